Background: an optimization exercise with open tools, aiming at small area and a short achievable clock period. Do not read the settings as production practice. Function was checked by simulation only, so behaviour that the tests miss may differ from the original. Order is by start time. A run may have started before the one above it ended, and the first run may already hold edits. The series may have gaps, and a smaller design here may also do less where the tests do not look. No activity file was given, so power comes from the tool's default toggle rates.

$ cat design.v
module ALU ( SrcA, SrcB, ALUControl, Zero, ALUResult, sign_flag);
    input [31:0] SrcA, SrcB;
    input [2:0]ALUControl;
    output reg Zero, sign_flag;
    output reg [31:0]ALUResult;
    always @(*) begin
        case (ALUControl)
            3'b000: ALUResult=SrcA+SrcB;
            3'b001: ALUResult=SrcA<<SrcB;
            3'b010: ALUResult=SrcA-SrcB;
            3'b100: ALUResult=SrcA^SrcB;
            3'b101: ALUResult=SrcA>>SrcB;
            3'b110: ALUResult=SrcA|SrcB;
            3'b111: ALUResult=SrcA&SrcB;
            default: ALUResult=0;
        endcase
        Zero =~|ALUResult;
        sign_flag=ALUResult[31];
    end
endmodule
module ALU_Decoder (
    input [1:0] ALUOP, 
    input [2:0]Funct3, 
    input Op5,
    input Funct7,
    output reg [2:0] ALUcontrol
);
 wire [6:0]sel={ALUOP,Funct3,Op5,Funct7};
 localparam [2:0]   ADD = 3'b000,
                    SUB = 3'b010,
                    SHL = 3'b001,
                    XOR = 3'b100,
                    SHR = 3'b101,
                    OR = 3'b110,
                    AND = 3'b111,
                    Default = 3'b000;
 always @(*) begin
casex (sel)
    7'b00_???_??, 7'b10_000_00, 7'b10_000_01, 7'b10_000_10: ALUcontrol =ADD;
    7'b01_000_??, 7'b01_001_??, 7'b01_100_??, 7'b10_000_11: ALUcontrol =SUB;
    7'b10_001_??: ALUcontrol =SHL;
    7'b10_101_??: ALUcontrol =SHR;
    7'b10_100_??: ALUcontrol =XOR;
    7'b10_110_??: ALUcontrol =OR;
    7'b10_111_??: ALUcontrol =AND;
    default: ALUcontrol =Default;
endcase
 end
endmodule
module Main_Decoder ( 
    input [6:0] Opcode,
    output reg RegWrite,ALUSrc,MemWrite,ResultSrc,Branch, load,
    output reg [1:0] ImmSrc,ALUOp
);
localparam Load =7'b000_0011 ,
           Store =7'b010_0011 ,
           R_Type =7'b011_0011 ,
           I_Type =7'b001_0011 ,
           Branch_if =7'b110_0011,
           halt = 7'b000_0000;
always @(*) begin
    RegWrite=0; 
    ImmSrc=2'b00; 
    ALUSrc=0;
    MemWrite=0;
    ResultSrc=0;
    Branch=0;
    ALUOp=2'b00;
    load = 1;
    case (Opcode)
        Load: 
        begin
            RegWrite=1; 
            ImmSrc=2'b00; 
            ALUSrc=1;
            MemWrite=0;
            ResultSrc=1;
            Branch=0;
            ALUOp=2'b00;
        end
        Store:
        begin
             RegWrite=0;
             ImmSrc=2'b01;
             ALUSrc=1;
             MemWrite=1;
             Branch=0;
             ALUOp=2'b00;
        end
        R_Type: 
        begin
            RegWrite=1;
            ALUSrc=0;
            MemWrite=0;
            ResultSrc=0;
            Branch=0;
            ALUOp=2'b10;
        end
        I_Type: 
        begin
            RegWrite=1;
            ImmSrc=2'b00;
            ALUSrc=1;
            MemWrite=0;
            ResultSrc=0;
            Branch=0;  
        ALUOp=2'b10;
        end
        Branch_if: 
        begin
            RegWrite=0;
            ImmSrc=2'b10;
            ALUSrc=0;
            MemWrite=0;
            Branch=1;
            ALUOp=2'b01;
        end
        halt:
        load=0;
        default:
        begin
            RegWrite=0;
            ImmSrc=2'b00;
            ALUSrc=0;
            MemWrite=0;
            ResultSrc=0;
            Branch=0;
            ALUOp=2'b00; 
        end
    endcase
end
endmodule
module Control_unit (
    input Zero, funct7,Sign_Flag,
    input [6:0] OP,
    input [2:0]  funct3,
    output ResultSrc,MemWrite,ALUSrc,RegWrite, load,
    output [1:0] ImmSrc,
    output [2:0] ALUControl,
    output reg PCSrc
);
wire Branch;
wire [1:0] ALUOp;
ALU_Decoder U1 (
.Op5(OP[5]),.Funct3(funct3),.Funct7(funct7),
.ALUOP(ALUOp),.ALUcontrol(ALUControl)
);
Main_Decoder U2(
    .Opcode(OP),.RegWrite(RegWrite),.ALUSrc(ALUSrc),
    .MemWrite(MemWrite),.ResultSrc(ResultSrc),
    .Branch(Branch),.ImmSrc(ImmSrc),.ALUOp(ALUOp),.load(load)
);
reg beq,bnq,blt;
always @(*) begin
    beq=Zero&Branch;
    bnq=~Zero&Branch;
    blt=Sign_Flag&Branch;
    case (funct3)
       3'b000 : PCSrc=beq;
       3'b001 : PCSrc=bnq;
       3'b100 : PCSrc=blt;
        default: PCSrc=0;
    endcase
end
endmodule
module Register_file #(
    parameter Adress_width =5,
                Data_width = 32
) (
    input [4:0] A1,A2,A3,
    input [31:0] WD3,
    input CLK , WE3,reset,
    output reg [31:0] RD1,RD2
);
    reg [31:0] REG_FILE[0:31];   
    integer i;
    always @(posedge CLK or negedge reset) begin
        if (reset==0) begin
            for (i=0  ; i<=31; i=i+1) begin
                REG_FILE[i]<=0;
            end
        end
        else if (WE3==1) begin
            REG_FILE[A3]<=WD3;
        end
    end
    always @(*) begin
        RD1=REG_FILE[A1];        
        RD2=REG_FILE[A2];        
    end
endmodule 
module Data_Path (
    input [4:0] A1_DP,A2_DP,A3_DP,
    input [31:0]WD3_DP,ImmExt_DP,
    input [2:0]ALUControl_DP,
    input CLK_DP,WE3_DP,reset_DP,ALUSrc,
    output Zero_DP, sign_flag_DP,
    output [31:0] ALUResult_DP,RD2_DP
);
wire [31:0]RD1_DP;
reg [31:0]SrcB_DP;
ALU U1(
.SrcA(RD1_DP),.SrcB(SrcB_DP),.ALUControl(ALUControl_DP),
.Zero(Zero_DP),.sign_flag(sign_flag_DP),
.ALUResult(ALUResult_DP)
);
Register_file U2 (
.A1(A1_DP),.A2(A2_DP),.A3(A3_DP),
.WD3(WD3_DP),.CLK(CLK_DP),.WE3(WE3_DP),.reset(reset_DP),
.RD1(RD1_DP),.RD2(RD2_DP)
);
always @(*) begin
if (ALUSrc) begin
    SrcB_DP=ImmExt_DP;
end else begin
   SrcB_DP=RD2_DP; 
end
end
endmodule
module Extender (
    input [1:0]ImmSrc,
    input [31:7]INPUT,
    output reg [31:0] ImmExt
);
localparam I_Type =2'b00,
           S_Type =2'b01,
           B_Type =2'b10;
 always @(*) begin
    case (ImmSrc)
        I_Type:ImmExt={{ 20{INPUT[31] }},INPUT[31:20]};
        S_Type:ImmExt={{ 20{INPUT[31] }},INPUT[31:25],INPUT[11:7]};
        B_Type:ImmExt={{ 20{INPUT[31] }},INPUT[7],INPUT[30:25],INPUT[11:8],1'b0};
         default: ImmExt=0;
    endcase
 end   
endmodule
module PC_Next (
    PCSrc,immExt,PC_next,PC
);
 input PCSrc;
 input [31:0]  immExt,PC;
 output reg [31:0] PC_next;
 always @(*) begin
    if (PCSrc==0) begin
        PC_next=PC+4;
    end else begin
        PC_next=PC+immExt;
    end
 end
endmodule
module PC_Register (
    PC_next,areset,clk,load,PC
);
    input [31:0]PC_next;
    input areset,clk,load;
    output reg [31:0]PC;
    always @(posedge clk or negedge areset ) begin
        if (areset==0) begin
            PC<=0;
        end else begin
            if (load==1) begin
               PC<=PC_next;
            end
        end
    end
endmodule
module IFU (
    input PCSrc_IF,
    input [1:0] ImmSrc_IF,
    input [31:7] Instr,
    input areset_IF,clk_IF,load_IF,
    output [31:0]ImmExt_IF,PC_IF
);
  wire [31:0] PC_Next_IF; 
PC_Next U1(
.PCSrc(PCSrc_IF),
.immExt(ImmExt_IF),
.PC(PC_IF),
.PC_next(PC_Next_IF)
);
PC_Register U2(
.areset(areset_IF),
.clk(clk_IF),
.load(load_IF),
.PC_next(PC_Next_IF),
.PC(PC_IF)
);
Extender U3(
.ImmSrc(ImmSrc_IF),
.INPUT(Instr),
.ImmExt(ImmExt_IF)
);
endmodule
module MIPS (
    input[31:0] instr, ReadData,
    input CLK_MIPS,reset_MIPS,
    output [31:0] ALUResult_MIPS,PC_MIPS,
    output [31:0] WriteData_MIPS,
    output MemWrite_MIPS
);
wire ResultSrc_MIPS,ALUSrc_MIPS,RegWrite_MIPS,load_MIPS,PCSrc_MIPS;
wire [31:0] ImmExt_MIPS;
wire [1:0] ImmSrc_MIPS;
wire [2:0] ALUControl_MIPS;
reg [31:0]Result;
wire Zero_MIPS,sign_flag_MIPS;
Control_unit U1(
.Zero(Zero_MIPS),
.Sign_Flag(sign_flag_MIPS),
.funct7(instr[30]),
.OP(instr[6:0]),
.funct3(instr[14:12]),
.ResultSrc(ResultSrc_MIPS),
.MemWrite(MemWrite_MIPS),
.ALUSrc(ALUSrc_MIPS),
.RegWrite(RegWrite_MIPS),
.load(load_MIPS),
.ImmSrc(ImmSrc_MIPS),
.ALUControl(ALUControl_MIPS),
.PCSrc(PCSrc_MIPS)
);
IFU U2(
.areset_IF(reset_MIPS),
.clk_IF(CLK_MIPS),
.load_IF(load_MIPS),
.PCSrc_IF(PCSrc_MIPS),
.ImmSrc_IF(ImmSrc_MIPS),
.Instr(instr[31:7]),
.ImmExt_IF(ImmExt_MIPS),
.PC_IF(PC_MIPS)
);
Data_Path U3(
.A1_DP(instr[19:15]),
.A2_DP(instr[24:20]),
.A3_DP(instr [11:7]),
.WD3_DP(Result),
.ImmExt_DP(ImmExt_MIPS),
.ALUControl_DP(ALUControl_MIPS),
.CLK_DP(CLK_MIPS),
.WE3_DP(RegWrite_MIPS),
.reset_DP(reset_MIPS),
.ALUSrc(ALUSrc_MIPS),
.Zero_DP(Zero_MIPS),
.sign_flag_DP(sign_flag_MIPS),
.ALUResult_DP(ALUResult_MIPS),
.RD2_DP(WriteData_MIPS)
);
always @(*) begin
  if (ResultSrc_MIPS)
Result =ReadData;
else
Result =ALUResult_MIPS;  
end
endmodule
$ cat run.sh
#!/bin/bash
# synth_recipe.tcl (not shown) runs the flow's synth.tcl, then flattens the netlist and writes it again
# the make line also repeats each setting of config.mk as NAME=value (left out here)
make -C /OpenROAD-flow-scripts/flow DESIGN_CONFIG=/design/flow/config.mk WORK_HOME=/design/flow/orfs CLKGATE_MAP_FILE= SYNTH_SCRIPT=/design/flow/synth_recipe.tcl finish
$ cat config.mk
export PLATFORM = sky130hd
export DESIGN_NAME = MIPS
export DESIGN_NICKNAME = MIPS
export VERILOG_FILES = /design/flow/design.v
export SDC_FILE = /design/flow/constraint.sdc
export NUM_CORES = 4
export LEC_CHECK = 0
export CAP_MARGIN = 20
export CORE_MARGIN = 2
export CORE_UTILIZATION = 30
export PLACE_DENSITY = 0.5
export SLEW_MARGIN = 20
$ cat constraint.sdc
create_clock -name core_clock -period 17.0 [get_ports {CLK_MIPS}]
set_input_delay 3.4000 -clock core_clock [delete_from_list [all_inputs] [get_ports {CLK_MIPS}]]
set_output_delay 3.4000 -clock core_clock [all_outputs]
set_load 0.01 [all_outputs]
==> results of run 1 <==
==> routing by layer <==
metal	part of all wire	vias to the layer above	GRT usage
met1	0.37	35067	0.469
met5	0.0011	-	0.00791
met4	0.090	34	0.270
li1	-	28532	-
met2	0.40	6324	0.538
met3	0.14	1943	0.155
==> power by group <==
part | leakage [nW] | total (mW) | switching [mW] | internal (mW)
registers | 14.6 | 2.74 | 0.138 | 2.61
clock network | 2.20 | 3.01 | 1.27 | 1.74
logic | 15.9 | 1.70 | 1.21 | 0.484
total | 32.7 | 7.45 | 2.62 | 4.83
==> final timing paths <==
kind	cells past startpoint	from	slack (ps)	to
worst max-delay path	32	instr[24]	720	ALUResult_MIPS[31]
min in group asynchronous	1	reset_MIPS	2630	U3.U2.REG_FILE[22][25]$_DFFE_PN0P_
worst min register to register	2	U3.U2.REG_FILE[19][31]$_DFFE_PN0P_	480	U3.U2.REG_FILE[19][31]$_DFFE_PN0P_
max in group asynchronous	4	reset_MIPS	11190	U3.U2.REG_FILE[0][26]$_DFFE_PN0P_
worst min-delay path	2	U3.U2.REG_FILE[19][31]$_DFFE_PN0P_	480	U3.U2.REG_FILE[19][31]$_DFFE_PN0P_
worst max register to register	31	U3.U2.REG_FILE[24][2]$_DFFE_PN0P_	6890	U2.U2.PC[1]$_DFFE_PN0P_
==> logic make-up (layout without fill, tap and decap cells) <==
family | Yosys count | after routing | synth area share
flip-flops | 1056 | 1056 | 0.412
other | 0 | 47 | 0
AO/OA/AOI/OAI | 2284 | 2284 | 0.225
AND/OR/NAND/NOR | 3296 | 3296 | 0.252
adder cells (fa/ha/maj) | 130 | 130 | 0.0256
XOR/XNOR | 76 | 76 | 0.0104
multiplexers | 127 | 127 | 0.0212
buffers and inverters | 829 | 833 | 0.0539
==> cells in the mapped netlist, types with 15 or more instances <==
library cell,instances
and2_1,28
o21ai_0,1157
a221oi_1,40
and4_1,27
a211oi_1,25
o21ai_1,16
inv_1,93
nor2b_1,26
a22oi_1,326
buf_1,33
a21o_1,23
nor3_1,96
a32oi_1,45
a21oi_1,151
a22o_1,42
o21a_1,21
o31a_1,16
mux2i_1,66
buf_4,15
a2111oi_0,117
dfrtp_1,1056
nand2_1,1281
or3_1,36
nor3b_1,22
and3_1,415
mux2_2,54
nor2_1,248
nand3b_1,35
o31ai_1,15
or2_2,17
nand3_1,698
nand4_1,213
nand2b_1,20
nor4_1,61
a31oi_1,49
xnor2_1,63
clkbuf_1,574
o22ai_1,26
buf_6,24
ha_1,128
buf_2,86
o211ai_1,24
==> layout make-up <==
| cell class | count | area share |
|---|---|---|
| clock buffers | 188 | 0.0512 |
| multi-input cells | 5913 | 0.473 |
| flip-flops and latches | 1056 | 0.355 |
| inverters | 96 | 0.00484 |
| repair buffers | 503 | 0.0572 |
| well taps | 2821 | 0.0474 |
| diodes | 47 | 0.00158 |
| clock inverters | 46 | 0.00946 |
==> flip-flops by register name, indices dropped and copies added (netlist names) <==
| signal | count |
|---|---|
| U3.U2.REG_FILE | 1024 |
| U2.U2.PC | 32 |
==> worst max-delay path: cells and delay by family <==
family                   cells  cell delay, ps
AND/OR/NAND/NOR             13            4100
buffers and inverters        6            2220
adder cells (fa/ha/maj)      1             360
XOR/XNOR                     2             200
AO/OA/AOI/OAI               10            2480
==> metrics.yaml, run 1 <==
drt:
  viasPerCell: 6.74
  drtAntennaViolNets: 0
  wire_per_inst_um: 40.1
  firstDrtPassIters: 7
  dr.first_iter.drc_count: 12640
  num_vias: 71900
  drc: 0
  wl_um: 428000
timing:
  min_period_ps: 16280
  skew_ps: 84.2
  period_share: 0.958
  rsz0062_at_grt: "false"
  fin_ws_ps: 720
  setup_tns_ps: 0
  setup_viol: 0
  slew_headroom: 0.0757
  maxSlewViolCount: 0
  whs_ps: 485
  worstMarginPinSlew_ps: 1380
  hold_viol: 0
  clock.fmax_mhz: 61.4
cells_and_area:
  utilization: 0.351
  layout_commonest_cell: "nand2_1"
  stdcell_area_um2: 74500
  final_cell_mix: "nand2_1 (1247), o21ai_0 (1154), dfrtp_1 (1056), nand3_1 (698), and3_1 (413)"
  n_fill_cell: 22113
  seqCellArea_um2: 26400
  multi_input_area_um2: 35200
  area_delta_synth_final_pct: 16.1
  layout-drive-gt1-share: 0.109
  layout.cells.non_filler: 10670
  nNetsFinal: 7896
global_route:
  antenna_found_initial: 63
  grt_pass1_wl_um: 578000
  grt_max_degree: 153
  grt_pass1_vias: 65914
  grt_overflow_total: 0
  track_usage: 0.382
worst_setup_path:
  cp_data_arrival_time_ps: 12880
  cp_common_cell: "buf_4"
  critPathRequiredTime_ps: 13600
  end_kind: "output port"
  worst-setup-path-type: "in -> out"
  startpoint_type: "primary input"
  cp_slowest_stage_delay_ps: 980
  path_max_fanout: 38
  crit_slowest_cell: "nor4_2"
cts:
  ctsResizeCount: 0
  path_clk_slew_ps: 60
  htree_levels: 4
  clk-insertion-delay-late_ps: 860
  cts_sinks: 1056
  cts_setup_buffers: 0
  hold_buffers: 0
  cts_tree: "done"
  clock_path_buffers: 3
  cts_root_buffer: "clkbuf_16"
  cts_buffers: 130
pwr:
  p_total_mw: 7.45
  power_density_nw_per_um2: 100
  ir_drop_uv: 100
  p_leak_nw: 32.7
floorplan:
  die_h_um: 466
  initial_core_util: 0.302
  num_io_pins: 163
  die_area_um2: 218000
  core-area_um2: 212000
  num_rows: 169
  die_w_um: 466
synthesis:
  ys_ff_latch: 1056
  ys_warn_count: 11
  syn_area_um2: 64100
  synth_ff_type: "dfrtp_1"
  synth-async-reset-ratio: 1.00
  synth_top_cell_area_share: 0.412
  synth.distinct_cells: 107
  syn_inst: 7798
  ys_seq_area_frac: 0.412
  synth_nets: 7994
  synth.top_cells.by_area: "dfrtp_1 (41%), o21ai_0 (9.0%), nand2_1 (7.5%), nand3_1 (5.4%), and3_1 (4.0%)"
  yosys.area.top_type: "dfrtp_1"
  synth_edf_count: 0
  avgSynthCellArea_um2: 8.23
placed_design:
  numPortBuffers: 162
  placed_cell_area_um2: 69700
  pre_cts_ws_ps: 1220
  hpwl_um: 292000
  gp_congestion: 1.09
  dpl.cell_count: 10385
run:
  drv_cap: 0
worst_hold_path:
  worst_hold_path_type: "reg -> reg"
outcome:
  outcome: "timing/DRC/antenna clean"
==> inputs of run 2 (changes only) <==
==> design.v (replaced) <==
module ALU (
    input  [31:0] SrcA, SrcB,
    input         Sub, IsAlu,
    input  [2:0]  Funct3,
    output [31:0] ALUResult, Sum
);
    wire [31:0] B = SrcB ^ {32{Sub}};
    wire [32:0] S = {SrcA, Sub} + {B, Sub};
    assign Sum = S[32:1];
    wire        Big = |SrcB[31:5];
    wire        Left = ~Funct3[2];
    wire [31:0] ARev;
    genvar i;
    generate
        for (i = 0; i < 32; i = i + 1) begin : rev
            assign ARev[i] = SrcA[31-i];
        end
    endgenerate
    wire [31:0] ShIn = Left ? ARev : SrcA;
    wire [31:0] ShOut = ShIn >> SrcB[4:0];
    wire [31:0] ShRev;
    generate
        for (i = 0; i < 32; i = i + 1) begin : rev2
            assign ShRev[i] = ShOut[31-i];
        end
    endgenerate
    wire selAdd = ~IsAlu | (Funct3 == 3'b000) | (Funct3[2:1] == 2'b01);
    wire selShl = IsAlu & (Funct3 == 3'b001) & ~Big;
    wire selShr = IsAlu & (Funct3 == 3'b101) & ~Big;
    wire selXor = IsAlu & (Funct3 == 3'b100);
    wire selOr  = IsAlu & (Funct3 == 3'b110);
    wire selAnd = IsAlu & (Funct3 == 3'b111);
    assign ALUResult = ({32{selAdd}} & Sum)
                     | ({32{selShl}} & ShRev)
                     | ({32{selShr}} & ShOut)
                     | ({32{selXor}} & (SrcA ^ SrcB))
                     | ({32{selOr}}  & (SrcA | SrcB))
                     | ({32{selAnd}} & (SrcA & SrcB));
endmodule
module Control_unit (
    input  [6:0] OP,
    input  [2:0] funct3,
    input        funct7,
    output       RegWrite, MemWrite, ALUSrc, ResultSrc, Sub, IsAlu, Halt, Branch
);
    assign RegWrite = (OP == 7'b0000011) | (OP == 7'b0110011) | (OP == 7'b0010011);
    assign MemWrite = (OP == 7'b0100011);
    assign Branch   = (OP == 7'b1100011);
    assign Halt     = (OP == 7'b0000000);
    assign ResultSrc = ~OP[4];                     
    assign ALUSrc    = ~OP[5] | (~OP[4] & ~OP[6]);  
    assign IsAlu     = OP[4];                      
    assign Sub       = OP[6] | (OP[5] & OP[4] & (funct3 == 3'b000) & funct7);
endmodule
module Register_file (
    input  [4:0]  A1, A2, A3,
    input  [31:0] WD3,
    input         CLK, WE3, reset,
    output reg [31:0] RD1, RD2
);
    reg [1023:0] regs;
    reg [31:0]   valid;
    wire [31:0]  we = WE3 ? (32'd1 << A3) : 32'd0;
    genvar g;
    generate
        for (g = 0; g < 32; g = g + 1) begin : r
            always @(posedge CLK)
                if (we[g]) regs[32*g +: 32] <= WD3;
            always @(posedge CLK or negedge reset)
                if (!reset)     valid[g] <= 1'b0;
                else if (we[g]) valid[g] <= 1'b1;
        end
    endgenerate
    wire [31:0] s1 = valid & (32'd1 << A1);
    wire [31:0] s2 = valid & (32'd1 << A2);
    integer i;
    always @(*) begin
        RD1 = 32'd0;
        RD2 = 32'd0;
        for (i = 0; i < 32; i = i + 1) begin
            RD1 = RD1 | ({32{s1[i]}} & regs[32*i +: 32]);
            RD2 = RD2 | ({32{s2[i]}} & regs[32*i +: 32]);
        end
    end
endmodule
module PC_Register (
    input         clk, areset, load, PCSrc,
    input  [31:0] ImmB,
    output reg [31:0] PC
);
    wire [31:0] PC_next = PCSrc ? PC + ImmB : PC + 32'd4;
    always @(posedge clk or negedge areset)
        if (!areset)   PC <= 32'd0;
        else if (load) PC <= PC_next;
endmodule
module MIPS (
    input  [31:0] instr, ReadData,
    input         CLK_MIPS, reset_MIPS,
    output [31:0] ALUResult_MIPS, PC_MIPS,
    output [31:0] WriteData_MIPS,
    output        MemWrite_MIPS
);
    wire [6:0] op = instr[6:0];
    wire [2:0] f3 = instr[14:12];
    wire RegWrite, MemWrite, ALUSrc, ResultSrc, Sub, IsAlu, Halt, Branch;
    Control_unit U1 (
        .OP(op), .funct3(f3), .funct7(instr[30]),
        .RegWrite(RegWrite), .MemWrite(MemWrite), .ALUSrc(ALUSrc),
        .ResultSrc(ResultSrc), .Sub(Sub), .IsAlu(IsAlu),
        .Halt(Halt), .Branch(Branch)
    );
    wire [31:0] RD1, RD2, ALUResult, Sum;
    wire [31:0] Result = ResultSrc ? ReadData : ALUResult;
    Register_file U2 (
        .A1(instr[19:15]), .A2(instr[24:20]), .A3(instr[11:7]),
        .WD3(Result), .CLK(CLK_MIPS), .WE3(RegWrite), .reset(reset_MIPS),
        .RD1(RD1), .RD2(RD2)
    );
    wire [31:0] ImmIS = {{20{instr[31]}}, instr[31:25],
                         op[5] ? instr[11:7] : instr[24:20]};
    wire [31:0] SrcB = ALUSrc ? ImmIS : RD2;
    ALU U3 (
        .SrcA(RD1), .SrcB(SrcB), .Sub(Sub), .IsAlu(IsAlu), .Funct3(f3),
        .ALUResult(ALUResult), .Sum(Sum)
    );
    wire Zero = ~|Sum;
    reg PCSrc;
    always @(*) begin
        case (f3)
            3'b000:  PCSrc = Branch & Zero;
            3'b001:  PCSrc = Branch & ~Zero;
            3'b100:  PCSrc = Branch & Sum[31];
            default: PCSrc = 1'b0;
        endcase
    end
    wire [31:0] ImmB = {{20{instr[31]}}, instr[7], instr[30:25], instr[11:8], 1'b0};
    PC_Register U4 (
        .clk(CLK_MIPS), .areset(reset_MIPS), .load(~Halt),
        .PCSrc(PCSrc), .ImmB(ImmB), .PC(PC_MIPS)
    );
    assign ALUResult_MIPS = ALUResult;
    assign WriteData_MIPS = RD2;
    assign MemWrite_MIPS  = MemWrite;
endmodule
==> run 2 against run 1 <==
Worst hold slack got worse by 1.7 ps. Still clean on timing, DRC and antenna. Die area shrank 14%. Routed wire length is 30% lower. Critical path depth down 8. First-iteration DRC count fell by 14%. Synthesized cell count shrank 43%. Highest routed layer unchanged. Cell count shrank 34%. Setup slack better by 810 ps. Sequential share of layout area rose by 15 points.
==> metrics.yaml, run 2 <==
outcome:
  outcome: "timing/DRC/antenna clean"
drt:
  num_vias: 48597  # -32%
  wl_um: 300000  # -30%
  firstDrtPassIters: 12  # +5
  wire_per_inst_um: 42.7  # +6.6%
  viasPerCell: 6.93  # +2.9%
  drc: 0  # unchanged
  dr.first_iter.drc_count: 10887  # -14%
  drtAntennaViolNets: 0  # unchanged
synthesis:
  syn_inst: 4413  # -43%
  synth_most_common_cell: "edfxtp_1"
  synth.top_cells.by_area: "edfxtp_1 (56%), a22oi_1 (12%), dfrtp_1 (2.9%), ha_1 (2.9%), mux2i_1 (1.8%)"
  synth_top_cell_area_share: 0.561  # +0.149
  avgSynthCellArea_um2: 12.4  # +51%
  synth_common_cells: "edfxtp_1 (1024), a22oi_1 (867), nand2_1 (206), nor2_1 (191), clkbuf_1 (180)"
  synth-async-reset-ratio: 0.0580  # -0.942
  synth_nets: 4606  # -42%
  synth_ff_type: "edfxtp_1"
  ys_warn_count: 3  # -8
  synth_edf_count: 1024  # +1024
  synth.distinct_cells: 94  # -12%
  ys_seq_area_frac: 0.590  # +0.178
  yosys.area.top_type: "edfxtp_1"
  syn_area_um2: 54800  # -15%
  ys_ff_latch: 1087  # +2.9%
cts:
  clk-insertion-delay-late_ps: 810  # -50 ps
  cts_tree: "done"
  hold_buffers: 0  # unchanged
  clock_path_buffers: 3  # unchanged
  htree_levels: 3  # -1
  cts_root_buffer: "clkbuf_16"
  cts_setup_buffers: 0  # unchanged
  ctsResizeCount: 0  # unchanged
  path_clk_slew_ps: 60  # about the same
  cts_sinks: 1087  # +2.9%
  cts_buffers: 114  # -12%
cells_and_area:
  reg_top3: "U2.regs x1024, U2.valid x32, U4.PC x31"
  layout.cells.non_filler: 7011  # -34%
  stdcell_area_um2: 63600  # -15%
  n_fill_cell: 17534  # -21%
  layout-drive-gt1-share: 0.122  # +0.0138
  largest_reg_flops: 1024  # unchanged
  final_cell_mix: "edfxtp_1 (1024), a22oi_1 (867), nand2_1 (206), nand3_1 (171), clkdlybuf4s50_1 (158)"
  area_delta_synth_final_pct: 16.1  # about the same
  regMostFlops: "U2.regs"
  utilization: 0.351  # +0.000373
  nNetsFinal: 4725  # -40%
  layout_commonest_cell: "edfxtp_1"
timing:
  maxSlewViolCount: 0  # unchanged
  rsz0062_at_grt: "false"
  hold_viol: 0  # unchanged
  period_share: 0.910  # -0.0479
  setup_viol: 0  # unchanged
  skew_ps: 78.1  # -6.15 ps
  whs_ps: 483  # -1.71 ps
  clock.fmax_mhz: 64.7  # +5.3%
  setup_tns_ps: 0  # unchanged
  slew_headroom: 0.108  # +0.0320
  worstMarginPinSlew_ps: 1340  # -46.5 ps
  min_period_ps: 15470  # -813 ps
worst_setup_path:
  critPathRequiredTime_ps: 13600  # about the same
  reg2reg_slack_ps: 8140  # +1250 ps
  cp_slowest_stage_delay_ps: 1260  # +280 ps
  path_cells: "clkdlybuf4s50_1 -> nor2b_1 -> and4_2 -> buf_4 -> a22oi_1 -> nand2_1 -> nor3_1 -> nand4_1 -> mux2_2 -> mux2_2 -> xnor2_1 -> ha_1 -> nand4_1 -> a211oi_1 -> a21boi_1 -> o21ai_0 -> o22ai_1 -> o2111ai_1 -> and3_1 -> or2_2 -> o21ai_0 -> xnor2_1 -> o21ai_0 -> clkdlybuf4s50_1"
  cp_common_cell: "o21ai_0"
  r2r_cells: 29  # -6.5%
  path_max_fanout: 21  # -45%
  crit_slowest_cell: "and4_2"
  worst-setup-path-type: "in -> out"
  reg2reg_from: "U2.valid[15]$_DFFE_PN0P_"
  timing.rr.end: "U4.PC[23]$_DFFE_PN0P_"
  cp_data_arrival_time_ps: 12070  # -810 ps
  startpoint_type: "primary input"
  end_kind: "output port"
global_route:
  grt_overflow_total: 0  # unchanged
  grt_max_degree: 64  # -58%
  antenna_found_initial: 19  # -70%
  grt_pass1_wl_um: 397000  # -31%
  track_usage: 0.311  # -0.0702
  grt_pass1_vias: 45293  # -31%
floorplan:
  die_w_um: 431  # -7.5%
  initial_core_util: 0.302  # about the same
  die_area_um2: 186000  # -14%
  die_h_um: 431  # -7.5%
  num_io_pins: 163  # unchanged
  core-area_um2: 181000  # -15%
  num_rows: 156  # -7.7%
pwr:
  p_sw_frac: 0.261  # -0.0908
  power_frac_clock: 0.411  # +0.007
  p_leak_nw: 21.2  # -35%
  pwr-share-comb: 0.117  # -0.111
  ir_drop_uv: 91.3  # -8.7%
  internal_power_mw: 4.78  # -1.0%
  p_sw_mw: 1.69  # -36%
  p_seq_frac: 0.472  # +0.104
  power_density_nw_per_um2: 102  # +1.7%
placed_design:
  hpwl_um: 180000  # -38%
  gp_congestion: 0.986  # -9.4%
  dpl.cell_count: 6784  # -35%
  numPortBuffers: 161  # -0.62%
  placed_cell_area_um2: 59600  # -15%
worst_hold_path:
  holdPathEnd: "U4.PC[31]$_DFFE_PN0P_"
  hp-start: "U4.PC[31]$_DFFE_PN0P_"
  worst_hold_path_type: "reg -> reg"
  holdPathStages: 1  # -1
run:
  drv_cap: 0  # unchanged
[run 2: cell types whose count changed in the layout (fill, tap and decap cells not counted), sizes merged, moves of 43 or more]
cell     change
nand3      -527
o21ai     -1097
buf        -188
edfxtp    +1024
nand4       -65
dfrtp      -993
clkbuf      -57
and3       -339
a21oi       -55
nand2     -1076
a2111oi    -121
a22oi      +541
nor2        -58
a32oi       -43
[run 2: cell families (layout without fill, tap and decap cells)]
| family | Yosys count | in the layout | share of synthesized area |
|---|---|---|---|
| compound gates | 1413 | 1413 | 0.193 |
| xor+xnor | 83 | 83 | 0.0133 |
| fa+ha+maj | 127 | 127 | 0.0291 |
| buf+inv | 413 | 630 | 0.0308 |
| flops | 1087 | 1087 | 0.590 |
| mux | 162 | 162 | 0.0346 |
| other cells | 1 | 12 | 0.0000685 |
| simple gates | 1127 | 1127 | 0.109 |
[run 2: power by group through the flow]
stage	sequential (mW)	clock (mW)	combinational, mW
2_1_floorplan	3.10	0	0.428
3_3_place_gp	3.11	0	0.734
3_5_place_dp	3.11	0	0.740
4_1_cts	3.05	2.66	0.742
5_1_grt	3.06	2.76	0.813
6_report	3.05	2.66	0.755
[run 2: through the flow]
| step | worst slack (ps) | power (mW) |
|---|---|---|
| 3_3_place_gp | 2120 | 3.84 |
| 2_1_floorplan | 4880 | 3.53 |
| 4_1_cts | 2010 | 6.45 |
| 5_1_grt | 1510 | 6.63 |
| 3_5_place_dp | 2060 | 3.85 |
| 6_report | 1530 | 6.47 |
[run 2: worst max path at each step]
stage,from,end,slack (ps)
6_report,instr[23],ALUResult_MIPS[28],1530
5_1_grt,instr[24],ALUResult_MIPS[28],1510
4_1_cts,instr[24],ALUResult_MIPS[28],2010
3_5_place_dp,instr[24],ALUResult_MIPS[28],2060
3_3_place_gp,instr[24],ALUResult_MIPS[3],2120
2_1_floorplan,instr[20],ALUResult_MIPS[28],4880
[run 2: layout make-up]
cell class	count	area (µm²)	area share
sequential	1087	32300	0.508
multi-input combinational	2913	21200	0.333
tap	2370	2970	0.0466
clock buffer	132	2940	0.0462
timing repair buffer	321	2840	0.0446
clock inverter	82	982	0.0154
inverter	95	357	0.00561
antenna	11	27.5	0.000433
[run 2: worst max-delay path, delay by kind of cell]
family | cells | cell delay, ps
XOR/XNOR | 2 | 270
AO/OA/AOI/OAI | 8 | 2130
AND/OR/NAND/NOR | 8 | 3170
adder cells (fa/ha/maj) | 1 | 410
multiplexers | 2 | 640
buffers and inverters | 3 | 1990
[run 2: layer usage]
layer | track usage | up-vias | part of all wire
li1 | - | 18281 | -
met1 | 0.387 | 23794 | 0.35
met2 | 0.443 | 4926 | 0.40
met3 | 0.133 | 1561 | 0.16
met4 | 0.191 | 35 | 0.084
met5 | 0.0174 | - | 0.0023
==> inputs of run 3 (changes only) <==
--- a/config.mk
+++ b/config.mk
@@ -5,8 +5,10 @@
 export SDC_FILE = /design/flow/constraint.sdc
 export NUM_CORES = 4
 export LEC_CHECK = 0
+export ABC_CLOCK_PERIOD_IN_PS = 2500
 export CAP_MARGIN = 20
 export CORE_MARGIN = 2
 export CORE_UTILIZATION = 30
 export PLACE_DENSITY = 0.5
+export SETUP_SLACK_MARGIN = 5
 export SLEW_MARGIN = 20
==> run 3 against run 2 <==
Total power increased by 2.3%. Clock skew increased by 34 ps. Clock power about the same. Critical path depth decreased by 1. Sequential share of layout area decreased by 4.4 points. Global-route usage increased by 1.8 points. Sequential power about the same. Maximum frequency increased by 27%. Routed wire length increased by 6.6%. Combinational power increased by 18%. First-iteration DRC count decreased by 0.82%. Register-to-register slack got worse by 560 ps. Critical endpoint is now ALUResult_MIPS[27].
==> metrics.yaml, run 3 <==
worst_setup_path:
  path_max_fanout: 16  # -24%
  cp_common_cell: "nand2_1"
  crit_slowest_cell: "and3_2"
  cp_slowest_stage_delay_ps: 620  # -640 ps
  timing.rr.end: "U4.PC[5]$_DFFE_PN0P_"
  reg2reg_slack_ps: 7580  # -560 ps
  startpoint_type: "primary input"
  end_kind: "output port"
  critPathRequiredTime_ps: 13600  # about the same
  worst-setup-path-type: "in -> out"
  r2r_cells: 51  # +76%
  reg2reg_from: "U2.valid[4]$_DFFE_PN0P_"
  cp_data_arrival_time_ps: 8740  # -3330 ps
  path_buf_inv: 3  # unchanged
  path_cells: "buf_6 -> nor3b_4 -> buf_4 -> and3_2 -> a22oi_1 -> nand3_1 -> nor3_1 -> nand3_1 -> mux2i_4 -> xnor2_1 -> ha_1 -> a21o_1 -> nand2_1 -> nand2b_1 -> a21o_1 -> nand2_1 -> nand2_1 -> o211a_1 -> o21ai_2 -> a21oi_1 -> or3_1 -> a221o_1 -> buf_2"
  critPathTopFamily: "simple AND/OR/NAND/NOR gates"
global_route:
  antenna_found_initial: 25  # +6
  track_usage: 0.329  # +0.0177
  grt_pass1_wl_um: 419000  # +5.5%
  grt_overflow_total: 0  # unchanged
  grt_max_degree: 64  # unchanged
  grt_pass1_vias: 47705  # +5.3%
floorplan:
  num_io_pins: 163  # unchanged
  die_area_um2: 186000  # unchanged
  die_w_um: 431  # unchanged
  num_rows: 156  # unchanged
  initial_core_util: 0.302  # unchanged
  die_h_um: 431  # unchanged
  core-area_um2: 181000  # unchanged
placed_design:
  numPortBuffers: 161  # unchanged
  hpwl_um: 181000  # +0.27%
  gp_congestion: 0.985  # about the same
synthesis:
  synth_xor_area_frac: 0.0133  # unchanged
  syn_inst: 4413  # unchanged
  synth_top_cell_area_share: 0.561  # unchanged
  yosys.area.top_type: "edfxtp_1"
  synth_nets: 4606  # unchanged
  synth-async-reset-ratio: 0.0580  # unchanged
  synth_edf_count: 1024  # unchanged
  syn_area_um2: 54800  # unchanged
  synth.top_cells.by_area: "edfxtp_1 (56%), a22oi_1 (12%), dfrtp_1 (2.9%), ha_1 (2.9%), mux2i_1 (1.8%)"
  synthSimpleGateAreaFrac: 0.109  # unchanged
  yosys-mux-area-fraction: 0.0346  # unchanged
  synth.distinct_cells: 94  # unchanged
  synth_top_family_by_area: "compound AO/OA/AOI/OAI gates"
  synth_compound_area_frac: 0.193  # unchanged
  synth_ff_type: "edfxtp_1"
  synthAdderAreaFrac: 0.0291  # unchanged
  synth_common_cells: "edfxtp_1 (1024), a22oi_1 (867), nand2_1 (206), nor2_1 (191), clkbuf_1 (180)"
  ys_seq_area_frac: 0.590  # unchanged
  synth_most_common_cell: "edfxtp_1"
  avgSynthCellArea_um2: 12.4  # unchanged
  ys_ff_latch: 1087  # unchanged
  ys_warn_count: 3  # unchanged
timing:
  period_share: 0.714  # -0.195
  worstMarginPinSlew_ps: 1220  # -123 ps
  setup_viol: 0  # unchanged
  rsz0062_at_grt: "true"
  maxSlewViolCount: 0  # unchanged
  hold_viol: 0  # unchanged
  slew_headroom: 0.190  # +0.0818
  min_period_ps: 12140  # -3320 ps
  whs_ps: 466  # -16.6 ps
  clock.fmax_mhz: 82.3  # +27%
  skew_ps: 112  # +34.4 ps
  setup_tns_ps: 0  # unchanged
cells_and_area:
  n_fill_cell: 17293  # -1.4%
  area_delta_synth_final_pct: 27.0
  final_cell_mix: "edfxtp_1 (1024), a22oi_1 (853), buf_4 (414), nand2_1 (192), nand3_1 (159)"
  nNetsFinal: 5102  # +8.0%
  seqCellArea_um2: 32300  # unchanged
  layout_commonest_cell: "edfxtp_1"
  layout-drive-gt1-share: 0.247  # +0.125
  regMostFlops: "U2.regs"
  largest_reg_flops: 1024  # unchanged
  multi_input_area_um2: 23100  # +9.2%
  reg_top3: "U2.regs x1024, U2.valid x32, U4.PC x31"
drt:
  drc: 0  # unchanged
  num_vias: 51423  # +5.8%
  wl_um: 320000  # +6.6%
  drtAntennaViolNets: 0  # unchanged
  dr.first_iter.drc_count: 10798  # -0.82%
  firstDrtPassIters: 13  # +1
  viasPerCell: 6.95  # +0.33%
  wire_per_inst_um: 43.2  # +1.1%
worst_hold_path:
  holdPathEnd: "U4.PC[31]$_DFFE_PN0P_"
  worst_hold_path_type: "reg -> reg"
  holdPathStages: 1  # unchanged
  hp-start: "U4.PC[31]$_DFFE_PN0P_"
cts:
  path_clk_slew_ps: 60  # about the same
  clk-insertion-delay-late_ps: 820  # about the same
  cts_tree: "done"
  hold_buffers: 0  # unchanged
  cts_root_buffer: "clkbuf_16"
  cts_sinks: 1087  # unchanged
  htree_levels: 3  # unchanged
  cts_buffers: 116  # +1.8%
  clock_path_buffers: 3  # unchanged
pwr:
  p_leak_nw: 24.0  # +13%
  p_total_mw: 6.62  # +2.3%
  power_density_nw_per_um2: 95.2  # -6.5%
  ir_drop_uv: 93.8  # +2.8%
outcome:
  outcome: "timing/DRC/antenna clean"
run:
  drv_cap: 0  # unchanged
run 3: cell counts after synthesis:
Identical to the previous run, type by type.
run 3: cell families after synthesis:
group	count (synthesis)
muxes	162
other	1
xor gates and xnor gates	83
buffers and inverters	413
and+or+nand+nor	1127
AOI/OAI and AO/OA	1413
DFF	1087
adders and majority gates	127
run 3: timing repair:
action	in CTS	in global routing
endpoints found under the setup margin	54	63
hold endpoints to repair	0	0
setup buffers	269	73
gates cloned	20	6
gates resized for setup	528	156
pin swaps	150	122
run 3: layout make-up:
cell class,count,area share
timing repair inverter,1,0.0000720
tap,2370,0.0426
antenna,13,0.000468
multi-input combinational,2920,0.332
inverter,95,0.00523
clock buffer,131,0.0425
clock inverter,89,0.0144
timing repair buffer,688,0.0977
sequential,1087,0.465
run 3: worst reg2reg max path: cells and delay by family (launching register included):
family / cells / cell delay [ps]
AO/OA/AOI/OAI: 11 / 2740
XOR/XNOR: 2 / 230
multiplexers: 2 / 540
AND/OR/NAND/NOR: 10 / 1730
flip-flops: 1 / 630
adder cells (fa/ha/maj): 1 / 240
buffers and inverters: 25 / 3190
run 3: worst max-delay path by stage:
stage / to / slack, ps / startpoint / depth (start not counted)
6_report: ALUResult_MIPS[27] / 4860 / instr[21] / 23
5_1_grt: ALUResult_MIPS[27] / 4750 / instr[20] / 24
4_1_cts: ALUResult_MIPS[30] / 5000 / instr[24] / 26
3_5_place_dp: ALUResult_MIPS[24] / 2310 / instr[21] / 24
3_3_place_gp: ALUResult_MIPS[31] / 2410 / instr[24] / 25
2_1_floorplan: ALUResult_MIPS[28] / 5010 / instr[20] / 27
run 3: per-stage QoR:
| stage | utilization | setup slack, ps | instances | area [µm²] |
|---|---|---|---|---|
| global route | 0.384 | 4750 | 7384 | 69500 |
| finish | 0.384 | 4860 | 7394 | 69600 |
| floorplan | - | 5010 | 4413 | 54800 |
| CTS | 0.376 | 5000 | 7302 | 68100 |
| global placement | 0.330 | 2410 | 6793 | 59700 |
| detailed placement | 0.330 | 2310 | 6793 | 59700 |
run 3: power by group:
group	total, mW	internal, mW	switching, mW
Combinational	0.893	0.349	0.545
Sequential	3.06	3.01	0.0451
Clock	2.67	1.49	1.18
run 3: layer usage:
metal | track usage | wire, µm
met1 | 0.393 | 107000
met2 | 0.464 | 126000
met3 | 0.155 | 53100
met4 | 0.233 | 32200
met5 | 0.00911 | 625
==> inputs of run 4 (changes only) <==
--- a/design.v
+++ b/design.v
@@ -88,7 +88,15 @@
     input  [31:0] ImmB,
     output reg [31:0] PC
 );
-    wire [31:0] PC_next = PCSrc ? PC + ImmB : PC + 32'd4;
+    wire [18:0] Hi   = PC[31:13];
+    wire [18:0] HiP1 = Hi + 19'd1;
+    wire [18:0] HiM1 = Hi - 19'd1;
+    wire [13:0] Lo4  = {1'b0, PC[12:0]} + 14'd4;
+    wire [13:0] LoB  = {1'b0, PC[12:0]} + {1'b0, ImmB[12:0]};
+    wire        Sign = ImmB[12];
+    wire [18:0] HiB  = Sign ? (LoB[13] ? Hi : HiM1) : (LoB[13] ? HiP1 : Hi);
+    wire [18:0] Hi4  = Lo4[13] ? HiP1 : Hi;
+    wire [31:0] PC_next = PCSrc ? {HiB, LoB[12:0]} : {Hi4, Lo4[12:0]};
     always @(posedge clk or negedge areset)
         if (!areset)   PC <= 32'd0;
         else if (load) PC <= PC_next;
==> flow/run.sh (new file) <==
#!/bin/bash
# Own flow: the standard layout (standard.sh), with these make settings
# given after the standard flow's own so that they take precedence:
#  - synthesis: no full/half-adder cells (ADDER_MAP_FILE empty), so that abc
#    sees the adders' timing, and abc's mapping script replaced by
#    flow/abc_speed.script (delay-targeted map with area recovery). The flow
#    scripts are copied unchanged apart from that one abc script.
#  - port buffers are buf_2 (the default pick is a delay cell), and the
#    resizer may change a cell's footprint, so it can size them up
#  - CTS without dummy loads, with clkbuf_16 clusters of up to 32 sinks
#    within 70 um
set -euo pipefail
cd "$(dirname "$0")/.."
W=$(pwd)
rm -rf "$W/scripts_mod"
cp -r "$FLOW_HOME/scripts" "$W/scripts_mod"
cp "$W/flow/abc_speed.script" "$W/scripts_mod/abc_speed.script"
bash standard.sh \
  "SCRIPTS_DIR=$W/scripts_mod" \
  "ADDER_MAP_FILE=" \
  "BUFFER_PORTS_ARGS=-buffer_cell sky130_fd_sc_hd__buf_2" \
  "MATCH_CELL_FOOTPRINT=0" \
  "CTS_ARGS=-sink_clustering_enable -repair_clock_nets -dont_use_dummy_load -buf_list sky130_fd_sc_hd__clkbuf_16 -sink_clustering_size 32 -sink_clustering_max_diameter 70" \
  finish > flow_standard.log 2>&1
==> flow/abc_speed.script (new file) <==
strash
dch -f
map -D 3500
topo
stime -c
buffer -c
upsize -c -D 3500
dnsize -c -D 3500
==> standard.sh (new file) <==
#!/bin/bash
# synth_recipe.tcl (not shown) runs the flow's synth.tcl, then flattens the netlist and writes it again
# the make line also repeats each setting of config.mk as NAME=value (left out here)
make -C /OpenROAD-flow-scripts/flow DESIGN_CONFIG=/design/flow/config.mk WORK_HOME=/design/flow/orfs CLKGATE_MAP_FILE= SYNTH_SCRIPT=/design/flow/synth_recipe.tcl "${@:-finish}"
==> config.mk (replaced) <==
export PLATFORM = sky130hd
export DESIGN_NAME = MIPS
export DESIGN_NICKNAME = MIPS
export VERILOG_FILES = /design/flow/design.v
export SDC_FILE = /design/flow/constraint.sdc
export NUM_CORES = 4
export LEC_CHECK = 0
export CAP_MARGIN = 20
export CORE_MARGIN = 2
export CORE_UTILIZATION = 35
export PLACE_DENSITY = 0.55
export SETUP_SLACK_MARGIN = 5
export SLEW_MARGIN = 20
removed: run.sh
==> run 4 against run 3 <==
Routed wire length is 7.3% lower. Clock skew is 2.0 ps lower. Core utilization is 2.5 points higher. Area after synthesis is 1.7% lower. First-iteration DRC count is 16% lower. Non-clock buffer count is 212 lower. Sequential power is 1% higher. Die area is 16% lower. Cell area is 10% lower. Sequential share of layout area is 5.4 points higher. Cell count is 1.1% lower. Still clean on timing, DRC and antenna. Register-to-register slack better by 1200 ps.
==> metrics.yaml, run 4 <==
worst_setup_path:
  cp_common_cell: "o21ai_0"
  reg2reg_slack_ps: 8780  # +1200 ps
  path_buf_inv: 7  # +4
  cp_data_arrival_time_ps: 8710  # -30 ps
  crit_slowest_cell: "nor3_2"
  cp_slowest_stage_delay_ps: 510  # -110 ps
  end_kind: "output port"
  path_max_fanout: 17  # +1
  worst-setup-path-type: "in -> out"
  critPathTopFamily: "compound AO/OA/AOI/OAI gates"
  critPathRequiredTime_ps: 13600  # about the same
  startpoint_type: "primary input"
  path_cells: "buf_2 -> inv_2 -> nor2_1 -> inv_1 -> nor3_2 -> buf_6 -> buf_6 -> a22oi_1 -> nand4_1 -> nor2_1 -> nand3_1 -> clkinvlp_4 -> o21ai_0 -> o21ai_0 -> nand2_1 -> o21ai_0 -> nand2_1 -> nand2_1 -> nand2_1 -> o21ai_0 -> o21ai_0 -> a221oi_2 -> o21ai_0 -> buf_2"
synthesis:
  synth.distinct_cells: 82  # -13%
  ys_ff_latch: 1087  # unchanged
  synth.top_cells.by_area: "edfxtp_1 (57%), a22oi_1 (9.8%), nand2_1 (5.7%), dfrtp_1 (2.9%), nor2_1 (2.8%)"
  avgSynthCellArea_um2: 10.8  # -13%
  yosys.area.top_type: "edfxtp_1"
  syn_area_um2: 53900  # -1.7%
  synth_most_common_cell: "edfxtp_1"
  ys_seq_area_frac: 0.600  # +0.00994
  synth_common_cells: "edfxtp_1 (1024), nand2_1 (821), a22oi_1 (700), nor2_1 (407), inv_1 (311)"
  synth_top_cell_area_share: 0.571  # +0.00945
  synth_edf_count: 1024  # unchanged
  synth_nets: 5055  # +9.7%
  syn_inst: 4989  # +13%
  ys_warn_count: 3  # unchanged
  synth_ff_type: "edfxtp_1"
  synth-async-reset-ratio: 0.0580  # unchanged
cells_and_area:
  reg_top3: "U2.regs x1024, U2.valid x32, U4.PC x31"
  area_delta_synth_final_pct: 15.7
  final_cell_mix: "edfxtp_1 (1024), nand2_1 (809), a22oi_1 (696), nor2_1 (351), inv_1 (297)"
  utilization: 0.409  # +0.0250
  regMostFlops: "U2.regs"
  seqCellArea_um2: 32300  # unchanged
  layout-drive-gt1-share: 0.168  # -0.0789
  n_fill_cell: 14626  # -15%
  nNetsFinal: 5331  # +4.5%
  largest_reg_flops: 1024  # unchanged
  layout_commonest_cell: "edfxtp_1"
  multi_input_area_um2: 20200  # -13%
timing:
  setup_viol: 0  # unchanged
  worstMarginPinSlew_ps: 1200  # -15.0 ps
  maxSlewViolCount: 0  # unchanged
  setup_tns_ps: 0  # unchanged
  skew_ps: 110  # -2.04 ps
  rsz0062_at_grt: "true"
  whs_ps: 502  # +35.4 ps
  min_period_ps: 12110  # -34.0 ps
  period_share: 0.712  # -0.00200
  fin_ws_ps: 4890  # +34.0 ps
  clock.fmax_mhz: 82.6  # +0.28%
  slew_headroom: 0.200  # +0.00997
  hold_viol: 0  # unchanged
cts:
  cts_tree: "done"
  htree_levels: 3  # unchanged
  cts_root_buffer: "clkbuf_16"
  clock_path_buffers: 3  # unchanged
  clk-insertion-delay-late_ps: 740  # -80 ps
  hold_buffers: 0  # unchanged
  path_clk_slew_ps: 60  # about the same
  cts_buffers: 73  # -37%
  cts_sinks: 1087  # unchanged
run:
  drv_cap: 0  # unchanged
floorplan:
  core-area_um2: 152000  # -16%
  num_rows: 143  # -8.3%
  die_w_um: 396  # -8.1%
  die_area_um2: 157000  # -16%
  num_io_pins: 163  # unchanged
  initial_core_util: 0.353  # +0.0510
  die_h_um: 396  # -8.1%
global_route:
  antenna_found_initial: 26  # +4.0%
  grt_pass1_wl_um: 391000  # -6.7%
  track_usage: 0.364  # +0.0344
  grt_overflow_total: 0  # unchanged
  grt_max_degree: 64  # unchanged
  grt_pass1_vias: 46317  # -2.9%
placed_design:
  gp_congestion: 1.02  # +3.3%
  numPortBuffers: 161  # unchanged
  pre_cts_ws_ps: 3120  # +813 ps
  hpwl_um: 178000  # -1.7%
drt:
  drc: 0  # unchanged
  firstDrtPassIters: 7  # -6
  num_vias: 50068  # -2.6%
  wire_per_inst_um: 40.5  # -6.3%
  dr.first_iter.drc_count: 9103  # -16%
  wl_um: 296000  # -7.3%
  drtAntennaViolNets: 0  # unchanged
  viasPerCell: 6.85  # -1.6%
worst_hold_path:
  worst_hold_path_type: "reg -> reg"
pwr:
  ir_drop_uv: 70.9  # -24%
  p_total_mw: 6.24  # -5.7%
  power_density_nw_per_um2: 100  # +5.2%
  p_leak_nw: 21.8  # -9.2%
outcome:
  outcome: "timing/DRC/antenna clean"
[run 4: cell count changes after synthesis, moves of 126 or more]
cell / delta
ha_1: -126
nand2_1: +615
a22oi_1: -167
o21ai_0: +193
nor2_1: +216
inv_1: +221
[run 4: timing repair]
item / in CTS / in global routing
resized for setup: 209 / 191
buffers inserted: 72 / 51
gates cloned: 2 / 4
endpoints found under the setup margin: 50 / 30
pin swaps: 36 / 30
[run 4: where the power goes]
group / switching (mW) / total, mW / internal (mW)
logic: 1.09 / 1.47 / 0.381
registers: 0.0133 / 3.10 / 3.08
clock network: 0.910 / 1.67 / 0.762
[run 4: cell type report]
type / instances / share of cell area
diodes: 20 / 0.000803
multi-input cells: 3277 / 0.324
repair buffers: 476 / 0.0621
well taps: 2030 / 0.0407
inverters: 349 / 0.0246
flip-flops and latches: 1087 / 0.519
repair inverters: 1 / 0.000140
clock buffers: 73 / 0.0293
[run 4: logic make-up (layout without fill, tap and decap cells)]
logic type	after synthesis	count (layout)	synth area share
other	1	21	0.0000696
AOI/OAI and AO/OA	1490	1490	0.193
DFF	1087	1087	0.600
and+or+nand+nor	1692	1693	0.142
muxes	1	1	0.000186
xor gates and xnor gates	91	91	0.0159
buffers and inverters	626	899	0.0489
adders and majority gates	1	1	0.000186
[run 4: layer usage]
metal	share of wire	global-route usage	routed length, µm	up-vias
li1	-	-	-	19383
met3	0.15	0.134	45100	1528
met1	0.32	0.417	95400	24250
met2	0.42	0.546	125000	4885
met5	0.00047	0	138	-
met4	0.10	0.291	31100	22
[run 4: path summary, 6_finish.rpt]
| check | from | end | cells past startpoint |
|---|---|---|---|
| hold reg to reg | U4.PC[1]$_DFFE_PN0P_ | U4.PC[1]$_DFFE_PN0P_ | 1 |
| setup / recovery | instr[18] | ALUResult_MIPS[21] | 24 |
| min in group asynchronous | reset_MIPS | U4.PC[24]$_DFFE_PN0P_ | 2 |
| setup reg to reg | U2.valid[13]$_DFFE_PN0P_ | U4.PC[29]$_DFFE_PN0P_ | 27 |
| max in group asynchronous | reset_MIPS | U2.valid[0]$_DFFE_PN0P_ | 2 |
| hold / removal | U4.PC[1]$_DFFE_PN0P_ | U4.PC[1]$_DFFE_PN0P_ | 1 |
[run 4: stage by stage]
stage,cell area [µm²],std cells
floorplan,53900,4989
global placement,57800,7084
detailed placement,57800,7087
CTS,61000,7234
global route,62300,7296
finish,62300,7313
==> inputs of run 5 (changes only) <==
--- a/design.v
+++ b/design.v
@@ -71,15 +71,23 @@
                 else if (we[g]) valid[g] <= 1'b1;
         end
     endgenerate
-    wire [31:0] s1 = valid & (32'd1 << A1);
-    wire [31:0] s2 = valid & (32'd1 << A2);
-    integer i;
+    wire [7:0] lo1 = 8'd1 << A1[2:0], lo2 = 8'd1 << A2[2:0];
+    wire [3:0] hi1 = 4'd1 << A1[4:3], hi2 = 4'd1 << A2[4:3];
+    reg  [31:0] g1 [0:3];
+    reg  [31:0] g2 [0:3];
+    integer h, l;
     always @(*) begin
         RD1 = 32'd0;
         RD2 = 32'd0;
-        for (i = 0; i < 32; i = i + 1) begin
-            RD1 = RD1 | ({32{s1[i]}} & regs[32*i +: 32]);
-            RD2 = RD2 | ({32{s2[i]}} & regs[32*i +: 32]);
+        for (h = 0; h < 4; h = h + 1) begin
+            g1[h] = 32'd0;
+            g2[h] = 32'd0;
+            for (l = 0; l < 8; l = l + 1) begin
+                g1[h] = g1[h] | ({32{lo1[l] & valid[8*h+l]}} & regs[32*(8*h+l) +: 32]);
+                g2[h] = g2[h] | ({32{lo2[l] & valid[8*h+l]}} & regs[32*(8*h+l) +: 32]);
+            end
+            RD1 = RD1 | ({32{hi1[h]}} & g1[h]);
+            RD2 = RD2 | ({32{hi2[h]}} & g2[h]);
         end
     end
 endmodule
--- a/flow/run.sh
+++ b/flow/run.sh
@@ -8,7 +8,8 @@
 #  - port buffers are buf_2 (the default pick is a delay cell), and the
 #    resizer may change a cell's footprint, so it can size them up
 #  - CTS without dummy loads, with clkbuf_16 clusters of up to 32 sinks
-#    within 70 um
+#    within 60 um
+#  - setup margin 5.5 ns for the resizer's timing repair
 set -euo pipefail
 cd "$(dirname "$0")/.."
 W=$(pwd)
@@ -20,5 +21,6 @@
   "ADDER_MAP_FILE=" \
   "BUFFER_PORTS_ARGS=-buffer_cell sky130_fd_sc_hd__buf_2" \
   "MATCH_CELL_FOOTPRINT=0" \
-  "CTS_ARGS=-sink_clustering_enable -repair_clock_nets -dont_use_dummy_load -buf_list sky130_fd_sc_hd__clkbuf_16 -sink_clustering_size 32 -sink_clustering_max_diameter 70" \
+  "SETUP_SLACK_MARGIN=5.5" \
+  "CTS_ARGS=-sink_clustering_enable -repair_clock_nets -dont_use_dummy_load -buf_list sky130_fd_sc_hd__clkbuf_16 -sink_clustering_size 32 -sink_clustering_max_diameter 60" \
   finish > flow_standard.log 2>&1
==> run 5 against run 4 <==
Largest cell class unchanged. Clock power up 8%. Worst hold slack gained 24 ps. Core utilization decreased by 0.067 points. Area after synthesis is 0.71% lower. Synthesized cell count shrank 4.6%. Still clean on timing, DRC and antenna. Sequential power about the same. Routed wire length decreased by 20%.
==> metrics.yaml, run 5 <==
timing:
  rsz0062_at_grt: "true"
  period_share: 0.680  # -0.0325
  slew_headroom: 0.270  # +0.0708
  setup_tns_ps: 0  # unchanged
  setup_viol: 0  # unchanged
  worstMarginPinSlew_ps: 1090  # -109 ps
  hold_viol: 0  # unchanged
  min_period_ps: 11560  # -553 ps
  clock.fmax_mhz: 86.5  # +4.8%
  skew_ps: 88.0  # -22.4 ps
  maxSlewViolCount: 0  # unchanged
floorplan:
  num_io_pins: 163  # unchanged
  core-area_um2: 152000  # -0.35%
  die_h_um: 395  # -0.35%
  die_w_um: 395  # -0.35%
  num_rows: 143  # unchanged
  die_area_um2: 156000  # -0.70%
  initial_core_util: 0.352  # -0.00127
cells_and_area:
  final_cell_mix: "a22oi_1 (1061), edfxtp_1 (1024), nand2_1 (580), nor2_1 (257), nand4_1 (243)"
  layout-drive-gt1-share: 0.176  # +0.00800
  layout_commonest_cell: "a22oi_1"
  layout.cells.non_filler: 6988  # -4.4%
  n_fill_cell: 14296  # -2.3%
  seqCellArea_um2: 32300  # unchanged
  reg_top3: "U2.regs x1024, U2.valid x32, U4.PC x31"
  nNetsFinal: 5024  # -5.8%
  regMostFlops: "U2.regs"
  area_delta_synth_final_pct: 16.0
  largest_reg_flops: 1024  # unchanged
  multi_input_area_um2: 20600  # +1.8%
worst_setup_path:
  critPathTopFamily: "compound AO/OA/AOI/OAI gates"
  startpoint_type: "primary input"
  cp_data_arrival_time_ps: 8160  # -550 ps
  path_cells: "clkbuf_4 -> clkinvlp_4 -> nand2_4 -> nor2_4 -> buf_4 -> a22oi_1 -> nand4_1 -> nand2_1 -> nand3_2 -> nand2_1 -> o21ai_0 -> o21ai_1 -> buf_4 -> nand2_1 -> nand2_1 -> nor2_1 -> a31oi_1 -> nand2_1 -> o21ai_0 -> nand2_1 -> o21ai_1 -> o211ai_1 -> buf_2"
  worst-setup-path-type: "in -> out"
  path_max_fanout: 32  # +15
  cp_common_cell: "nand2_1"
  critPathRequiredTime_ps: 13600  # about the same
  path_buf_inv: 5  # -2
  cp_slowest_stage_delay_ps: 360  # -150 ps
  end_kind: "output port"
  crit_slowest_cell: "o21ai_1"
drt:
  num_vias: 45949  # -8.2%
  firstDrtPassIters: 9  # +2
  wl_met3_um: 31600  # -30%
  viasPerCell: 6.58  # -4.0%
  drtAntennaViolNets: 0  # unchanged
  wl_met1_um: 91600  # -4.0%
  drc: 0  # unchanged
  routed.top_layer: "met4"
  dr.first_iter.drc_count: 7467  # -18%
  wire_per_inst_um: 33.9  # -16%
  wl_met2_um: 101000  # -19%
  wl_um: 237000  # -20%
cts:
  clk-insertion-delay-late_ps: 730  # about the same
  cts_root_buffer: "clkbuf_16"
  cts_sinks: 1087  # unchanged
  cts_buffers: 87  # +19%
  htree_levels: 3  # unchanged
  path_clk_slew_ps: 40  # -20 ps
  clock_path_buffers: 3  # unchanged
  cts_tree: "done"
synthesis:
  ys_ff_latch: 1087  # unchanged
  syn_area_um2: 53500  # -0.71%
  synth.top_cells.by_area: "edfxtp_1 (57%), a22oi_1 (15%), nand2_1 (4.3%), dfrtp_1 (2.9%), nand4_1 (2.8%)"
  synth_ff_type: "edfxtp_1"
  synth_common_cells: "a22oi_1 (1099), edfxtp_1 (1024), nand2_1 (615), nor2_1 (352), nand4_1 (243)"
  synth-async-reset-ratio: 0.0580  # unchanged
  synth_top_cell_area_share: 0.575  # +0.00409
  ys_seq_area_frac: 0.604  # +0.00429
  ys_warn_count: 5  # +2
  synth_nets: 4825  # -4.5%
  synth_edf_count: 1024  # unchanged
  synth_most_common_cell: "a22oi_1"
  synth.distinct_cells: 67  # -18%
  syn_inst: 4759  # -4.6%
  avgSynthCellArea_um2: 11.2  # +4.1%
  yosys.area.top_type: "edfxtp_1"
global_route:
  grt_overflow_total: 0  # unchanged
  grt_pass1_vias: 43444  # -6.2%
  track_usage: 0.292  # -0.0715
  grt_pass1_wl_um: 328000  # -16%
  antenna_found_initial: 4  # -85%
  grt_max_degree: 48  # -25%
pwr:
  p_leak_nw: 20.6  # -5.3%
  ir_drop_uv: 77.5  # +9.4%
  power_density_nw_per_um2: 103  # +3.1%
  p_total_mw: 6.40  # +2.6%
run:
  drv_cap: 0  # unchanged
placed_design:
  dpl.cell_count: 6793  # -4.1%
  gp_congestion: 0.999  # -1.9%
  numPortBuffers: 161  # unchanged
  hpwl_um: 149000  # -16%
outcome:
  outcome: "timing/DRC/antenna clean"
worst_hold_path:
  worst_hold_path_type: "reg -> reg"
run 5: routing by layer:
| layer | GRT usage | vias up |
|---|---|---|
| met2 | 0.430 | 3819 |
| met1 | 0.402 | 22594 |
| met5 | 0 | - |
| met4 | 0.131 | 0 |
| li1 | - | 18865 |
| met3 | 0.0793 | 671 |
run 5: report_power, final:
part	internal [mW]	switching, mW	total (mW)
Clock	0.898	0.898	1.80
Sequential	3.07	0.0196	3.09
Combinational	0.417	1.10	1.51
run 5: final cells by class:
| cell class | instances | area share |
|---|---|---|
| diodes | 2 | 0.0000807 |
| clock buffers | 87 | 0.0351 |
| inverters | 250 | 0.0160 |
| multi-input cells | 3117 | 0.331 |
| flip-flops and latches | 1087 | 0.521 |
| well taps | 2030 | 0.0410 |
| repair buffers | 412 | 0.0549 |
| repair inverters | 3 | 0.000323 |
run 5: tightest hold or removal path, stage by stage (launching register included):
cell,delay (ps)
dfrtp_1,370
nand2_1,70
o31ai_1,60
run 5: logic make-up after synthesis:
logic type	after synthesis	synth area share
other cells	1	0.0000701
mux	8	0.00150
compound gates	1603	0.215
buf+inv	555	0.0448
flops	1087	0.604
simple gates	1412	0.119
xor+xnor	93	0.0154
run 5: path summary, 6_finish.rpt:
| check | start | endpoint | slack, ps | cells after the start |
|---|---|---|---|---|
| worst min-delay path | U4.PC[20]$_DFFE_PN0P_ | U4.PC[20]$_DFFE_PN0P_ | 530 | 2 |
| worst max register to register | U2.valid[13]$_DFFE_PN0P_ | U4.PC[21]$_DFFE_PN0P_ | 9730 | 32 |
| min in group asynchronous | reset_MIPS | U2.valid[29]$_DFFE_PN0P_ | 2600 | 1 |
| max in group asynchronous | reset_MIPS | U4.PC[5]$_DFFE_PN0P_ | 13450 | 2 |
| worst max-delay path | instr[17] | ALUResult_MIPS[26] | 5440 | 23 |
| worst min register to register | U4.PC[20]$_DFFE_PN0P_ | U4.PC[20]$_DFFE_PN0P_ | 530 | 2 |
run 5: repair_timing:
| item | CTS | global route |
|---|---|---|
| setup endpoints to repair | 32 | 31 |
| hold buffers | 0 | 0 |
| gates resized for setup | 224 | 214 |
| setup buffers | 48 | 50 |
| pin swaps | 34 | 56 |
| gates cloned | 3 | 4 |
run 5: metrics by stage:
stage | cell area [µm²] | util | hold slack, ps | worst slack [ps]
floorplan | 53500 | - | 449 | 6820
global placement | 57100 | 0.376 | 505 | 4060
detailed placement | 57100 | 0.376 | 508 | 4150
CTS | 60600 | 0.399 | 518 | 5500
global route | 62000 | 0.408 | 530 | 5380
finish | 62000 | 0.408 | 526 | 5440
==> inputs of run 6 (changes only) <==
--- a/design.v
+++ b/design.v
@@ -30,12 +30,12 @@
     wire selXor = IsAlu & (Funct3 == 3'b100);
     wire selOr  = IsAlu & (Funct3 == 3'b110);
     wire selAnd = IsAlu & (Funct3 == 3'b111);
-    assign ALUResult = ({32{selAdd}} & Sum)
-                     | ({32{selShl}} & ShRev)
-                     | ({32{selShr}} & ShOut)
-                     | ({32{selXor}} & (SrcA ^ SrcB))
-                     | ({32{selOr}}  & (SrcA | SrcB))
-                     | ({32{selAnd}} & (SrcA & SrcB));
+    wire [31:0] Other = ({32{selShl}} & ShRev)
+                      | ({32{selShr}} & ShOut)
+                      | ({32{selXor}} & (SrcA ^ SrcB))
+                      | ({32{selOr}}  & (SrcA | SrcB))
+                      | ({32{selAnd}} & (SrcA & SrcB));
+    assign ALUResult = selAdd ? Sum : Other;
 endmodule
 module Control_unit (
     input  [6:0] OP,
--- a/flow/run.sh
+++ b/flow/run.sh
@@ -9,7 +9,7 @@
 #    resizer may change a cell's footprint, so it can size them up
 #  - CTS without dummy loads, with clkbuf_16 clusters of up to 32 sinks
 #    within 60 um
-#  - setup margin 5.5 ns for the resizer's timing repair
+#  - setup margin 5.75 ns for the resizer's timing repair
 set -euo pipefail
 cd "$(dirname "$0")/.."
 W=$(pwd)
@@ -21,6 +21,6 @@
   "ADDER_MAP_FILE=" \
   "BUFFER_PORTS_ARGS=-buffer_cell sky130_fd_sc_hd__buf_2" \
   "MATCH_CELL_FOOTPRINT=0" \
-  "SETUP_SLACK_MARGIN=5.5" \
+  "SETUP_SLACK_MARGIN=5.75" \
   "CTS_ARGS=-sink_clustering_enable -repair_clock_nets -dont_use_dummy_load -buf_list sky130_fd_sc_hd__clkbuf_16 -sink_clustering_size 32 -sink_clustering_max_diameter 60" \
   finish > flow_standard.log 2>&1
==> run 6 against run 5 <==
Critical path type unchanged. Sequential share of layout area fell by 1.2 points. Sequential cell count did not move. Register-to-register slack improved by 760 ps. Synthesized cell count rose by 0.55%. Die area rose by 0.26%. Via count rose by 2.5%. Setup slack improved by 180 ps. Highest routed layer is now met5. Worst hold slack got worse by 19 ps. Still clean on timing, DRC and antenna. Global-route usage fell by 0.36 points.
==> metrics.yaml, run 6 <==
drt:
  num_vias: 47106  # +2.5%
  wl_um: 244000  # +3.1%
  wire_per_inst_um: 34.5  # +1.9%
  drtAntennaViolNets: 0  # unchanged
  firstDrtPassIters: 9  # unchanged
  viasPerCell: 6.66  # +1.3%
  drc: 0  # unchanged
  dr.first_iter.drc_count: 8344  # +12%
worst_setup_path:
  path_max_fanout: 14  # -56%
  path_buf_inv: 8  # +3
  crit_slowest_cell: "or4_4"
  path_cells: "clkbuf_4 -> inv_4 -> nor2_4 -> nand2_4 -> nor2_4 -> buf_12 -> buf_4 -> a22oi_1 -> nand4_1 -> a22oi_1 -> nand2_1 -> nand2_1 -> nand2_1 -> nor4_4 -> nand4_1 -> or4_4 -> nor2_4 -> buf_6 -> clkinvlp_4 -> buf_12 -> o22ai_4 -> nor4_2 -> mux2i_1 -> buf_2"
  startpoint_type: "primary input"
  worst-setup-path-type: "in -> out"
  cp_slowest_stage_delay_ps: 570  # +210 ps
  end_kind: "output port"
  cp_data_arrival_time_ps: 7970  # -190 ps
  critPathRequiredTime_ps: 13600  # about the same
  critPathTopFamily: "simple AND/OR/NAND/NOR gates"
cells_and_area:
  final_cell_mix: "a22oi_1 (1029), edfxtp_1 (1024), nand2_1 (573), nor2_1 (270), nand4_1 (261)"
  largest_reg_flops: 1024  # unchanged
  layout-drive-gt1-share: 0.205  # +0.0285
  stdcell_area_um2: 63400  # +2.3%
  layout_commonest_cell: "a22oi_1"
  reg_top3: "U2.regs x1024, U2.valid x32, U4.PC x31"
  layout.cells.non_filler: 7073  # +1.2%
  n_fill_cell: 14354  # +0.41%
  regMostFlops: "U2.regs"
  area_delta_synth_final_pct: 18.3
  utilization: 0.417  # +0.00884
  nNetsFinal: 5107  # +1.7%
synthesis:
  synth_common_cells: "a22oi_1 (1080), edfxtp_1 (1024), nand2_1 (632), nor2_1 (370), nand4_1 (261)"
  ys_warn_count: 5  # unchanged
  synth.distinct_cells: 68  # +1.5%
  synth.top_cells.by_area: "edfxtp_1 (57%), a22oi_1 (15%), nand2_1 (4.4%), nand4_1 (3.0%), dfrtp_1 (2.9%)"
  synth-async-reset-ratio: 0.0580  # unchanged
  synth_most_common_cell: "a22oi_1"
  ys_seq_area_frac: 0.603  # -0.00161
  yosys.area.top_type: "edfxtp_1"
  ys_ff_latch: 1087  # unchanged
  avgSynthCellArea_um2: 11.2  # -0.28%
  syn_area_um2: 53600  # +0.27%
  syn_inst: 4785  # +0.55%
  synth_edf_count: 1024  # unchanged
  synth_nets: 4851  # +0.54%
  synth_top_cell_area_share: 0.573  # -0.00153
  synth_ff_type: "edfxtp_1"
global_route:
  grt_pass1_vias: 43226  # -0.50%
  grt_pass1_wl_um: 325000  # -1.1%
  grt_max_degree: 64  # +33%
  grt-busiest-layer: "met2"
  track_usage: 0.288  # -0.00360
  antenna_found_initial: 4  # unchanged
  grt_overflow_total: 0  # unchanged
  use_met2: 0.409  # -0.0214
  grt_util_met3: 0.0932  # +0.0139
  grt_use_met1: 0.392  # -0.00951
cts:
  cts_root_buffer: "clkbuf_16"
  cts_buffers: 87  # unchanged
  cts_sinks: 1087  # unchanged
  htree_levels: 3  # unchanged
  hold_buffers: 0  # unchanged
  clk-insertion-delay-late_ps: 740  # about the same
  cts_tree: "done"
  clock_path_buffers: 3  # unchanged
  path_clk_slew_ps: 80  # +40 ps
timing:
  hold_viol: 0  # unchanged
  maxSlewViolCount: 0  # unchanged
  setup_viol: 0  # unchanged
  rsz0062_at_grt: "true"
  worstMarginPinSlew_ps: 1100  # +12.9 ps
  slew_headroom: 0.262  # -0.00797
  skew_ps: 105  # +17.2 ps
  fin_ws_ps: 5630  # +183 ps
  min_period_ps: 11370  # -183 ps
  setup_tns_ps: 0  # unchanged
  period_share: 0.669  # -0.0108
  clock.fmax_mhz: 87.9  # +1.6%
  whs_ps: 507  # -19.0 ps
pwr:
  power_frac_clock: 0.278  # -0.003
  p_leak_nw: 21.1  # +2.3%
  pwr-share-comb: 0.244  # +0.008
  p_sw_frac: 0.317  # +0.00208
  p_total_mw: 6.47  # +1.1%
  ir_drop_uv: 82.3  # +6.1%
  power_density_nw_per_um2: 102  # -1.2%
  internal_power_mw: 4.42  # +0.79%
  p_sw_mw: 2.05  # +1.8%
  p_seq_frac: 0.478  # -0.005
floorplan:
  die_w_um: 395  # +0.13%
  num_io_pins: 163  # unchanged
  die_h_um: 395  # +0.13%
  core-area_um2: 152000  # +0.12%
  initial_core_util: 0.353  # +0.000524
  num_rows: 143  # unchanged
  die_area_um2: 156000  # +0.26%
placed_design:
  pre_cts_ws_ps: 4350  # +196 ps
  hpwl_um: 145000  # -2.9%
  dpl.cell_count: 6826  # +0.49%
  numPortBuffers: 161  # unchanged
  gp_congestion: 0.989  # -1.1%
  placed_cell_area_um2: 57200  # +0.14%
worst_hold_path:
  worst_hold_path_type: "reg -> reg"
run:
  drv_cap: 0  # unchanged
outcome:
  outcome: "timing/DRC/antenna clean"
## run 6: kinds of logic (layout without fill, tap and decap cells)
kind of cell    count (synthesis)  count (layout)  share of synthesized area
xor+xnor                       90              90                     0.0153
mux                             3               3                   0.000560
other cells                     1               5                  0.0000699
simple gates                 1500            1500                      0.129
flops                        1087            1087                      0.603
buf+inv                       535             789                     0.0453
compound gates               1569            1569                      0.208
## run 6: worst paths after layout
kind	from	to	slack [ps]	cells after the start
min	U4.PC[1]$_DFFE_PN0P_	U4.PC[1]$_DFFE_PN0P_	510	1
max	instr[20]	ALUResult_MIPS[26]	5630	24
max in group asynchronous	reset_MIPS	U4.PC[8]$_DFFE_PN0P_	13530	1
min in group asynchronous	reset_MIPS	U2.valid[22]$_DFFE_PN0P_	2810	1
min reg2reg	U4.PC[1]$_DFFE_PN0P_	U4.PC[1]$_DFFE_PN0P_	510	1
max reg2reg	U2.valid[20]$_DFFE_PN0P_	U4.PC[26]$_DFFE_PN0P_	10490	31
## run 6: area by class of cell
| cell class | instances | area, µm² | share of cell area |
|---|---|---|---|
| Antenna cell | 4 | 10.0 | 0.000158 |
| Clock buffer | 87 | 2180 | 0.0343 |
| Inverter | 229 | 936 | 0.0148 |
| Multi-Input combinational cell | 3163 | 21200 | 0.334 |
| Sequential cell | 1087 | 32300 | 0.510 |
| Tap cell | 2030 | 2540 | 0.0400 |
| Timing Repair Buffer | 471 | 4260 | 0.0672 |
| Timing Repair inverter | 2 | 12.5 | 0.000197 |
## run 6: layer usage
metal | vias to the layer above | wire length, µm
li1 | 19048 | -
met1 | 23206 | 90800
met2 | 4130 | 101000
met3 | 714 | 37500
met4 | 8 | 14600
met5 | - | 73
## run 6: power by group through the flow
stage	sequential (mW)	combinational [mW]	clock, mW
finish	3.09	1.58	1.80
global route	3.09	1.65	1.90
CTS	3.09	1.37	1.81
global placement	3.15	1.31	0
detailed placement	3.15	1.31	0
floorplan	3.15	0.740	0
## run 6: timing repair
action,in CTS,in global routing
pin swaps,25,125
gates resized for setup,241,406
cloned,2,23
endpoints found under the setup margin,32,32
buffers inserted,26,105
==> inputs of run 7 (changes only) <==
--- a/flow/run.sh
+++ b/flow/run.sh
@@ -9,7 +9,7 @@
 #    resizer may change a cell's footprint, so it can size them up
 #  - CTS without dummy loads, with clkbuf_16 clusters of up to 32 sinks
 #    within 60 um
-#  - setup margin 5.75 ns for the resizer's timing repair
+#  - setup margin 5.5 ns for the resizer's timing repair
 set -euo pipefail
 cd "$(dirname "$0")/.."
 W=$(pwd)
@@ -21,6 +21,6 @@
   "ADDER_MAP_FILE=" \
   "BUFFER_PORTS_ARGS=-buffer_cell sky130_fd_sc_hd__buf_2" \
   "MATCH_CELL_FOOTPRINT=0" \
-  "SETUP_SLACK_MARGIN=5.75" \
+  "SETUP_SLACK_MARGIN=5.5" \
   "CTS_ARGS=-sink_clustering_enable -repair_clock_nets -dont_use_dummy_load -buf_list sky130_fd_sc_hd__clkbuf_16 -sink_clustering_size 32 -sink_clustering_max_diameter 60" \
   finish > flow_standard.log 2>&1
==> run 7 against run 6 <==
Global-route usage fell by 0.091 points. Setup slack got worse by 130 ps. Sequential power barely moved. Maximum frequency fell by 1.1%. Cell area fell by 3.8%. First-iteration DRC count fell by 7.2%. Area after synthesis did not move. Synthesized cell count did not move. Critical path depth fell by 4. Via count fell by 1.9%. Core utilization fell by 1.6 points. Clock-buffer cell count did not move.
==> metrics.yaml, run 7 <==
synthesis:
  synth.top_cells.by_area: "edfxtp_1 (57%), a22oi_1 (15%), nand2_1 (4.4%), nand4_1 (3.0%), dfrtp_1 (2.9%)"
  synth_ff_type: "edfxtp_1"
  synth_top_cell_area_share: 0.573  # unchanged
  yosys.area.top_type: "edfxtp_1"
  synth_common_cells: "a22oi_1 (1080), edfxtp_1 (1024), nand2_1 (632), nor2_1 (370), nand4_1 (261)"
  ys_ff_latch: 1087  # unchanged
  synth_edf_count: 1024  # unchanged
  synth_nets: 4851  # unchanged
  avgSynthCellArea_um2: 11.2  # unchanged
  ys_warn_count: 5  # unchanged
  ys_seq_area_frac: 0.603  # unchanged
  syn_inst: 4785  # unchanged
  syn_area_um2: 53600  # unchanged
  synth-async-reset-ratio: 0.0580  # unchanged
  synth.distinct_cells: 68  # unchanged
  synth_most_common_cell: "a22oi_1"
cts:
  clk-insertion-delay-late_ps: 740  # about the same
  cts_sinks: 1087  # unchanged
  path_clk_slew_ps: 70  # about the same
  cts_root_buffer: "clkbuf_16"
  cts_tree: "done"
  htree_levels: 3  # unchanged
  cts_buffers: 87  # unchanged
  clock_path_buffers: 3  # unchanged
  hold_buffers: 0  # unchanged
timing:
  period_share: 0.676  # +0.00741
  whs_ps: 506  # -0.471 ps
  fin_ws_ps: 5500  # -126 ps
  min_period_ps: 11500  # +126 ps
  skew_ps: 111  # +6.17 ps
  maxSlewViolCount: 0  # unchanged
  rsz0062_at_grt: "true"
  setup_tns_ps: 0  # unchanged
  setup_viol: 0  # unchanged
  slew_headroom: 0.266  # +0.00407
  hold_viol: 0  # unchanged
  worstMarginPinSlew_ps: 1100  # -6.09 ps
  clock.fmax_mhz: 87.0  # -1.1%
drt:
  drtAntennaViolNets: 0  # unchanged
  wire_per_inst_um: 33.6  # -2.5%
  drc: 0  # unchanged
  num_vias: 46230  # -1.9%
  viasPerCell: 6.64  # -0.37%
  firstDrtPassIters: 8  # -1
  wl_um: 234000  # -4.0%
  dr.first_iter.drc_count: 7744  # -7.2%
pwr:
  p_seq_frac: 0.488  # +0.010
  internal_power_mw: 4.36  # -1.6%
  power_frac_clock: 0.283  # +0.005
  p_sw_frac: 0.313  # -0.00383
  p_sw_mw: 1.98  # -3.3%
  pwr-share-comb: 0.229  # -0.015
  p_leak_nw: 20.1  # -4.5%
  power_density_nw_per_um2: 104  # +1.7%
  ir_drop_uv: 83.2  # +1.1%
floorplan:
  die_h_um: 395  # unchanged
  die_w_um: 395  # unchanged
  num_rows: 143  # unchanged
  initial_core_util: 0.353  # unchanged
  die_area_um2: 156000  # unchanged
  num_io_pins: 163  # unchanged
  core-area_um2: 152000  # unchanged
placed_design:
  hpwl_um: 145000  # unchanged
  gp_congestion: 0.989  # unchanged
  pre_cts_ws_ps: 4350  # unchanged
  dpl.cell_count: 6826  # unchanged
  numPortBuffers: 161  # unchanged
worst_setup_path:
  startpoint_type: "primary input"
  cp_data_arrival_time_ps: 8100  # +130 ps
  end_kind: "output port"
  worst-setup-path-type: "in -> out"
  path_max_fanout: 32  # +18
  path_cells: "buf_2 -> nor2_2 -> nand2_2 -> nor2_4 -> buf_12 -> a22oi_1 -> nand4_1 -> a22oi_1 -> nand2_1 -> nand2_1 -> nand4_1 -> or4_4 -> nor2_1 -> buf_6 -> clkinvlp_4 -> buf_4 -> nor3_2 -> a221oi_1 -> o2111ai_1 -> buf_2"
  cp_slowest_stage_delay_ps: 610  # +40 ps
  critPathRequiredTime_ps: 13600  # about the same
  crit_slowest_cell: "a22oi_1"
global_route:
  grt-busiest-layer: "met2"
  grt_pass1_wl_um: 324000  # -0.30%
  grt_max_degree: 64  # unchanged
  grt_util_met3: 0.0921  # -0.00103
  track_usage: 0.288  # -0.000913
  grt_overflow_total: 0  # unchanged
  grt_pass1_vias: 43136  # -0.21%
  grt_use_met1: 0.391  # -0.00105
  antenna_found_initial: 2  # -2
  use_met2: 0.408  # about the same
cells_and_area:
  layout_commonest_cell: "a22oi_1"
  area_delta_synth_final_pct: 13.8
  layout-drive-gt1-share: 0.160  # -0.0441
  layout.cells.non_filler: 6967  # -1.5%
  regMostFlops: "U2.regs"
  nNetsFinal: 5003  # -2.0%
  n_fill_cell: 14568  # +1.5%
  largest_reg_flops: 1024  # unchanged
  final_cell_mix: "a22oi_1 (1053), edfxtp_1 (1024), nand2_1 (603), nor2_1 (287), nand4_1 (261)"
  reg_top3: "U2.regs x1024, U2.valid x32, U4.PC x31"
run:
  drv_cap: 0  # unchanged
outcome:
  outcome: "timing/DRC/antenna clean"
worst_hold_path:
  worst_hold_path_type: "reg -> reg"
## run 7: per-layer routing
metal | share of wire | vias up
met4 | 0.062 | 2
met5 | 0.000034 | -
li1 | - | 18819
met1 | 0.38 | 22741
met2 | 0.41 | 3966
met3 | 0.14 | 702
## run 7: cell families (layout without fill, tap and decap cells)
| kind of cell | count (synthesis) | after routing | share of synthesized area |
|---|---|---|---|
| DFF | 1087 | 1087 | 0.603 |
| xor gates and xnor gates | 90 | 90 | 0.0153 |
| other | 1 | 3 | 0.0000699 |
| buffers and inverters | 535 | 685 | 0.0453 |
| and+or+nand+nor | 1500 | 1500 | 0.129 |
| AOI/OAI and AO/OA | 1569 | 1569 | 0.208 |
| muxes | 3 | 3 | 0.000560 |
## run 7: final timing paths
path / start / endpoint / slack, ps / cells after the start
worst max-delay path: instr[21] / ALUResult_MIPS[21] / 5500 / 20
worst min register to register: U4.PC[1]$_DFFE_PN0P_ / U4.PC[1]$_DFFE_PN0P_ / 510 / 1
max in group asynchronous: reset_MIPS / U4.PC[8]$_DFFE_PN0P_ / 13540 / 1
worst min-delay path: U4.PC[1]$_DFFE_PN0P_ / U4.PC[1]$_DFFE_PN0P_ / 510 / 1
min in group asynchronous: reset_MIPS / U2.valid[22]$_DFFE_PN0P_ / 2820 / 1
worst max register to register: U2.valid[30]$_DFFE_PN0P_ / U4.PC[26]$_DFFE_PN0P_ / 10280 / 29
## run 7: critical path: cells and delay by family
kind,cells,cell delay [ps]
and+or+nand+nor,10,2390
AOI/OAI and AO/OA,4,1130
buffers and inverters,6,1100
## run 7: repair_timing
item | in CTS | in global routing
pin swaps | 13 | 35
setup buffers | 19 | 29
cloned | 1 | 3
gates resized for setup | 122 | 212
setup endpoints to repair | 32 | 31
## run 7: power groups by stage
stage / Combinational (mW) / Clock, mW / Sequential (mW)
2_1_floorplan: 0.740 / 0 / 3.15
3_3_place_gp: 1.31 / 0 / 3.15
3_5_place_dp: 1.31 / 0 / 3.15
4_1_cts: 1.34 / 1.81 / 3.09
5_1_grt: 1.52 / 1.90 / 3.09
6_report: 1.45 / 1.80 / 3.09
## run 7: area by class of cell
cell class | count | area (µm²) | share of cell area
Inverter | 229 | 912 | 0.0149
Sequential cell | 1087 | 32300 | 0.529
Multi-Input combinational cell | 3163 | 20300 | 0.332
Timing Repair Buffer | 367 | 2810 | 0.0459
Antenna cell | 2 | 5.00 | 0.0000820
Tap cell | 2030 | 2540 | 0.0416
Clock buffer | 87 | 2180 | 0.0357
Timing Repair inverter | 2 | 12.5 | 0.000205
## run 7: stage by stage
stage                util  power, mW  instance area (µm²)
floorplan               -       3.89                53600
global placement    0.376       4.46                57200
detailed placement  0.376       4.46                57200
CTS                 0.395       6.24                60000
global route        0.401       6.51                61100
finish              0.401       6.34                61100
==> inputs of run 8 (changes only) <==
--- a/flow/run.sh
+++ b/flow/run.sh
@@ -9,7 +9,9 @@
 #    resizer may change a cell's footprint, so it can size them up
 #  - CTS without dummy loads, with clkbuf_16 clusters of up to 32 sinks
 #    within 60 um
-#  - setup margin 5.5 ns for the resizer's timing repair
+#  - setup margin 5.5 ns for the resizer's timing repair, which works on
+#    the worst path only (TNS_END_PERCENT 0)
+#  - global placement without the routability mode
 set -euo pipefail
 cd "$(dirname "$0")/.."
 W=$(pwd)
@@ -22,5 +24,7 @@
   "BUFFER_PORTS_ARGS=-buffer_cell sky130_fd_sc_hd__buf_2" \
   "MATCH_CELL_FOOTPRINT=0" \
   "SETUP_SLACK_MARGIN=5.5" \
+  "TNS_END_PERCENT=0" \
+  "GPL_ROUTABILITY_DRIVEN=0" \
   "CTS_ARGS=-sink_clustering_enable -repair_clock_nets -dont_use_dummy_load -buf_list sky130_fd_sc_hd__clkbuf_16 -sink_clustering_size 32 -sink_clustering_max_diameter 60" \
   finish > flow_standard.log 2>&1
==> run 8 against run 7 <==
Maximum frequency down 1.0%. Global-route usage down 0.64 points. Clock skew decreased by 8.9 ps. First-iteration DRC count is 3.3% lower. Combinational power fell by 4%. Routed wire length is 2.3% lower.
==> metrics.yaml, run 8 <==
outcome:
  outcome: "timing/DRC/antenna clean"
synthesis:
  syn_area_um2: 53600  # unchanged
  synth_compound_area_frac: 0.208  # unchanged
  synth-async-reset-ratio: 0.0580  # unchanged
  synth_top_family_by_area: "compound AO/OA/AOI/OAI gates"
  yosys.area.top_type: "edfxtp_1"
  ys_ff_latch: 1087  # unchanged
  synth_xor_area_frac: 0.0153  # unchanged
  synth_common_cells: "a22oi_1 (1080), edfxtp_1 (1024), nand2_1 (632), nor2_1 (370), nand4_1 (261)"
  synth_nets: 4851  # unchanged
  synth_edf_count: 1024  # unchanged
  yosys-mux-area-fraction: 0.000560  # unchanged
  synth_most_common_cell: "a22oi_1"
  ys_seq_area_frac: 0.603  # unchanged
  syn_inst: 4785  # unchanged
  synth.distinct_cells: 68  # unchanged
  synthAdderAreaFrac: 0  # unchanged
  synthSimpleGateAreaFrac: 0.129  # unchanged
  ys_warn_count: 5  # unchanged
  synth.top_cells.by_area: "edfxtp_1 (57%), a22oi_1 (15%), nand2_1 (4.4%), nand4_1 (3.0%), dfrtp_1 (2.9%)"
  synth_ff_type: "edfxtp_1"
  synth_top_cell_area_share: 0.573  # unchanged
  avgSynthCellArea_um2: 11.2  # unchanged
global_route:
  grt_overflow_total: 0  # unchanged
  antenna_found_initial: 1  # -1
  track_usage: 0.281  # -0.00643
  grt_pass1_wl_um: 319000  # -1.5%
  grt_pass1_vias: 43518  # +0.89%
  grt_max_degree: 64  # unchanged
timing:
  slew_headroom: 0.242  # -0.0249
  skew_ps: 102  # -8.94 ps
  min_period_ps: 11620  # +117 ps
  maxSlewViolCount: 0  # unchanged
  clock.fmax_mhz: 86.1  # -1.0%
  rsz0062_at_grt: "true"
  setup_viol: 0  # unchanged
  worstMarginPinSlew_ps: 1140  # +39.0 ps
  period_share: 0.683  # +0.00689
  whs_ps: 496  # -9.77 ps
  hold_viol: 0  # unchanged
  setup_tns_ps: 0  # unchanged
drt:
  drtAntennaViolNets: 0  # unchanged
  wire_per_inst_um: 33.0  # -1.9%
  viasPerCell: 6.63  # about the same
  dr.first_iter.drc_count: 7487  # -3.3%
  wl_um: 229000  # -2.3%
  drc: 0  # unchanged
  num_vias: 45953  # -0.60%
  firstDrtPassIters: 8  # unchanged
cells_and_area:
  regMostFlops: "U2.regs"
  utilization: 0.397  # -0.00408
  largest_reg_flops: 1024  # unchanged
  final_cell_mix: "a22oi_1 (1055), edfxtp_1 (1024), nand2_1 (612), nor2_1 (293), nand4_1 (261)"
  area_delta_synth_final_pct: 12.7
  n_fill_cell: 14589  # +0.14%
  seqCellArea_um2: 32300  # unchanged
  layout_commonest_cell: "a22oi_1"
  multi_input_area_um2: 20100  # -1.0%
  nNetsFinal: 4968  # -0.70%
  layout-drive-gt1-share: 0.146  # -0.0142
  layout.cells.non_filler: 6932  # -0.50%
  reg_top3: "U2.regs x1024, U2.valid x32, U4.PC x31"
worst_setup_path:
  reg2reg_from: "U2.valid[13]$_DFFE_PN0P_"
  timing.rr.end: "U4.PC[21]$_DFFE_PN0P_"
  worst-setup-path-type: "in -> out"
  startpoint_type: "primary input"
  r2r_cells: 28  # -3.4%
  path_max_fanout: 32  # unchanged
  end_kind: "output port"
  cp_data_arrival_time_ps: 8220  # +120 ps
  critPathRequiredTime_ps: 13600  # about the same
  cp_slowest_stage_delay_ps: 500  # -110 ps
  reg2reg_slack_ps: 10410  # +130 ps
  crit_slowest_cell: "or4_4"
  path_cells: "buf_2 -> inv_2 -> nor2_4 -> nand2_4 -> nor2_4 -> clkbuf_8 -> a22oi_1 -> nand4_1 -> a22oi_2 -> nand2_1 -> nand2_1 -> nand2_2 -> nor4_1 -> nand4_1 -> or4_4 -> nor2_1 -> buf_6 -> clkinvlp_4 -> buf_4 -> o21ai_0 -> or3_1 -> buf_2"
floorplan:
  die_area_um2: 156000  # unchanged
  core-area_um2: 152000  # unchanged
  die_h_um: 395  # unchanged
  initial_core_util: 0.353  # unchanged
  num_io_pins: 163  # unchanged
  die_w_um: 395  # unchanged
  num_rows: 143  # unchanged
cts:
  cts_tree: "done"
  hold_buffers: 0  # unchanged
  cts_root_buffer: "clkbuf_16"
  cts_buffers: 81  # -6.9%
  clock_path_buffers: 3  # unchanged
  clk-insertion-delay-late_ps: 740  # about the same
  path_clk_slew_ps: 70  # about the same
  cts_sinks: 1087  # unchanged
  htree_levels: 3  # unchanged
pwr:
  p_leak_nw: 19.9  # -1.2%
  ir_drop_uv: 73.9  # -11%
  power_density_nw_per_um2: 103  # -1.1%
worst_hold_path:
  holdPathEnd: "U4.PC[1]$_DFFE_PN0P_"
  holdPathStages: 1  # unchanged
  worst_hold_path_type: "reg -> reg"
  hp-start: "U4.PC[1]$_DFFE_PN0P_"
run:
  drv_cap: 0  # unchanged
placed_design:
  dpl.cell_count: 6819  # -0.10%
  numPortBuffers: 161  # unchanged
  hpwl_um: 141000  # -3.1%
==> run 8: area by class of cell <==
class | count | share of cell area
flip-flops and latches | 1087 | 0.535
multi-input cells | 3163 | 0.332
repair buffers | 339 | 0.0423
well taps | 2030 | 0.0420
clock buffers | 81 | 0.0335
inverters | 229 | 0.0149
repair inverters | 1 | 0.000124
diodes | 2 | 0.0000828
==> run 8: worst max-delay path by stage <==
stage | startpoint | to | slack [ps] | cells past startpoint
after global routing | instr[17] | ALUResult_MIPS[2] | 5400 | 26
after CTS | instr[20] | ALUResult_MIPS[19] | 5440 | 25
after floorplan | instr[22] | ALUResult_MIPS[28] | 6680 | 22
after global placement | instr[20] | ALUResult_MIPS[16] | 4520 | 24
final | instr[20] | ALUResult_MIPS[23] | 5380 | 22
after detailed placement | instr[22] | ALUResult_MIPS[16] | 4490 | 23
==> run 8: kinds of logic (layout without fill, tap and decap cells) <==
| family | count (synthesis) | after routing |
|---|---|---|
| XOR/XNOR | 90 | 90 |
| other | 1 | 3 |
| AO/OA/AOI/OAI | 1569 | 1569 |
| buffers and inverters | 535 | 650 |
| multiplexers | 3 | 3 |
| AND/OR/NAND/NOR | 1500 | 1500 |
| flip-flops | 1087 | 1087 |
==> run 8: worst max-delay path: cells and delay by family <==
family / cells / cell delay, ps
AOI/OAI and AO/OA: 3 / 1000
buffers and inverters: 7 / 1370
and+or+nand+nor: 12 / 2380
==> run 8: report_power, final <==
part,leakage (nW),switching (mW),internal (mW)
clock,0.998,0.877,0.839
combinational,9.06,1.02,0.371
sequential,9.83,0.0250,3.07
total,19.9,1.92,4.28
==> run 8: metal layers <==
metal / routed length [µm] / vias up / global-route usage
li1: - / 18776 / -
met1: 85300 / 22478 / 0.370
met2: 96100 / 3944 / 0.406
met3: 32600 / 755 / 0.0927
met4: 14900 / 0 / 0.155
met5: 0 / - / 0
==> run 8: stage by stage <==
step / area, µm² / total power [mW] / worst slack, ps
6_report: 60400 / 6.20 / 5380
5_1_grt: 60400 / 6.39 / 5400
4_1_cts: 59600 / 6.12 / 5440
3_5_place_dp: 57200 / 4.43 / 4490
3_3_place_gp: 57100 / 4.42 / 4520
2_1_floorplan: 53600 / 3.89 / 6680
==> run 8: repair_timing <==
action	CTS	global route
pin swaps	7	23
setup buffers	11	16
gates resized for setup	96	157
gates cloned	1	2
endpoints found under the setup margin	32	32
==> inputs of run 9 (changes only) <==
--- a/flow/run.sh
+++ b/flow/run.sh
@@ -9,9 +9,8 @@
 #    resizer may change a cell's footprint, so it can size them up
 #  - CTS without dummy loads, with clkbuf_16 clusters of up to 32 sinks
 #    within 60 um
-#  - setup margin 5.5 ns for the resizer's timing repair, which works on
+#  - setup margin 5.25 ns for the resizer's timing repair, which works on
 #    the worst path only (TNS_END_PERCENT 0)
-#  - global placement without the routability mode
 set -euo pipefail
 cd "$(dirname "$0")/.."
 W=$(pwd)
@@ -23,8 +22,7 @@
   "ADDER_MAP_FILE=" \
   "BUFFER_PORTS_ARGS=-buffer_cell sky130_fd_sc_hd__buf_2" \
   "MATCH_CELL_FOOTPRINT=0" \
-  "SETUP_SLACK_MARGIN=5.5" \
+  "SETUP_SLACK_MARGIN=5.25" \
   "TNS_END_PERCENT=0" \
-  "GPL_ROUTABILITY_DRIVEN=0" \
   "CTS_ARGS=-sink_clustering_enable -repair_clock_nets -dont_use_dummy_load -buf_list sky130_fd_sc_hd__clkbuf_16 -sink_clustering_size 32 -sink_clustering_max_diameter 60" \
   finish > flow_standard.log 2>&1
==> run 9 against run 8 <==
Clock power up 5%. Sequential cell count unchanged. Cell count is 0.10% higher. Area after synthesis stayed put. Critical path type unchanged. Largest cell class unchanged. Largest power group unchanged.
==> metrics.yaml, run 9 <==
floorplan:
  die_area_um2: 156000  # unchanged
  die_h_um: 395  # unchanged
  num_rows: 143  # unchanged
  core-area_um2: 152000  # unchanged
  die_w_um: 395  # unchanged
  initial_core_util: 0.353  # unchanged
  num_io_pins: 163  # unchanged
cts:
  hold_buffers: 0  # unchanged
  clk-insertion-delay-late_ps: 750  # about the same
  cts_buffers: 87  # +7.4%
  cts_sinks: 1087  # unchanged
  path_clk_slew_ps: 70  # about the same
  htree_levels: 3  # unchanged
  cts_tree: "done"
  cts_root_buffer: "clkbuf_16"
  clock_path_buffers: 3  # unchanged
timing:
  period_share: 0.695  # +0.0119
  slew_headroom: 0.270  # +0.0289
  hold_viol: 0  # unchanged
  setup_viol: 0  # unchanged
  setup_tns_ps: 0  # unchanged
  whs_ps: 508  # +11.4 ps
  clock.fmax_mhz: 84.6  # -1.7%
  fin_ws_ps: 5180  # -203 ps
  min_period_ps: 11820  # +203 ps
  rsz0062_at_grt: "true"
  worstMarginPinSlew_ps: 1090  # -44.9 ps
  skew_ps: 111  # +8.10 ps
  maxSlewViolCount: 0  # unchanged
synthesis:
  ys_ff_latch: 1087  # unchanged
  synth.top_cells.by_area: "edfxtp_1 (57%), a22oi_1 (15%), nand2_1 (4.4%), nand4_1 (3.0%), dfrtp_1 (2.9%)"
  synth_most_common_cell: "a22oi_1"
  synth_ff_type: "edfxtp_1"
  synth_common_cells: "a22oi_1 (1080), edfxtp_1 (1024), nand2_1 (632), nor2_1 (370), nand4_1 (261)"
  yosys.area.top_type: "edfxtp_1"
  avgSynthCellArea_um2: 11.2  # unchanged
  synth.distinct_cells: 68  # unchanged
  syn_area_um2: 53600  # unchanged
  synth_nets: 4851  # unchanged
  ys_warn_count: 5  # unchanged
  syn_inst: 4785  # unchanged
  synth_edf_count: 1024  # unchanged
  ys_seq_area_frac: 0.603  # unchanged
  synth-async-reset-ratio: 0.0580  # unchanged
  synth_top_cell_area_share: 0.573  # unchanged
pwr:
  power_density_nw_per_um2: 104  # +1.8%
  ir_drop_uv: 82.7  # +12%
  p_leak_nw: 19.8  # -0.30%
worst_setup_path:
  cp_slowest_stage_delay_ps: 540  # +40 ps
  path_max_fanout: 32  # unchanged
  reg2reg_slack_ps: 10220  # -190 ps
  critPathRequiredTime_ps: 13600  # about the same
  crit_slowest_cell: "or4_1"
  end_kind: "output port"
  startpoint_type: "primary input"
  cp_common_cell: "nand2_1"
  reg2reg_from: "U2.valid[17]$_DFFE_PN0P_"
  cp_data_arrival_time_ps: 8420  # +200 ps
  path_cells: "buf_2 -> inv_2 -> nor2_4 -> nand2_4 -> nor2_4 -> clkbuf_8 -> a22oi_1 -> nand4_1 -> a22oi_1 -> nand2_1 -> nand2_1 -> nand2_1 -> nor4_1 -> nand4_1 -> or4_1 -> nor2_1 -> buf_4 -> clkinvlp_4 -> o22ai_2 -> nor4_1 -> mux2i_1 -> buf_2"
  timing.rr.end: "U4.PC[19]$_DFFE_PN0P_"
  worst-setup-path-type: "in -> out"
  r2r_cells: 30  # +7.1%
placed_design:
  gp_congestion: 0.989
  hpwl_um: 145000  # +3.2%
  pre_cts_ws_ps: 4350  # -144 ps
  numPortBuffers: 161  # unchanged
cells_and_area:
  n_fill_cell: 14625  # +0.25%
  largest_reg_flops: 1024  # unchanged
  regMostFlops: "U2.regs"
  nNetsFinal: 4973  # +0.10%
  final_cell_mix: "a22oi_1 (1067), edfxtp_1 (1024), nand2_1 (613), nor2_1 (292), nand4_1 (261)"
  reg_top3: "U2.regs x1024, U2.valid x32, U4.PC x31"
  area_delta_synth_final_pct: 12.2
  layout_commonest_cell: "a22oi_1"
  layout-drive-gt1-share: 0.143  # -0.00382
global_route:
  grt_pass1_vias: 42965  # -1.3%
  track_usage: 0.287  # +0.00607
  grt_max_degree: 64  # unchanged
  grt_pass1_wl_um: 323000  # +1.4%
  grt_overflow_total: 0  # unchanged
  antenna_found_initial: 2  # +1
drt:
  drc: 0  # unchanged
  wire_per_inst_um: 33.7  # +2.0%
  dr.first_iter.drc_count: 7217  # -3.6%
  drtAntennaViolNets: 0  # unchanged
  firstDrtPassIters: 9  # +1
  wl_um: 234000  # +2.1%
  viasPerCell: 6.61  # -0.24%
  num_vias: 45887  # -0.14%
run:
  drv_cap: 0  # unchanged
outcome:
  outcome: "timing/DRC/antenna clean"
worst_hold_path:
  holdPathEnd: "U4.PC[1]$_DFFE_PN0P_"
  worst_hold_path_type: "reg -> reg"
  hp-start: "U4.PC[1]$_DFFE_PN0P_"
  holdPathStages: 1  # unchanged
-- run 9: per-stage QoR --
stage | std cells | util | total power, mW | area [µm²]
after CTS | 6924 | 0.392 | 6.22 | 59600
after detailed placement | 6826 | 0.376 | 4.46 | 57200
final | 6939 | 0.396 | 6.28 | 60200
after global routing | 6935 | 0.396 | 6.46 | 60200
after global placement | 6826 | 0.376 | 4.46 | 57200
after floorplan | 4785 | - | 3.89 | 53600
-- run 9: worst max path at each step --
| stage | from | endpoint | slack (ps) | depth (start not counted) |
|---|---|---|---|---|
| finish | instr[20] | ALUResult_MIPS[26] | 5180 | 22 |
| global route | instr[17] | ALUResult_MIPS[29] | 5190 | 26 |
| CTS | instr[22] | ALUResult_MIPS[28] | 5160 | 24 |
| detailed placement | instr[22] | ALUResult_MIPS[21] | 4350 | 21 |
| global placement | instr[20] | ALUResult_MIPS[21] | 4320 | 22 |
| floorplan | instr[22] | ALUResult_MIPS[28] | 6680 | 22 |
-- run 9: where the power goes --
group          total [mW]  internal [mW]  switching, mW
clock                1.80          0.898          0.899
combinational        1.40          0.360           1.04
sequential           3.09           3.07         0.0244
total                6.28           4.32           1.96
-- run 9: worst max-delay path, delay by kind of cell --
family	cells	cell delay, ps
buffers and inverters	6	1250
AND/OR/NAND/NOR	12	2320
AO/OA/AOI/OAI	3	1170
multiplexers	1	220
-- run 9: per-layer routing --
| metal | track usage | up-vias | wire (µm) |
|---|---|---|---|
| li1 | - | 18768 | - |
| met1 | 0.391 | 22486 | 89000 |
| met2 | 0.407 | 3948 | 96900 |
| met3 | 0.0929 | 683 | 33800 |
| met4 | 0.149 | 2 | 14000 |
| met5 | 0 | - | 13 |
-- run 9: area by class of cell --
type	instances	area, µm²	area share
flip-flops and latches	1087	32300	0.537
multi-input cells	3163	19900	0.330
well taps	2030	2540	0.0422
repair buffers	337	2350	0.0390
clock buffers	87	2180	0.0362
inverters	229	902	0.0150
repair inverters	2	12.5	0.000208
diodes	4	10.0	0.000166
-- run 9: logic make-up (layout without fill, tap and decap cells) --
| group | after synthesis | after routing | synth area share |
|---|---|---|---|
| XOR/XNOR | 90 | 90 | 0.0153 |
| AND/OR/NAND/NOR | 1500 | 1500 | 0.129 |
| multiplexers | 3 | 3 | 0.000560 |
| flip-flops | 1087 | 1087 | 0.603 |
| other | 1 | 5 | 0.0000699 |
| buffers and inverters | 535 | 655 | 0.0453 |
| AO/OA/AOI/OAI | 1569 | 1569 | 0.208 |
-- run 9: what timing repair did --
action | 4_1_cts | 5_1_grt
resized for setup | 27 | 142
cloned | 1 | 1
pin swaps | 2 | 12
setup endpoints to repair | 32 | 32
setup buffers | 10 | 10
hold endpoints to repair | 0 | 0
==> inputs of run 10 (changes only) <==
--- a/flow/run.sh
+++ b/flow/run.sh
@@ -9,7 +9,7 @@
 #    resizer may change a cell's footprint, so it can size them up
 #  - CTS without dummy loads, with clkbuf_16 clusters of up to 32 sinks
 #    within 60 um
-#  - setup margin 5.25 ns for the resizer's timing repair, which works on
+#  - setup margin 5.75 ns for the resizer's timing repair, which works on
 #    the worst path only (TNS_END_PERCENT 0)
 set -euo pipefail
 cd "$(dirname "$0")/.."
@@ -22,7 +22,7 @@
   "ADDER_MAP_FILE=" \
   "BUFFER_PORTS_ARGS=-buffer_cell sky130_fd_sc_hd__buf_2" \
   "MATCH_CELL_FOOTPRINT=0" \
-  "SETUP_SLACK_MARGIN=5.25" \
+  "SETUP_SLACK_MARGIN=5.75" \
   "TNS_END_PERCENT=0" \
   "CTS_ARGS=-sink_clustering_enable -repair_clock_nets -dont_use_dummy_load -buf_list sky130_fd_sc_hd__clkbuf_16 -sink_clustering_size 32 -sink_clustering_max_diameter 60" \
   finish > flow_standard.log 2>&1
==> run 10 against run 9 <==
Non-clock buffer count is 94 higher. Clock skew decreased by 4.0 ps. Cell count is 1.3% higher. Maximum frequency is 4.2% higher. Via count rose by 1.4%. Still clean on timing, DRC and antenna. Clock power about the same.
==> metrics.yaml, run 10 <==
worst_hold_path:
  holdPathStages: 1  # unchanged
  worst_hold_path_type: "reg -> reg"
synthesis:
  synth_top_cell_area_share: 0.573  # unchanged
  syn_area_um2: 53600  # unchanged
  synth-async-reset-ratio: 0.0580  # unchanged
  avgSynthCellArea_um2: 11.2  # unchanged
  ys_warn_count: 5  # unchanged
  ys_ff_latch: 1087  # unchanged
  synth_edf_count: 1024  # unchanged
  yosys.area.top_type: "edfxtp_1"
  synth.distinct_cells: 68  # unchanged
  syn_inst: 4785  # unchanged
  synth_common_cells: "a22oi_1 (1080), edfxtp_1 (1024), nand2_1 (632), nor2_1 (370), nand4_1 (261)"
  synth_most_common_cell: "a22oi_1"
  ys_seq_area_frac: 0.603  # unchanged
  synth.top_cells.by_area: "edfxtp_1 (57%), a22oi_1 (15%), nand2_1 (4.4%), nand4_1 (3.0%), dfrtp_1 (2.9%)"
  synth_ff_type: "edfxtp_1"
  synth_nets: 4851  # unchanged
pwr:
  ir_drop_uv: 83.5  # +1.0%
  power_density_nw_per_um2: 103  # -1.4%
  p_total_mw: 6.43  # +2.4%
  p_leak_nw: 20.7  # +4.4%
cells_and_area:
  area_delta_synth_final_pct: 16.5
  regMostFlops: "U2.regs"
  reg_top3: "U2.regs x1024, U2.valid x32, U4.PC x31"
  largest_reg_flops: 1024  # unchanged
  layout-drive-gt1-share: 0.192  # +0.0493
  layout_commonest_cell: "a22oi_1"
  final_cell_mix: "a22oi_1 (1040), edfxtp_1 (1024), nand2_1 (585), nor2_1 (272), nand4_1 (261)"
  nNetsFinal: 5067  # +1.9%
timing:
  maxSlewViolCount: 0  # unchanged
  period_share: 0.667  # -0.0281
  setup_tns_ps: 0  # unchanged
  min_period_ps: 11340  # -477 ps
  hold_viol: 0  # unchanged
  slew_headroom: 0.265  # -0.00500
  worstMarginPinSlew_ps: 1100  # +7.49 ps
  setup_viol: 0  # unchanged
  rsz0062_at_grt: "true"
  skew_ps: 107  # -4.00 ps
  clock.fmax_mhz: 88.2  # +4.2%
worst_setup_path:
  worst-setup-path-type: "in -> out"
  path_max_fanout: 32  # unchanged
  worst-path-stages: 24  # +9.1%
  end_kind: "output port"
  startpoint_type: "primary input"
  critPathTopFamily: "simple AND/OR/NAND/NOR gates"
  cp_data_arrival_time_ps: 7940  # -480 ps
  path_buf_inv: 8  # +2
  r2r_cells: 33  # +10%
  path_cells: "buf_2 -> inv_4 -> nor2_4 -> nand2_4 -> nor2_4 -> buf_12 -> a22oi_1 -> nand4_1 -> nand2_2 -> nand4_4 -> nand2_1 -> o21ai_4 -> nor4_4 -> nand4_1 -> or4_4 -> nor2_4 -> buf_6 -> clkinvlp_4 -> buf_4 -> buf_4 -> o211ai_1 -> a21oi_1 -> o221ai_1 -> buf_2"
  cp_common_cell: "nor2_4"
  critPathRequiredTime_ps: 13600  # about the same
  crit_slowest_cell: "or4_4"
  cp_slowest_stage_delay_ps: 570  # +30 ps
cts:
  cts_buffers: 87  # unchanged
  clk-insertion-delay-late_ps: 750  # about the same
  cts_sinks: 1087  # unchanged
  cts_tree: "done"
  cts_root_buffer: "clkbuf_16"
  clock_path_buffers: 3  # unchanged
  path_clk_slew_ps: 70  # about the same
  htree_levels: 3  # unchanged
  hold_buffers: 0  # unchanged
floorplan:
  initial_core_util: 0.353  # unchanged
  num_io_pins: 163  # unchanged
  num_rows: 143  # unchanged
  die_area_um2: 156000  # unchanged
  die_h_um: 395  # unchanged
  die_w_um: 395  # unchanged
  core-area_um2: 152000  # unchanged
global_route:
  grt_util_met3: 0.0903  # -0.00264
  grt_max_degree: 64  # unchanged
  grt_pass1_vias: 43187  # +0.52%
  grt_pass1_wl_um: 325000  # +0.34%
  grt_overflow_total: 0  # unchanged
  antenna_found_initial: 3  # +1
  grt_use_met1: 0.393  # +0.00257
  track_usage: 0.288  # +0.00108
  grt-busiest-layer: "met2"
  use_met2: 0.408  # +0.00159
drt:
  viasPerCell: 6.62  # about the same
  wl_um: 238000  # +1.9%
  num_vias: 46533  # +1.4%
  dr.first_iter.drc_count: 7870  # +9.0%
  drc: 0  # unchanged
  drtAntennaViolNets: 0  # unchanged
  firstDrtPassIters: 8  # -1
  wire_per_inst_um: 33.9  # +0.59%
placed_design:
  numPortBuffers: 161  # unchanged
  hpwl_um: 145000  # unchanged
  gp_congestion: 0.989  # unchanged
outcome:
  outcome: "timing/DRC/antenna clean"
run:
  drv_cap: 0  # unchanged
## run 10: metrics by stage
stage | utilization | instance area, µm² | instances | hold slack, ps | setup slack, ps
floorplan | - | 53600 | 4785 | 449 | 6680
CTS | 0.397 | 60400 | 6940 | 514 | 5700
global route | 0.411 | 62500 | 7029 | 535 | 5680
finish | 0.411 | 62500 | 7030 | 507 | 5660
detailed placement | 0.376 | 57200 | 6826 | 503 | 4350
global placement | 0.376 | 57200 | 6826 | 495 | 4320
## run 10: logic make-up after synthesis
logic type / after synthesis / synth area share
compound gates: 1569 / 0.208
simple gates: 1500 / 0.129
flops: 1087 / 0.603
buf+inv: 535 / 0.0453
xor+xnor: 90 / 0.0153
mux: 3 / 0.000560
other cells: 1 / 0.0000699
## run 10: final timing paths
| check | start | slack [ps] | to |
|---|---|---|---|
| max in group asynchronous | reset_MIPS | 13540 | U4.PC[8]$_DFFE_PN0P_ |
| min | U4.PC[1]$_DFFE_PN0P_ | 510 | U4.PC[1]$_DFFE_PN0P_ |
| max reg2reg | U2.valid[22]$_DFFE_PN0P_ | 10490 | U4.PC[26]$_DFFE_PN0P_ |
| max | instr[20] | 5660 | ALUResult_MIPS[15] |
| min reg2reg | U4.PC[1]$_DFFE_PN0P_ | 510 | U4.PC[1]$_DFFE_PN0P_ |
| min in group asynchronous | reset_MIPS | 2810 | U2.valid[22]$_DFFE_PN0P_ |
## run 10: power breakdown
group	leakage (nW)	switching [mW]	internal, mW
sequential	9.83	0.0244	3.07
combinational	9.80	1.10	0.441
clock	1.07	0.900	0.898
## run 10: layer usage
layer | vias to the layer above | part of all wire
met3 | 685 | 0.15
met2 | 3994 | 0.42
met1 | 22889 | 0.38
met5 | - | 0.000055
met4 | 2 | 0.058
li1 | 18963 | -
## run 10: layout make-up
cell class / instances / area, µm²
inverter: 229 / 920
timing repair inverter: 2 / 12.5
timing repair buffer: 431 / 3570
sequential: 1087 / 32300
fill: 14481 / 89600
antenna: 1 / 2.50
clock buffer: 87 / 2180
multi-input combinational: 3163 / 20900
tap: 2030 / 2540
## run 10: repair_timing
| item | 4_1_cts | 5_1_grt |
|---|---|---|
| gates resized for setup | 217 | 320 |
| gates cloned | 2 | 11 |
| buffers inserted | 25 | 78 |
| setup endpoints to repair | 32 | 32 |
| pin swaps | 21 | 87 |

-- port drivers added, routing unchanged --
No port has a modelled driver above. Below, the same layouts with a new extraction and two added sets of constraints. Step 1 sets driving cells, clkbuf_16 on the clock port and buf_2 on the other inputs (assumed; they add their load-dependent delay and slew). Step 2 also shifts input and output timing later by t, the mid clock arrival at the registers, as if the neighbouring blocks saw the same clock. a / b / c = ideal ports / drivers / drivers and shift; a / b = the first two.
| run | t, ns | setup WS [ns] | worst setup path at the end | pins driven straight from the clock port |
|---|---|---|---|---|
| run 1 | 0.909 | 0.720 / 0.698 / 0.698 | input to output | 1 |
| run 2 | 0.857 | 1.534 / 1.468 / 1.468 | input to output | 1 |
| run 3 | 0.849 | 4.855 / 4.743 / 4.333 | input to register | 1 |
| run 4 | 0.768 | 4.889 / 4.869 / 4.869 | input to output | 1 |
| run 5 | 0.759 | 5.442 / 5.396 / 5.396 | input to output | 1 |
| run 6 | 0.775 | 5.626 / 5.582 / 5.582 | input to output | 1 |
| run 7 | 0.769 | 5.499 / 5.442 / 5.442 | input to output | 1 |
| run 8 | 0.775 | 5.382 / 5.333 / 5.333 | input to output | 1 |
| run 9 | 0.775 | 5.180 / 5.128 / 5.128 | input to output | 1 |
| run 10 | 0.774 | 5.657 / 5.624 / 5.624 | input to output | 1 |
After both steps every run listed still meets setup and hold. For run 3, which loses most, drivers alone change the setup slack by -0.112 ns; drivers and shift together by -0.522 ns.
